This design comes from an exercise in tuning for small area and a short achievable clock period on the open sky130 flow, not from production work. Only simulation tests tie the RTL to the original design; equivalence was not proved. The runs stand in the order in which they began. Some may have run side by side, so a run need not build on the results above it, and the first need not be the original design. Not every run is shown, and edits may drop behaviour that the tests do not exercise. Power is estimated from default activity; no workload was simulated.

===== config.mk =====
export PLATFORM = sky130hd
export DESIGN_NAME = top
export DESIGN_NICKNAME = top
export VERILOG_FILES = /design/flow/design.v
export SDC_FILE = /design/flow/constraint.sdc
export NUM_CORES = 4
export LEC_CHECK = 0
export CAP_MARGIN = 20
export CORE_MARGIN = 2
export CORE_UTILIZATION = 40
export PLACE_DENSITY = 0.6
export SLEW_MARGIN = 20

===== constraint.sdc =====
create_clock -name core_clock -period 5.5 [get_ports {clk}]
set_input_delay 1.1000 -clock core_clock [delete_from_list [all_inputs] [get_ports {clk}]]
set_output_delay 1.1000 -clock core_clock [all_outputs]
set_load 0.01 [all_outputs]

===== design.v =====
`timescale 1ns / 1ps
module top(clk, reset, imem_addr, imem_data, dmem_addr, dmem_wdata, dmem_we, dmem_rdata, writed);
    input clk, reset;
    output [8:0] imem_addr;
    input [31:0] imem_data;
    output [31:0] dmem_addr, dmem_wdata;
    output dmem_we;
    input [31:0] dmem_rdata;
    output [31:0] writed;
    wire [31:0] outa, outb, mr;
    wire wreg, m2reg, wmem, aluimm, regrt, ewreg, em2reg, ewmem, ealuimm, mwreg, mm2reg, mwmem, wwreg, wm2reg;
    wire [1:0] fwda, fwdb;
    wire [3:0] aluc, ealuc;
    wire [4:0] rn, rs, rd, rt, ern, mrn, wrn;
    wire [5:0] op, func;
    wire [8:0] pc_in, pc_out;
    wire [15:0] imm;
    wire [31:0] imm_ext, qa, qb, ido, eqa, eqb, eimm_ext, eb, er, mqb, mdo, wr, wdo;
    assign imem_addr = pc_out;
    assign ido = imem_data;
    assign dmem_addr = mr;
    assign dmem_wdata = mqb;
    assign dmem_we = mwmem;
    assign mdo = dmem_rdata;
    pc pc_inst(pc_in, pc_out, reset, clk);
    pc_adder pc_adder_inst(pc_out, pc_in);
    if_id if_id_inst(ido, op, func, rs, rd, rt, imm, reset, clk);
    sign_ext sign_ext_inst(imm, imm_ext);
    control_unit control_unit_inst(op, func, rs, rt, wreg, m2reg, wmem, aluc, aluimm, regrt, mrn, mm2reg, mwreg, ern, em2reg, ewreg, fwda, fwdb);
    mux_5 wmux_inst(regrt, rd, rt, rn);
    reg_file reg_file_inst(rs, rt, wrn, writed, qa, qb, wwreg, clk);
    id_exe id_exe_inst(wreg, m2reg, wmem, aluc, aluimm, rn, outa, outb, imm_ext, ewreg, em2reg, ewmem, ealuc, ealuimm, ern, eqa, eqb, eimm_ext, reset, clk);
    mux_32 alu_mux_inst(ealuimm, eqb, eimm_ext, eb);
    alu alu_inst(ealuc, eqa, eb, er);
    exe_mem exe_mem_inst(ewreg, em2reg, ewmem, ern, er, eqb, mwreg, mm2reg, mwmem, mrn, mr, mqb, reset, clk);
    mem_wb mem_wb_inst(mwreg, mm2reg, mrn, mr, mdo, wwreg, wm2reg, wrn, wr, wdo, reset, clk);
    mux_32 wb_mux_inst(wm2reg, wr, wdo, writed);
    mux_fwd fwda_inst(fwda, qa, er, mr, mdo, outa);
    mux_fwd fwdb_inst(fwdb, qb, er, mr, mdo, outb);
endmodule
module pc(in, out, reset, clk);
    input [8:0] in;
    input clk, reset;
    output reg [8:0] out;
    always @ (posedge clk) begin
        if (reset) begin
            out <= 0;
        end
        else begin
            out <= in;
        end
    end   
endmodule
module pc_adder(in, out);
    input [8:0] in;
    output [8:0] out;
    assign out = in + 4;
endmodule
module if_id(ido, op, func, rs, rd, rt, imm, reset, clk);
    input [31:0] ido;
    input clk, reset;
    output reg [5:0] op, func;
    output reg [4:0] rs, rd, rt;
    output reg [15:0] imm;
    always @ (posedge clk) begin
        if (reset) begin  
            op <= 0;
            func <= 0;
        end
        else begin
            op <= ido[31:26];
            func <= ido[5:0];
        end
        rs <= ido[25:21];
        rt <= ido[20:16];
        rd <= ido[15:11];
        imm <= ido[15:0];
    end
endmodule
module sign_ext(in, out);
    input [15:0] in;
    output [31:0] out;
    assign out = {{16{in[15]}}, in};
endmodule
module control_unit(op, func, rs, rt, wreg, m2reg, wmem, aluc, aluimm, regrt, mrn, mm2reg, mwreg, ern, em2reg, ewreg, fwda, fwdb);
    input [5:0] op, func;
    input [4:0] rs, rt, mrn, ern;
    input mm2reg, mwreg, em2reg, ewreg;
    output reg wreg, m2reg, wmem, aluimm, regrt;
    output reg [1:0] fwda, fwdb;
    output reg [3:0] aluc;
    always @ (*) begin
        if(op == 6'b000000) begin  
            wreg = 1;
            wmem = 0;
            m2reg = 0;
            regrt = 0;
            aluimm = 0;
            if (func == 6'b100000) begin  
                aluc = 4'b0010;
            end
            else if (func == 6'b100010) begin  
                aluc = 4'b0110;
            end
            else if (func == 6'b100100) begin  
                aluc = 4'b0000;
            end
            else if (func == 6'b100101) begin  
                aluc = 4'b0001;
            end
            else if (func == 6'b101010) begin  
                aluc = 4'b0111;
            end
            else if (func == 6'b100110) begin  
                aluc = 4'b1101;
            end
            else begin  
                wreg = 0;
                aluc = 4'b0010;
            end
        end
        else if (op == 6'b100011) begin  
            wreg = 1;
            wmem = 0;
            m2reg = 1;
            regrt = 1;
            aluimm = 1;
            aluc = 4'b0010;
        end
        else if (op == 6'b101011) begin  
            wreg = 0;
            wmem = 1;
            m2reg = 0;
            regrt = 1;
            aluimm = 1;
            aluc = 4'b0010;
        end
        else begin  
            wreg = 0;
            wmem = 0;
            m2reg = 0;
            regrt = 1;
            aluimm = 1;
            aluc = 4'b0010;
        end
        fwda = 2'b00;
        fwdb = 2'b00;
        if(ewreg && !em2reg && rs == ern && ern != 0) begin
            fwda = 2'b01;
        end
        else if(mwreg && rs == mrn && mrn != 0) begin
           if(mm2reg) begin
                fwda = 2'b11;
            end
            else begin
                fwda = 2'b10;
            end
        end
        if(ewreg && !em2reg && rt == ern && ern != 0) begin
            fwdb = 2'b01;
        end
        else if(mwreg && rt == mrn && mrn != 0) begin
            if(mm2reg) begin
                fwdb = 2'b11;
            end
            else begin
                fwdb = 2'b10 ;
            end
        end
    end
endmodule
module mux_5(sel, rd, rt, out);
    input sel;
    input [4:0] rd, rt;
    output reg [4:0] out;
    always @ (*) begin
        if (sel) begin
            out = rt;
        end
        else begin
            out = rd;
        end
    end
endmodule
module mux_fwd(sel, q, r, mr, ido, out);
    input [1:0] sel;
    input [31:0] q, r, mr, ido;
    output reg [31:0] out;
    always @(*) begin
        case(sel)
            2'b00: out = q;
            2'b01: out = r;
            2'b10: out = mr;
            default: out = ido;
        endcase
    end
endmodule
module reg_file(read_a, read_b, writen, writed, qa, qb, write_enable, clk);
    input [4:0] read_a, read_b, writen;
    input [31:0] writed;
    input write_enable, clk;
    output [31:0] qa, qb;
    reg [31:0] file [1:31];
    always @ (posedge clk) begin
        if(write_enable && writen != 0) begin
            file[writen] <= writed;
        end
    end
    assign qa = (read_a == 0) ? 32'h0 :
                (write_enable && writen == read_a) ? writed : file[read_a];
    assign qb = (read_b == 0) ? 32'h0 :
                (write_enable && writen == read_b) ? writed : file[read_b];
endmodule
module id_exe(wreg, m2reg, wmem, aluc, aluimm, rn, qa, qb, imm_ext, ewreg, em2reg, ewmem, ealuc, ealuimm, ern, eqa, eqb, eimm_ext, reset, clk);
    input clk, reset;
    input wreg, m2reg, wmem, aluimm;
    input [3:0] aluc;
    input [4:0] rn;
    input [31:0] qa, qb, imm_ext;
    output reg ewreg, em2reg, ewmem, ealuimm;
    output reg [3:0] ealuc;
    output reg [4:0] ern;
    output reg [31:0] eqa, eqb, eimm_ext;
    always @ (posedge clk) begin
        if (reset) begin
            ewreg <= 0;
            ewmem <= 0;
        end
        else begin
            ewreg <= wreg;
            ewmem <= wmem;
        end
        em2reg <= m2reg;
        ealuimm <= aluimm;
        ealuc <= aluc;
        ern <= rn;
        eqa <= qa;
        eqb <= qb;
        eimm_ext <= imm_ext;
    end
endmodule
module mux_32(sel, qb, imm, out);
    input sel;
    input [31:0] qb, imm;
    output reg [31:0] out;
    always @ (*) begin
        if (sel) begin
            out = imm;
        end
        else begin
            out = qb;
        end
    end
endmodule
module alu(ealuc, a, b, r);
    input [3:0] ealuc;
    input [31:0] a, b;
    output reg [31:0] r;
    always @(*) begin
        case(ealuc)
            4'b0000: r = a & b;
            4'b0001: r = a | b;
            4'b0010: r = a + b;
            4'b0110: r = a - b;
            4'b0111: r = a < b ? 1 : 0;
            4'b1100: r = ~(a|b);
            4'b1101: r = a ^ b;
            default: r = 32'h00000000;
        endcase
    end
endmodule
module exe_mem(ewreg, em2reg, ewmem, ern, er, eqb, mwreg, mm2reg, mwmem, mrn, mr, mqb, reset, clk);
    input clk, reset;
    input ewreg, em2reg, ewmem;
    input [4:0] ern;
    input [31:0] er, eqb;
    output reg mwreg, mm2reg, mwmem;
    output reg [4:0] mrn;
    output reg [31:0] mr, mqb;
    always @ (posedge clk) begin
        if (reset) begin
            mwreg <= 0;
            mwmem <= 0;
        end
        else begin
            mwreg <= ewreg;
            mwmem <= ewmem;
        end
        mm2reg <= em2reg;
        mrn <= ern;
        mr <= er;
        mqb <= eqb;
    end
endmodule
module mem_wb(mwreg, mm2reg, mrn, mr, mdo, wwreg, wm2reg, wrn, wr, wdo, reset, clk);
    input clk, reset;
    input mwreg, mm2reg;
    input [4:0] mrn;
    input [31:0] mr, mdo;
    output reg wwreg, wm2reg;
    output reg [4:0] wrn;
    output reg [31:0] wr, wdo;
    always @ (posedge clk) begin
        if (reset) begin
            wwreg <= 0;
        end
        else begin
            wwreg <= mwreg;
        end
        wm2reg <= mm2reg;
        wrn <= mrn;
        wr <= mr;
        wdo <= mdo;
    end
endmodule

===== run.sh =====
#!/bin/bash
# synth_recipe.tcl (not shown) runs the flow's synth.tcl, then flattens the netlist and writes it again
# the make line also repeats each setting of config.mk as NAME=value (left out here)
make -C /OpenROAD-flow-scripts/flow DESIGN_CONFIG=/design/flow/config.mk WORK_HOME=/design/flow/orfs CLKGATE_MAP_FILE= SYNTH_SCRIPT=/design/flow/synth_recipe.tcl finish

==> results of run 1 <==
## final timing paths
path	startpoint	end	slack, ns	cells after the start
worst max-delay path	mem_wb_inst.wm2reg	writed[24]	1.00	3
worst min-delay path	if_id_inst.imm[6]	id_exe_inst.eimm_ext[6]	0.33	0
worst max register to register	id_exe_inst.ealuimm	id_exe_inst.eqb[24]	1.10	14
worst min register to register	if_id_inst.imm[6]	id_exe_inst.eimm_ext[6]	0.33	0
## stage by stage
stage / cells / area (um^2) / total power (uW)
6_report: 6262 / 69830 / 26150
5_1_grt: 6259 / 69820 / 26970
4_1_cts: 6258 / 69800 / 26200
3_5_place_dp: 6007 / 65330 / 17080
3_3_place_gp: 6004 / 65260 / 17050
2_1_floorplan: 3932 / 60790 / 14680
## cell type report
type	instances	area (um^2)	share of cell area, %
Inverter	130	493.0	0.7060
Sequential cell	1273	35450	50.76
Antenna cell	3	7.507	0.01075
Clock inverter	67	659.4	0.9443
Clock buffer	184	3805	5.449
Tap cell	2030	2540	3.637
Timing Repair Buffer	325	3083	4.415
Multi-Input combinational cell	2250	23790	34.07
## cells by family (layout without fill, tap and decap cells)
logic type               count (synthesis)  after routing  share of synthesized area [%]
buffers and inverters                  409            706                          3.063
multiplexers                           770            770                          23.12
adder cells (fa/ha/maj)                112            112                          2.330
AO/OA/AOI/OAI                          711            711                          7.896
other                                    1              5                       0.006169
XOR/XNOR                                51             51                         0.7348
AND/OR/NAND/NOR                        604            604                          4.596
flip-flops                            1273           1273                          58.26
## cells in the mapped netlist, drive strengths merged (10+ instances only)
| cell | instances | share of area [%] |
|---|---|---|
| a211oi | 46 | 0.58 |
| a21o | 20 | 0.25 |
| a21oi | 181 | 1.5 |
| a221o | 11 | 0.18 |
| a221oi | 32 | 0.47 |
| a31oi | 13 | 0.15 |
| buf | 141 | 1.4 |
| clkbuf | 138 | 0.85 |
| dfxtp | 281 | 9.3 |
| edfxtp | 992 | 49 |
| ha | 110 | 2.3 |
| inv | 128 | 0.79 |
| mux2 | 51 | 0.94 |
| mux2i | 217 | 3.6 |
| mux4 | 502 | 19 |
| nand2 | 120 | 0.74 |
| nand2b | 24 | 0.25 |
| nand3 | 40 | 0.34 |
| nor2 | 265 | 1.6 |
| nor2b | 34 | 0.35 |
| nor3 | 38 | 0.31 |
| nor4 | 16 | 0.21 |
| o211ai | 20 | 0.26 |
| o21a | 10 | 0.12 |
| o21ai | 141 | 1.2 |
| o21bai | 13 | 0.16 |
| o221ai | 40 | 0.60 |
| o22a | 24 | 0.35 |
| o22ai | 75 | 0.77 |
| xnor2 | 25 | 0.36 |
| xor2 | 26 | 0.37 |
## layer usage
layer | vias to the layer above | wire length [um]
met5 | - | 41
met4 | 6 | 5191
met3 | 333 | 20600
met2 | 2208 | 93280
met1 | 20630 | 83320
li1 | 16180 | -
## power by group
part	leakage [uW]	internal, uW	total, uW	switching [uW]
registers	0.0113	11600	12000	395
clock network	0.00218	5170	9190	4020
logic	0.0104	1700	4940	3240
## sequential cells by signal, summed over array words and instances, names as in the netlist, 16 cells and up
register and cells:
exe_mem_inst.mqb 32, exe_mem_inst.mr 32, id_exe_inst.eimm_ext 16, id_exe_inst.eqa 32
id_exe_inst.eqb 32, mem_wb_inst.wdo 32, mem_wb_inst.wr 32, reg_file_inst.file 992
==> results.ini, run 1 <==
[logic_synthesis]
seq_area_frac_synth_pct = 58.26
ys_ff_latch = 1273
yosys.cell_types.count = 92
syn_area_per_cell_um2 = 15.46
synth_ff_type = edfxtp_1
async_reset_ff_share_pct = 0
synth_edf_count = 992
syn_area_um2 = 60790
synthCells = 3931
ys_warn_count = 11

[final_layout]
nFillCells = 13170
layout_common_cells = edfxtp_1, mux4_2, dfxtp_1
mostFrequentLayoutCell = edfxtp_1
layout.nets = 4297
drive_above_1_share_pct = 23.48
area_delta_synth_final_pct = 14.87
fin_util_pct = 46.13

[route]
drtPass1Iterations = 7
ant_nets = 0
routed_wl_mm = 202.4
via_count = 39350
drt_iter0_markers = 5349
wl_per_cell_um = 32.33
vias_per_cell = 6.284
drc = 0

[setup_path]
cp_slowest_stage_delay_ns = 0.99
path_buf_inv = 2
crit_path_end_kind = output pin
path_delay_family = multiplexers
critPathMaxFanout = 18
critPathLaunchType = register
cp_cell_sequence = mux2i_1, inv_1, clkdlybuf4s50_1
cp_slowest_cell = mux2i_1
arrival_ns = 3.40
worstPathRequired_ns = 4.40
path_class = reg -> out

[worst_hold_path]
min_path_type = reg -> reg

[clock_network]
clk-insertion-delay-late_ns = 0.79
cts_made_buffers = 139
cts.clk_slew.worst_paths_ns = 0.06
hold_buffers = 0
htreeDepth = 4
cts_tree = built
clock_sink_count = 1273
root_buffer = clkbuf_16
cts_max_path_buffers = 3
post-cts-setup-buffer-count = 0
cts_resized = 0

[timing]
hold_ws_ns = 0.3258
setup_viol = 0
relSlewSlack_pct = 22.05
tns_ns = 0
fin_ws_ns = 1.005
finalMaxSlewViolations = 0
finalCritPeriodShare_pct = 81.73
fin_skew_ns = 0.04544
hold_viol = 0
period_minus_slack_ns = 4.495
fmax_mhz = 222.4
tightestPinTransition_ns = 1.137
rsz0062_at_grt = no

[grt]
busiest_layer = met2
grt_pass1_vias = 37960
grt_max_degree = 116
antenna_found_initial = 10
grtUsageMet1_pct = 36.94
use_met2_pct = 39.84
grt.total_usage_pct = 25.69
grt_pass1_wl_mm = 286.2
overflow = 0
use_met3_pct = 5.320

[place]
io_buffers = 169
gp_congestion = 0.9395
dp_slack_ns = 1.193
hpwl_mm = 129.0

[run_status]
outcome = complete, no violations

[floorplanning]
die_h_um = 393.8
die_area_um2 = 155100
die_w_um = 393.8
core_um2 = 151400
rows = 143
initial_core_util_pct = 40.16
ioPinCount = 172

[pwr]
peakVddDrop_uv = 320.2
leakagePower_uw = 0.02391
power_density_nw_per_um2 = 374.5

[run]
cap_viol_max_count = 0

==> run 2: changes to the inputs <==
==> design.v (replaced) <==
`timescale 1ns / 1ps
module top(clk, reset, imem_addr, imem_data, dmem_addr, dmem_wdata, dmem_we, dmem_rdata, writed);
    input clk, reset;
    output [8:0] imem_addr;
    input [31:0] imem_data;
    output [31:0] dmem_addr, dmem_wdata;
    output dmem_we;
    input [31:0] dmem_rdata;
    output [31:0] writed;
    reg [6:0] pc;
    always @(posedge clk) begin
        if (reset) pc <= 7'd0;
        else pc <= pc + 7'd1;
    end
    assign imem_addr = {pc, 2'b00};
    wire [5:0] f_op = imem_data[31:26];
    wire [5:0] f_fn = imem_data[5:0];
    wire f_r   = (f_op == 6'b000000);
    wire f_add = f_r && (f_fn == 6'b100000);
    wire f_sub = f_r && (f_fn == 6'b100010);
    wire f_and = f_r && (f_fn == 6'b100100);
    wire f_or  = f_r && (f_fn == 6'b100101);
    wire f_xor = f_r && (f_fn == 6'b100110);
    wire f_slt = f_r && (f_fn == 6'b101010);
    wire f_lw  = (f_op == 6'b100011);
    wire f_sw  = (f_op == 6'b101011);
    wire f_alu = f_add | f_sub | f_and | f_or | f_xor | f_slt;
    wire [4:0] f_rn = f_alu ? imem_data[15:11] : imem_data[20:16];
    wire f_wen = (f_alu | f_lw) && (f_rn != 5'd0);
    reg [4:0] d_rs, d_rt, d_rn;
    reg [15:0] d_imm;
    reg d_wen, d_lw, d_sw, d_inv, d_arith, d_and, d_or, d_xor, d_slt;
    always @(posedge clk) begin
        if (reset) begin
            d_wen <= 1'b0;
            d_sw <= 1'b0;
        end
        else begin
            d_wen <= f_wen;
            d_sw <= f_sw;
        end
        d_lw <= f_lw;
        d_inv <= f_sub | f_slt;
        d_arith <= f_add | f_sub | f_lw | f_sw;
        d_and <= f_and;
        d_or <= f_or;
        d_xor <= f_xor;
        d_slt <= f_slt;
        d_rs <= imem_data[25:21];
        d_rt <= imem_data[20:16];
        d_rn <= f_rn;
        d_imm <= imem_data[15:0];
    end
    reg [31:0] rf [1:31];
    reg [4:0] m_rn;
    reg m_wen, m_lw;
    reg [31:0] m_r;
    wire [31:0] m_val = m_lw ? dmem_rdata : m_r;
    genvar gi;
    generate
        for (gi = 1; gi < 32; gi = gi + 1) begin : g_rf
            always @(posedge clk)
                if (m_wen && m_rn == gi) rf[gi] <= m_val;
        end
    endgenerate
    reg [31:0] qa, qb;
    integer i;
    always @(*) begin
        qa = 32'h0;
        qb = 32'h0;
        for (i = 1; i < 32; i = i + 1) begin
            qa = qa | ({32{d_rs == i}} & rf[i]);
            qb = qb | ({32{d_rt == i}} & rf[i]);
        end
    end
    reg [4:0] e_rn;
    reg e_wen, e_lw;
    wire [31:0] e_r;
    wire fa_e = e_wen && !e_lw && d_rs == e_rn;
    wire fa_m = m_wen && d_rs == m_rn;
    wire fb_e = e_wen && !e_lw && d_rt == e_rn;
    wire fb_m = m_wen && d_rt == m_rn;
    wire [31:0] va = fa_e ? e_r : fa_m ? m_val : qa;
    wire [31:0] vb = fb_e ? e_r : fb_m ? m_val : qb;
    wire [31:0] d_immx = {{16{d_imm[15]}}, d_imm};
    wire d_aluimm = d_lw | d_sw;
    reg [31:0] e_a, e_b, e_s;
    reg e_sw, e_cin, e_arith, e_and, e_or, e_xor, e_slt;
    always @(posedge clk) begin
        if (reset) begin
            e_wen <= 1'b0;
            e_sw <= 1'b0;
        end
        else begin
            e_wen <= d_wen;
            e_sw <= d_sw;
        end
        e_lw <= d_lw;
        e_rn <= d_rn;
        e_cin <= d_inv;
        e_arith <= d_arith;
        e_and <= d_and;
        e_or <= d_or;
        e_xor <= d_xor;
        e_slt <= d_slt;
        e_a <= va;
        e_b <= d_aluimm ? d_immx : (d_inv ? ~vb : vb);
        e_s <= vb;
    end
    wire [32:0] e_sum = {1'b0, e_a} + {1'b0, e_b} + {32'h0, e_cin};
    wire [31:0] e_bt = e_b;    
    assign e_r = ({32{e_arith}} & e_sum[31:0])
               | ({32{e_and}} & (e_a & e_bt))
               | ({32{e_or}} & (e_a | e_bt))
               | ({32{e_xor}} & (e_a ^ e_bt))
               | {31'h0, e_slt & ~e_sum[32]};
    reg [31:0] m_s;
    reg m_sw;
    always @(posedge clk) begin
        if (reset) begin
            m_wen <= 1'b0;
            m_sw <= 1'b0;
        end
        else begin
            m_wen <= e_wen;
            m_sw <= e_sw;
        end
        m_lw <= e_lw;
        m_rn <= e_rn;
        m_r <= e_r;
        m_s <= e_s;
    end
    assign dmem_addr = m_r;
    assign dmem_wdata = m_s;
    assign dmem_we = m_sw;
    reg [31:0] w_r;
    always @(posedge clk) w_r <= m_val;
    assign writed = w_r;
endmodule
--- a/config.mk
+++ b/config.mk
@@ -7,2 +7,3 @@
 export LEC_CHECK = 0
+export ABC_CLOCK_PERIOD_IN_PS = 2500
 export CAP_MARGIN = 20
@@ -11,2 +12,3 @@
 export PLACE_DENSITY = 0.6
+export SETUP_SLACK_MARGIN = 2.5
 export SLEW_MARGIN = 20
==> results.ini, run 2 <==
[timing]
fin_skew_ns = 0.03335  ; -0.01209 ns
rsz0062_at_grt = yes
tightestPinTransition_ns = 1.151  ; +0.01420 ns
fmax_mhz = 302.8  ; +36%
period_minus_slack_ns = 3.302  ; -1.193 ns
setup_viol = 0  ; unchanged
finalCritPeriodShare_pct = 60.04  ; -22 points
finalMaxSlewViolations = 0  ; unchanged
tns_ns = 0  ; unchanged
hold_viol = 0  ; unchanged
relSlewSlack_pct = 23.27  ; +1.2 points

[final_layout]
drive_above_1_share_pct = 22.24  ; -1.2 points
regMostFlops = rf
layout.nets = 4632  ; +7.8%
instances_no_fill = 6379  ; +1.9%
largest_reg_flops = 992  ; unchanged
area_delta_synth_final_pct = 24.82
nFillCells = 11170  ; -15%
mostFrequentLayoutCell = edfxtp_1
layout_common_cells = edfxtp_1, a22oi_1, buf_4
fin_util_pct = 50.36  ; +4.2 points
fin_area_um2 = 66290  ; -5.1%

[pwr]
p_int_uw = 16640  ; -10%
comb_power_share_pct = 11.5  ; -7.4 points
power_density_nw_per_um2 = 337.5  ; -9.9%
peakVddDrop_uv = 225.3  ; -30%
p_sw_share_pct = 25.63  ; -3.6 points
seqPwrFrac_pct = 47.5  ; +1.5 points
leakagePower_uw = 0.02393  ; about the same
p_clk_share_pct = 40.9  ; +5.8 points
p_sw_uw = 5735  ; -25%

[setup_path]
critPathMaxFanout = 14  ; -4
worstPathRequired_ns = 6.13  ; +1.73 ns
rr_startpoint = d_rt[4]
path_delay_family = simple AND/OR/NAND/NOR gates
path_buf_inv = 2  ; unchanged
cpMostUsedCell = buf_4
rr_worst_depth = 11  ; -3
arrival_ns = 3.93  ; +0.53 ns
critPathLaunchType = register
crit_cells = 11  ; +8
cp_slowest_stage_delay_ns = 0.47  ; -0.52 ns
startpoint = d_rt[4]
crit_path_end_kind = register
cp_slowest_cell = or3b_4
path_class = reg -> reg
cp_cell_sequence = nor3b_4, buf_4, and2_1, buf_4, a2111oi_1, nand3_1, nor4_2, a21oi_2, or3b_4, xnor2_2, o21ai_1

[clock_network]
hold_buffers = 0  ; unchanged
cts.clk_slew.worst_paths_ns = 0.06  ; about the same
cts_made_buffers = 135  ; -2.9%
clock_sink_count = 1253  ; -1.6%
htreeDepth = 4  ; unchanged
root_buffer = clkbuf_16
cts_max_path_buffers = 3  ; unchanged
clk-insertion-delay-late_ns = 0.80  ; about the same
cts_tree = built

[floorplanning]
initial_core_util_pct = 40.35  ; +0.19 points
die_area_um2 = 135700  ; -13%
rows = 133  ; -7.0%
die_h_um = 368.4  ; -6.5%
core_um2 = 131600  ; -13%
ioPinCount = 172  ; unchanged
die_w_um = 368.4  ; -6.5%

[grt]
grt_pass1_vias = 43170  ; +14%
overflow = 0  ; unchanged
grt_max_degree = 52  ; -55%
grt.total_usage_pct = 38.61  ; +13 points
grt_pass1_wl_mm = 359.0  ; +25%
antenna_found_initial = 19  ; +9

[logic_synthesis]
synth_top_cell_area_share_pct = 56.09  ; +7.1 points
ys_warn_count = 2  ; -9
ys_ff_latch = 1253  ; -1.6%
syn_area_um2 = 53110  ; -13%
async_reset_ff_share_pct = 0  ; unchanged
yosys-top-cells-count = edfxtp_1, a22oi_1, dfxtp_1
synth_ff_type = edfxtp_1
synthMostInstantiatedCell = edfxtp_1
seq_area_frac_synth_pct = 65.93  ; +7.7 points
yosys.cell_types.count = 85  ; -7.6%
synth_top_area_cell = edfxtp_1
synthCells = 4046  ; +2.9%
synthTopCellsByArea = edfxtp_1, dfxtp_1, a22oi_1
syn_area_per_cell_um2 = 13.13  ; -15%
synth_edf_count = 992  ; unchanged

[route]
drtPass1Iterations = 13  ; +6
vias_per_cell = 7.429  ; +18%
via_count = 47390  ; +20%
ant_nets = 0  ; unchanged
drt_iter0_markers = 11680  ; +120%
drc = 0  ; unchanged
routed_wl_mm = 273.2  ; +35%
wl_per_cell_um = 42.83  ; +32%

[worst_hold_path]
whs_path_depth = 0  ; unchanged
hp-start = d_rn[0]
min_path_type = reg -> reg

[place]
postPlaceCellArea_um2 = 57860  ; -11%
placedCellCount = 5859  ; -2.5%
io_buffers = 169  ; unchanged
hpwl_mm = 159.1  ; +23%
gp_congestion = 0.9949  ; +5.9%

[run_status]
outcome = complete, no violations

[run]
cap_viol_max_count = 0  ; unchanged

## run 2: cell count changes after synthesis, moves of 95 or more
cell / previous run / this run
nand4_1: 8 / 125
a22oi_1: 6 / 548
nand3_1: 39 / 245
a21oi_1: 180 / 48
mux2i_1: 217 / 19
mux4_2: 502 / 0
a221oi_1: 31 / 126
a22o_1: 0 / 126
## run 2: kinds of logic (layout without fill, tap and decap cells)
kind of cell | after synthesis | in the layout | synth area share (%)
compound gates | 1207 | 1207 | 17.50
xor+xnor | 56 | 56 | 0.9235
fa+ha+maj | 67 | 67 | 1.607
buf+inv | 410 | 964 | 3.209
flops | 1253 | 1253 | 65.93
mux | 66 | 66 | 1.355
other cells | 1 | 18 | 0.007061
simple gates | 986 | 993 | 9.473
## run 2: what timing repair did
action,in CTS,in global routing
pin swaps,76,80
cloned,5,3
resized for setup,252,137
setup endpoints to repair,136,345
buffers inserted,128,121
## run 2: power by group through the flow
| stage | combinational (uW) | sequential, uW | clock, uW |
|---|---|---|---|
| 2_1_floorplan | 1100 | 10800 | 0 |
| 3_3_place_gp | 1990 | 10800 | 0 |
| 3_5_place_dp | 2010 | 10800 | 0 |
| 4_1_cts | 2280 | 10600 | 9150 |
| 5_1_grt | 2670 | 10600 | 9510 |
| 6_report | 2580 | 10600 | 9160 |
## run 2: layer usage
metal  routed length [um]  track usage, %
met5                  719          0.4274
met4                27010           27.54
met3                50280           20.58
met2               107100           53.51
met1                88090           45.35
## run 2: cell type report
cell class                      count  area, um^2  share of cell area, %
Antenna cell                       16       40.04                0.06040
Timing Repair Buffer              612        5747                  8.669
Clock inverter                     65       563.0                 0.8493
Clock buffer                      181        3820                  5.762
Sequential cell                  1253       35060                  52.89
Tap cell                         1755        2196                  3.312
Multi-Input combinational cell   2391       18460                  27.85
Inverter                          106       402.9                 0.6077
## run 2: per-stage QoR
stage               total power (uW)  setup WS (ns)  hold slack, ns
global route                   22820          2.133          0.3269
CTS                            22060          2.218          0.3219
floorplan                      11880          2.550          0.3096
detailed placement             12840          1.034          0.3121
global placement               12820          1.137          0.3119
finish                         22380          2.198          0.3255
## run 2: worst paths after layout
check | to | slack, ns
max | e_b[30] | 2.20
min | e_rn[0] | 0.33
max reg2reg | e_b[30] | 2.20
min reg2reg | e_rn[0] | 0.33
## run 2: worst register-to-register path, delay by kind of cell (launching register included)
| kind | cells | cell delay [ns] |
|---|---|---|
| and+or+nand+nor | 5 | 1.41 |
| DFF | 1 | 0.41 |
| xor gates and xnor gates | 1 | 0.13 |
| buffers and inverters | 2 | 0.51 |
| AOI/OAI and AO/OA | 3 | 0.70 |
==> run 3: changes to the inputs <==
--- a/config.mk
+++ b/config.mk
@@ -7,3 +7,2 @@
 export LEC_CHECK = 0
-export ABC_CLOCK_PERIOD_IN_PS = 2500
 export CAP_MARGIN = 20
@@ -12,3 +11,2 @@
 export PLACE_DENSITY = 0.6
-export SETUP_SLACK_MARGIN = 2.5
 export SLEW_MARGIN = 20
==> results.ini, run 3 <==
[clock_network]
cts_made_buffers = 135  ; unchanged
clk-insertion-delay-late_ns = 0.80  ; about the same
cts_max_path_buffers = 3  ; unchanged
htreeDepth = 4  ; unchanged
post-cts-setup-buffer-count = 0  ; -100%
clock_sink_count = 1253  ; unchanged
hold_buffers = 0  ; unchanged
cts_resized = 0  ; -100%
root_buffer = clkbuf_16
cts_tree = built
cts.clk_slew.worst_paths_ns = 0.07  ; about the same

[floorplanning]
core_um2 = 131600  ; unchanged
rows = 133  ; unchanged
initial_core_util_pct = 40.35  ; unchanged
die_area_um2 = 135700  ; unchanged
die_w_um = 368.4  ; unchanged
die_h_um = 368.4  ; unchanged
ioPinCount = 172  ; unchanged

[logic_synthesis]
yosys-top-cells-count = edfxtp_1, a22oi_1, dfxtp_1
syn_area_um2 = 53110  ; unchanged
synth_top_area_cell = edfxtp_1
synth_top_cell_area_share_pct = 56.09  ; unchanged
async_reset_ff_share_pct = 0  ; unchanged
synthTopCellsByArea = edfxtp_1, dfxtp_1, a22oi_1
ys_warn_count = 2  ; unchanged
synth_edf_count = 992  ; unchanged
synth_ff_type = edfxtp_1
ys_ff_latch = 1253  ; unchanged
synthCells = 4046  ; unchanged
yosys.cell_types.count = 85  ; unchanged
synthMostInstantiatedCell = edfxtp_1
syn_area_per_cell_um2 = 13.13  ; unchanged
seq_area_frac_synth_pct = 65.93  ; unchanged

[final_layout]
regMostFlops = rf
fin_area_um2 = 62340  ; -6.0%
layout.nets = 4376  ; -5.5%
nFillCells = 11450  ; +2.5%
seq_area_um2 = 35020  ; -0.14%
largest_reg_flops = 992  ; unchanged
layout_common_cells = edfxtp_1, a22oi_1, dfxtp_1
mostFrequentLayoutCell = edfxtp_1
area_delta_synth_final_pct = 17.38
instances_no_fill = 6129  ; -3.9%
fin_util_pct = 47.36  ; -3.0 points
multiInputGateArea_um2 = 16990  ; -8.0%
drive_above_1_share_pct = 12.98  ; -9.3 points

[place]
gp_congestion = 0.9949  ; unchanged
placedCellCount = 5859  ; unchanged
hpwl_mm = 159.1  ; unchanged
io_buffers = 169  ; unchanged
postPlaceCellArea_um2 = 57860  ; unchanged

[run]
cap_viol_max_count = 0  ; unchanged

[timing]
hold_viol = 0  ; unchanged
fmax_mhz = 196.6  ; -35%
tightestPinTransition_ns = 1.447  ; +0.2960 ns
period_minus_slack_ns = 5.087  ; +1.785 ns
fin_skew_ns = 0.03793  ; +0.004579 ns
finalMaxSlewViolations = 0  ; unchanged
setup_viol = 0  ; unchanged
tns_ns = 0  ; unchanged
relSlewSlack_pct = 3.087  ; -20 points
finalCritPeriodShare_pct = 92.49  ; +32 points
rsz0062_at_grt = no

[route]
wl_per_cell_um = 42.73  ; -0.24%
drtPass1Iterations = 12  ; -1
drt_iter0_markers = 10740  ; -8.1%
routed_wl_mm = 261.9  ; -4.1%
via_count = 45560  ; -3.9%
vias_per_cell = 7.434  ; about the same
ant_nets = 0  ; unchanged
drc = 0  ; unchanged

[pwr]
power_density_nw_per_um2 = 351.4  ; +4.1%
leakagePower_uw = 0.02209  ; -7.7%
peakVddDrop_uv = 252.2  ; +12%

[grt]
grt.total_usage_pct = 37.33  ; -1.3 points
use_met2_pct = 52.61  ; -0.90 points
grt_pass1_wl_mm = 347.8  ; -3.1%
grt_pass1_vias = 41840  ; -3.1%
grtUsageMet1_pct = 44.92  ; -0.43 points
grt_max_degree = 52  ; unchanged
busiest_layer = met2
use_met3_pct = 18.39  ; -2.2 points
overflow = 0  ; unchanged
antenna_found_initial = 22  ; +3

[setup_path]
cp_slowest_stage_delay_ns = 1.05  ; +0.58 ns
crit_path_end_kind = register
cp_slowest_cell = a31oi_1
critPathLaunchType = register
arrival_ns = 5.77  ; +1.84 ns
path_class = reg -> reg
critPathMaxFanout = 20  ; +6
cp_cell_sequence = nor2b_4, and2_2, buf_4, a22oi_1, nand2_1, nor4_1, a31oi_1, mux2_2, xnor2_1, o21ai_0
path_buf_inv = 1  ; -1
path_delay_family = simple AND/OR/NAND/NOR gates
worstPathRequired_ns = 6.18  ; +0.05 ns

[worst_hold_path]
min_path_type = reg -> reg

[run_status]
outcome = complete, no violations

[run 3: cells by family (layout without fill, tap and decap cells)]
group | count (synthesis) | in the layout | synth area share (%)
other | 1 | 24 | 0.007061
muxes | 66 | 66 | 1.355
DFF | 1253 | 1253 | 65.93
xor gates and xnor gates | 56 | 56 | 0.9235
adders and majority gates | 67 | 67 | 1.607
AOI/OAI and AO/OA | 1207 | 1207 | 17.50
buffers and inverters | 410 | 715 | 3.209
and+or+nand+nor | 986 | 986 | 9.473
[run 3: worst paths after layout]
path / startpoint / to / slack (ns) / cells after the start
max: d_rt[0] / e_b[11] / 0.41 / 10
min: d_rn[1] / e_rn[1] / 0.32 / 0
max reg2reg: d_rt[0] / e_b[11] / 0.41 / 10
min reg2reg: d_rn[1] / e_rn[1] / 0.32 / 0
[run 3: worst reg2reg max path, cell delays in order, from the launching register on]
cell,delay (ns)
dfxtp_1,0.70
nor2b_4,0.79
and2_2,0.94
buf_4,0.44
a22oi_1,0.17
nand2_1,0.13
nor4_1,0.06
a31oi_1,1.05
mux2_2,0.38
xnor2_1,0.06
o21ai_0,0.24
[run 3: through the flow]
| step | hold WS (ns) | setup slack (ns) | total power, uW |
|---|---|---|---|
| final | 0.3229 | 0.4132 | 21910 |
| after global routing | 0.3272 | 0.7639 | 22370 |
| after CTS | 0.3219 | 1.023 | 21790 |
| after detailed placement | 0.3121 | 1.034 | 12840 |
| after global placement | 0.3119 | 1.137 | 12820 |
| after floorplan | 0.3096 | 2.550 | 11880 |
[run 3: layout make-up]
type | count | area share, %
timing repair buffer | 363 | 5.302
multi-input combinational | 2384 | 27.25
antenna | 22 | 0.08831
sequential | 1253 | 56.17
clock inverter | 65 | 0.9031
inverter | 106 | 0.6382
tap | 1755 | 3.522
clock buffer | 181 | 6.127
[run 3: report_power, final]
| group | internal (uW) | total [uW] | leakage (uW) | switching (uW) |
|---|---|---|---|---|
| Clock | 5230 | 9150 | 0.00214 | 3920 |
| Sequential | 10500 | 10600 | 0.0118 | 154 |
| Combinational | 694 | 2130 | 0.00811 | 1440 |
| Total | 16400 | 21900 | 0.0221 | 5510 |
[run 3: routing by layer]
layer	wire length, um	vias up
li1	-	16750
met1	86620	21950
met2	106300	5317
met3	46500	1522
met4	22240	22
met5	211	-
==> run 4: changes to the inputs <==
--- a/design.v
+++ b/design.v
@@ -9,2 +9,4 @@
     output [31:0] writed;
+    genvar gi, gl;
+    integer i;
     reg [6:0] pc;
@@ -17,2 +19,4 @@
     wire [5:0] f_fn = imem_data[5:0];
+    wire [4:0] f_rs = imem_data[25:21];
+    wire [4:0] f_rt = imem_data[20:16];
     wire f_r   = (f_op == 6'b000000);
@@ -27,7 +31,11 @@
     wire f_alu = f_add | f_sub | f_and | f_or | f_xor | f_slt;
-    wire [4:0] f_rn = f_alu ? imem_data[15:11] : imem_data[20:16];
+    wire [4:0] f_rn = f_alu ? imem_data[15:11] : f_rt;
     wire f_wen = (f_alu | f_lw) && (f_rn != 5'd0);
-    reg [4:0] d_rs, d_rt, d_rn;
+    reg [4:0] d_rn;
     reg [15:0] d_imm;
+    reg [31:1] d_sa, d_sb;           
+    reg d_fma, d_fmb, d_fea, d_feb;   
     reg d_wen, d_lw, d_sw, d_inv, d_arith, d_and, d_or, d_xor, d_slt;
+    reg [4:0] e_rn;
+    reg e_wen, e_lw;
     always @(posedge clk) begin
@@ -48,6 +56,12 @@
         d_slt <= f_slt;
-        d_rs <= imem_data[25:21];
-        d_rt <= imem_data[20:16];
         d_rn <= f_rn;
         d_imm <= imem_data[15:0];
+        for (i = 1; i < 32; i = i + 1) begin
+            d_sa[i] <= (f_rs == i);
+            d_sb[i] <= (f_rt == i);
+        end
+        d_fma <= e_wen && (f_rs == e_rn);
+        d_fmb <= e_wen && (f_rt == e_rn);
+        d_fea <= d_wen && !d_lw && (f_rs == d_rn);
+        d_feb <= d_wen && !d_lw && (f_rt == d_rn);
     end
@@ -58,3 +72,2 @@
     wire [31:0] m_val = m_lw ? dmem_rdata : m_r;
-    genvar gi;
     generate
@@ -66,3 +79,2 @@
     reg [31:0] qa, qb;
-    integer i;
     always @(*) begin
@@ -71,19 +83,12 @@
         for (i = 1; i < 32; i = i + 1) begin
-            qa = qa | ({32{d_rs == i}} & rf[i]);
-            qb = qb | ({32{d_rt == i}} & rf[i]);
-        end
-    end
-    reg [4:0] e_rn;
-    reg e_wen, e_lw;
-    wire [31:0] e_r;
-    wire fa_e = e_wen && !e_lw && d_rs == e_rn;
-    wire fa_m = m_wen && d_rs == m_rn;
-    wire fb_e = e_wen && !e_lw && d_rt == e_rn;
-    wire fb_m = m_wen && d_rt == m_rn;
-    wire [31:0] va = fa_e ? e_r : fa_m ? m_val : qa;
-    wire [31:0] vb = fb_e ? e_r : fb_m ? m_val : qb;
+            qa = qa | ({32{d_sa[i]}} & rf[i]);
+            qb = qb | ({32{d_sb[i]}} & rf[i]);
+        end
+    end
+    wire [31:0] ua = d_fma ? m_val : qa;
+    wire [31:0] ub = d_fmb ? m_val : qb;
+    wire d_aluimm = d_lw | d_sw;
     wire [31:0] d_immx = {{16{d_imm[15]}}, d_imm};
-    wire d_aluimm = d_lw | d_sw;
     reg [31:0] e_a, e_b, e_s;
-    reg e_sw, e_cin, e_arith, e_and, e_or, e_xor, e_slt;
+    reg e_sw, e_cin, e_arith, e_and, e_or, e_xor, e_slt, e_fa, e_fb, e_fs;
     always @(posedge clk) begin
@@ -105,13 +110,70 @@
         e_slt <= d_slt;
-        e_a <= va;
-        e_b <= d_aluimm ? d_immx : (d_inv ? ~vb : vb);
-        e_s <= vb;
-    end
-    wire [32:0] e_sum = {1'b0, e_a} + {1'b0, e_b} + {32'h0, e_cin};
-    wire [31:0] e_bt = e_b;    
-    assign e_r = ({32{e_arith}} & e_sum[31:0])
-               | ({32{e_and}} & (e_a & e_bt))
-               | ({32{e_or}} & (e_a | e_bt))
-               | ({32{e_xor}} & (e_a ^ e_bt))
-               | {31'h0, e_slt & ~e_sum[32]};
+        e_fa <= d_fea;
+        e_fb <= d_feb && !d_aluimm;
+        e_fs <= d_feb;
+        e_a <= ua;
+        e_b <= d_aluimm ? d_immx : (d_inv ? ~ub : ub);
+        e_s <= ub;
+    end
+    wire [31:0] e_p1, e_p0, e_g1, e_g0, e_pn, e_gn;
+    wire [31:0] x_a = {32{e_fa}} & m_r | {32{~e_fa}} & e_a;
+    wire [31:0] x_b = {32{e_fb}} & (m_r ^ {32{e_cin}}) | {32{~e_fb}} & e_b;
+    wire [31:0] x_p = x_a ^ x_b;
+    wire [31:0] x_lg = ({32{e_and}} & x_a & x_b) | ({32{e_or}} & (x_a | x_b)) | ({32{e_xor}} & x_p);
+    wire [31:0] e_t1 = ({32{e_arith}} & ~x_p) | x_lg;
+    wire [31:0] e_t0 = ({32{e_arith}} & x_p) | x_lg;
+    ex_pre0 u_pre0(.ea(e_a[0]), .eb(e_b[0]), .fa(e_fa), .fb(e_fb), .inv(e_cin), .ci(e_cin),
+                   .p1(e_p1[0]), .p0(e_p0[0]), .g1(e_g1[0]), .g0(e_g0[0]));
+    generate
+        for (gi = 1; gi < 32; gi = gi + 1) begin : g_pre
+            ex_pre u_pre(.ea(e_a[gi]), .eb(e_b[gi]), .fa(e_fa), .fb(e_fb), .inv(e_cin),
+                         .p1(e_p1[gi]), .p0(e_p0[gi]), .g1(e_g1[gi]), .g0(e_g0[gi]));
+        end
+        for (gi = 0; gi < 32; gi = gi + 1) begin : g_pm
+            ex_pmux u_pm(.m(m_r[gi]), .p1(e_p1[gi]), .p0(e_p0[gi]), .g1(e_g1[gi]), .g0(e_g0[gi]),
+                         .pn(e_pn[gi]), .gn(e_gn[gi]));
+        end
+    endgenerate
+    wire [31:0] kg [0:5];
+    wire [31:0] kp [0:5];
+    assign kg[0] = e_gn;
+    assign kp[0] = e_pn;
+    generate
+        for (gl = 0; gl < 5; gl = gl + 1) begin : g_lvl
+            for (gi = 0; gi < 32; gi = gi + 1) begin : g_bit
+                if (gi < (1 << gl)) begin : g_pass
+                    assign kg[gl+1][gi] = ~kg[gl][gi];
+                    assign kp[gl+1][gi] = ~kp[gl][gi];
+                end
+                else if (gi < (2 << gl)) begin : g_gonly
+                    if (gl % 2 == 1) begin : g_a
+                        ks_ag u_n(.g(kg[gl][gi]), .p(kp[gl][gi]), .gj(kg[gl][gi - (1 << gl)]), .gn(kg[gl+1][gi]));
+                    end
+                    else begin : g_b
+                        ks_bg u_n(.gn(kg[gl][gi]), .pn(kp[gl][gi]), .gjn(kg[gl][gi - (1 << gl)]), .g(kg[gl+1][gi]));
+                    end
+                    assign kp[gl+1][gi] = 1'b0;
+                end
+                else begin : g_full
+                    if (gl % 2 == 1) begin : g_a
+                        ks_a u_n(.g(kg[gl][gi]), .p(kp[gl][gi]), .gj(kg[gl][gi - (1 << gl)]), .pj(kp[gl][gi - (1 << gl)]),
+                                 .gn(kg[gl+1][gi]), .pn(kp[gl+1][gi]));
+                    end
+                    else begin : g_b
+                        ks_b u_n(.gn(kg[gl][gi]), .pn(kp[gl][gi]), .gjn(kg[gl][gi - (1 << gl)]), .pjn(kp[gl][gi - (1 << gl)]),
+                                 .g(kg[gl+1][gi]), .p(kp[gl+1][gi]));
+                    end
+                end
+            end
+        end
+    endgenerate
+    wire [32:1] e_c = kg[5];
+    wire [31:0] e_r;
+    generate
+        for (gi = 1; gi < 32; gi = gi + 1) begin : g_out
+            ex_sel u_out(.s(e_c[gi]), .d1(e_t1[gi]), .d0(e_t0[gi]), .y(e_r[gi]));
+        end
+    endgenerate
+    wire e_r0e = e_cin ? e_t1[0] : e_t0[0];
+    ex_sel u_out0(.s(e_c[32]), .d1(!e_slt & e_r0e), .d0(e_slt | e_r0e), .y(e_r[0]));
     reg [31:0] m_s;
@@ -130,3 +192,3 @@
         m_r <= e_r;
-        m_s <= e_s;
+        m_s <= e_fs ? m_r : e_s;
     end
@@ -139 +201,58 @@
 endmodule
+module ex_pre(ea, eb, fa, fb, inv, p1, p0, g1, g0);
+    input ea, eb, fa, fb, inv;
+    output p1, p0, g1, g0;
+    wire a1 = fa | ea;
+    wire a0 = !fa & ea;
+    wire b1 = fb ? !inv : eb;
+    wire b0 = fb ? inv : eb;
+    assign p1 = a1 ^ b1;
+    assign g1 = a1 & b1;
+    assign p0 = a0 ^ b0;
+    assign g0 = a0 & b0;
+endmodule
+module ex_pre0(ea, eb, fa, fb, inv, ci, p1, p0, g1, g0);
+    input ea, eb, fa, fb, inv, ci;
+    output p1, p0, g1, g0;
+    wire a1 = fa | ea;
+    wire a0 = !fa & ea;
+    wire b1 = fb ? !inv : eb;
+    wire b0 = fb ? inv : eb;
+    assign p1 = a1 ^ b1;
+    assign g1 = (a1 & b1) | (p1 & ci);
+    assign p0 = a0 ^ b0;
+    assign g0 = (a0 & b0) | (p0 & ci);
+endmodule
+module ex_pmux(m, p1, p0, g1, g0, pn, gn);
+    input m, p1, p0, g1, g0;
+    output pn, gn;
+    assign pn = ~(m ? p1 : p0);
+    assign gn = ~(m ? g1 : g0);
+endmodule
+module ks_a(g, p, gj, pj, gn, pn);
+    input g, p, gj, pj;
+    output gn, pn;
+    assign gn = ~(g | (p & gj));
+    assign pn = ~(p & pj);
+endmodule
+module ks_ag(g, p, gj, gn);
+    input g, p, gj;
+    output gn;
+    assign gn = ~(g | (p & gj));
+endmodule
+module ks_b(gn, pn, gjn, pjn, g, p);
+    input gn, pn, gjn, pjn;
+    output g, p;
+    assign g = ~(gn & (pn | gjn));
+    assign p = ~(pn | pjn);
+endmodule
+module ks_bg(gn, pn, gjn, g);
+    input gn, pn, gjn;
+    output g;
+    assign g = ~(gn & (pn | gjn));
+endmodule
+module ex_sel(s, d1, d0, y);
+    input s, d1, d0;
+    output y;
+    assign y = s ? d1 : d0;
+endmodule
--- a/config.mk
+++ b/config.mk
@@ -11,2 +11,5 @@
 export PLACE_DENSITY = 0.6
+export SETUP_SLACK_MARGIN = 2.9
 export SLEW_MARGIN = 20
+export SYNTH_HIERARCHICAL = 1
+export TNS_END_PERCENT = 5
==> results.ini, run 4 <==
[timing]
finalCritPeriodShare_pct = 56.39  ; -36 points
fmax_mhz = 322.5  ; +64%
finalMaxSlewViolations = 0  ; unchanged
tightestPinTransition_ns = 1.285  ; -0.1615 ns
fin_ws_ns = 2.399  ; +1.986 ns
relSlewSlack_pct = 14.31  ; +11 points
hold_viol = 0  ; unchanged
tns_ns = 0  ; unchanged
period_minus_slack_ns = 3.101  ; -1.986 ns
fin_skew_ns = 0.03422  ; -0.003716 ns
setup_viol = 0  ; unchanged
rsz0062_at_grt = yes

[setup_path]
path_class = reg -> reg
cp-endpoint = e_b[29]
rr_startpoint = d_sb[14]
cp_slowest_cell = dfxtp_2
crit_path_end_kind = register
cp_cell_sequence = buf_4, a22o_1, a221oi_1, nand4_1, o31a_1, xnor2_1, a21oi_1
critPathLaunchType = register
rr_worst_depth = 7  ; -3
reg2reg_to = e_b[29]
critPathMaxFanout = 19  ; -5.0%
cp_slowest_stage_delay_ns = 1.18  ; +0.13 ns
startpoint = d_sb[14]
worstPathRequired_ns = 6.10  ; -0.08 ns
arrival_ns = 3.71  ; -2.06 ns
r2r_slack_ns = 2.40  ; +1.99 ns

[final_layout]
mostFrequentLayoutCell = edfxtp_1
layout.nets = 4687  ; +7.1%
drive_above_1_share_pct = 17.47  ; +4.5 points
area_delta_synth_final_pct = 17.89
fin_area_um2 = 67140  ; +7.7%
layout_common_cells = edfxtp_1, a22oi_1, a22o_1, a221oi_1, nand2_1
largest_reg_flops = 992  ; unchanged
regMostFlops = rf

[run]
cap_viol_max_count = 0  ; unchanged

[clock_network]
cts_max_path_buffers = 3  ; unchanged
clk-insertion-delay-late_ns = 0.79  ; about the same
cts_tree = built
root_buffer = clkbuf_16
clock_sink_count = 1312  ; +4.7%
cts_made_buffers = 141  ; +4.4%
htreeDepth = 4  ; unchanged
cts.clk_slew.worst_paths_ns = 0.06  ; about the same
hold_buffers = 0  ; unchanged

[floorplanning]
rows = 138  ; +3.8%
die_h_um = 381.3  ; +3.5%
core_um2 = 141400  ; +7.4%
initial_core_util_pct = 40.27  ; -0.077 points
ioPinCount = 172  ; unchanged
die_w_um = 381.3  ; +3.5%
die_area_um2 = 145400  ; +7.1%

[pwr]
power_density_nw_per_um2 = 342.8  ; -2.5%
peakVddDrop_uv = 357.0  ; +42%
power_uw = 23010  ; +5.0%
leakagePower_uw = 0.02294  ; +3.8%

[logic_synthesis]
syn_area_per_cell_um2 = 13.24  ; +0.85%
synthCells = 4302  ; +6.3%
ys_warn_count = 9  ; +7
syn_area_um2 = 56950  ; +7.2%

[grt]
overflow = 0  ; unchanged
antenna_found_initial = 14  ; -36%
grt.total_usage_pct = 35.99  ; -1.3 points
grt_max_degree = 44  ; -15%
grt_pass1_vias = 44120  ; +5.5%
grt_pass1_wl_mm = 363.8  ; +4.6%

[place]
io_buffers = 169  ; unchanged
hpwl_mm = 152.9  ; -3.9%
dp_slack_ns = 1.961  ; +0.9263 ns
postPlaceCellArea_um2 = 61360  ; +6.0%
gp_congestion = 0.9386  ; -5.7%

[route]
drt_iter0_markers = 9987  ; -7.0%
drc = 0  ; unchanged
via_count = 47430  ; +4.1%
drtPass1Iterations = 9  ; -3
vias_per_cell = 7.256  ; -2.4%
wl_per_cell_um = 41.44  ; -3.0%
ant_nets = 0  ; unchanged
routed_wl_mm = 270.9  ; +3.4%

[worst_hold_path]
min_path_type = reg -> reg
hp-start = d_or

[run_status]
outcome = complete, no violations

-- run 4: cell types whose count changed in the layout (fill, tap and decap cells not counted), sizes merged, moves of 63 or more --
cell,delta
a21oi,+121
a221oi,+194
a222oi,-65
a22o,+194
a22oi,-197
and3,-79
mux2i,+108
nand2,+85
nand3,-173
o21ai,+90
o31a,+63
-- run 4: how the worst min path moves through the flow --
stage            end  cells past startpoint  slack, ns
2_1_floorplan   e_fa                      0       0.31
4_1_cts         e_or                      0       0.32
3_5_place_dp    e_or                      0       0.31
5_1_grt         m_lw                      0       0.34
6_report        e_or                      0       0.32
3_3_place_gp   e_xor                      0       0.31
-- run 4: routing by layer --
layer	vias to the layer above	share of wire [%]	global-route usage [%]
li1	17730	-	-
met1	22830	33	43.22
met2	5264	41	52.37
met3	1597	17	15.29
met4	12	9.1	24.29
met5	-	0.054	0.1653
-- run 4: repair_timing --
action,4_1_cts,5_1_grt
resized for setup,186,11
pin swaps,5,2
setup buffers,39,14
gates cloned,4,1
endpoints found under the setup margin,1077,975
-- run 4: critical path: cells and delay by family, from the launching register on --
| family | cells | cell delay (ns) |
|---|---|---|
| AOI/OAI and AO/OA | 4 | 0.81 |
| buffers and inverters | 1 | 0.53 |
| DFF | 1 | 1.18 |
| xor gates and xnor gates | 1 | 0.19 |
| and+or+nand+nor | 1 | 0.18 |
-- run 4: layout make-up --
class | count | area, um^2
fillers | 12270 | 74270
flip-flops and latches | 1312 | 36490
multi-input cells | 2609 | 19900
clock buffers | 189 | 3821
repair buffers | 344 | 3438
well taps | 1890 | 2365
clock inverters | 67 | 649.4
inverters | 114 | 435.4
diodes | 10 | 25.02
repair inverters | 2 | 15.01
-- run 4: power by group --
part           internal [uW]  switching (uW)
clock network           5260            4150
logic                    957            1620
registers              10700             285
total                  17000            6050
-- run 4: through the flow --
stage                     hold WS (ns)  util [%]  instances
after floorplan                 0.3095         -       4303
after global placement          0.3132     43.27       6204
after detailed placement        0.3121     43.39       6211
after CTS                       0.3247     47.31       6510
after global routing            0.3364     47.46       6527
final                           0.3225     47.48       6537
==> run 5: changes to the inputs <==
--- a/design.v
+++ b/design.v
@@ -33,2 +33,3 @@
     wire f_wen = (f_alu | f_lw) && (f_rn != 5'd0);
+    wire f_fma, f_fmb;
     reg [4:0] d_rn;
@@ -40,2 +41,4 @@
     reg e_wen, e_lw;
+    assign f_fma = e_wen && (f_rs == e_rn);
+    assign f_fmb = e_wen && (f_rt == e_rn);
     always @(posedge clk) begin
@@ -59,7 +62,7 @@
         for (i = 1; i < 32; i = i + 1) begin
-            d_sa[i] <= (f_rs == i);
-            d_sb[i] <= (f_rt == i);
-        end
-        d_fma <= e_wen && (f_rs == e_rn);
-        d_fmb <= e_wen && (f_rt == e_rn);
+            d_sa[i] <= (f_rs == i) && !f_fma;
+            d_sb[i] <= (f_rt == i) && !f_fmb;
+        end
+        d_fma <= f_fma;
+        d_fmb <= f_fmb;
         d_fea <= d_wen && !d_lw && (f_rs == d_rn);
@@ -78,13 +81,26 @@
     endgenerate
-    reg [31:0] qa, qb;
-    always @(*) begin
-        qa = 32'h0;
-        qb = 32'h0;
-        for (i = 1; i < 32; i = i + 1) begin
-            qa = qa | ({32{d_sa[i]}} & rf[i]);
-            qb = qb | ({32{d_sb[i]}} & rf[i]);
-        end
-    end
-    wire [31:0] ua = d_fma ? m_val : qa;
-    wire [31:0] ub = d_fmb ? m_val : qb;
+    wire [31:0] qa, qb;
+    wire [32:1] sa = {1'b0, d_sa};
+    wire [32:1] sb = {1'b0, d_sb};
+    generate
+        for (gi = 0; gi < 32; gi = gi + 1) begin : g_rd
+            wire [10:0] na, nb;
+            for (gl = 0; gl < 11; gl = gl + 1) begin : g_grp
+                if (gl < 10) begin : g_3
+                    rd_aoi3 u_a(.s0(sa[3*gl+1]), .d0(rf[3*gl+1][gi]), .s1(sa[3*gl+2]), .d1(rf[3*gl+2][gi]),
+                                .s2(sa[3*gl+3]), .d2(rf[3*gl+3][gi]), .yn(na[gl]));
+                    rd_aoi3 u_b(.s0(sb[3*gl+1]), .d0(rf[3*gl+1][gi]), .s1(sb[3*gl+2]), .d1(rf[3*gl+2][gi]),
+                                .s2(sb[3*gl+3]), .d2(rf[3*gl+3][gi]), .yn(nb[gl]));
+                end
+                else begin : g_1
+                    rd_aoi2 u_a(.s0(sa[31]), .d0(rf[31][gi]), .s1(d_fma), .d1(m_val[gi]), .yn(na[gl]));
+                    rd_aoi2 u_b(.s0(sb[31]), .d0(rf[31][gi]), .s1(d_fmb), .d1(m_val[gi]), .yn(nb[gl]));
+                end
+            end
+            rd_or11 u_oa(.n(na), .y(qa[gi]));
+            rd_or11 u_ob(.n(nb), .y(qb[gi]));
+        end
+    endgenerate
+    wire [31:0] ua = qa;
+    wire [31:0] ub = qb;
     wire d_aluimm = d_lw | d_sw;
@@ -258 +274,16 @@
 endmodule
+module rd_aoi3(s0, d0, s1, d1, s2, d2, yn);
+    input s0, d0, s1, d1, s2, d2;
+    output yn;
+    assign yn = ~((s0 & d0) | (s1 & d1) | (s2 & d2));
+endmodule
+module rd_aoi2(s0, d0, s1, d1, yn);
+    input s0, d0, s1, d1;
+    output yn;
+    assign yn = ~((s0 & d0) | (s1 & d1));
+endmodule
+module rd_or11(n, y);
+    input [10:0] n;
+    output y;
+    assign y = ~&n;
+endmodule
==> flow/run.sh (new file) <==
#!/bin/bash
# The standard layout, with buf_2 cells (instead of the flow's default pick)
# buffering the input and output ports. make's output goes to flow_make.log;
# each ORFS step also keeps its own log under orfs/logs/.
set -euo pipefail
bash standard.sh 'BUFFER_PORTS_ARGS=-buffer_cell sky130_fd_sc_hd__buf_2' finish > flow_make.log 2>&1
==> standard.sh (new file) <==
#!/bin/bash
# synth_recipe.tcl (not shown) runs the flow's synth.tcl, then flattens the netlist and writes it again
# the make line also repeats each setting of config.mk as NAME=value (left out here)
make -C /OpenROAD-flow-scripts/flow DESIGN_CONFIG=/design/flow/config.mk WORK_HOME=/design/flow/orfs CLKGATE_MAP_FILE= SYNTH_SCRIPT=/design/flow/synth_recipe.tcl "${@:-finish}"
removed: run.sh
==> results.ini, run 5 <==
[floorplanning]
initial_core_util_pct = 40.17  ; -0.099 points
ioPinCount = 172  ; unchanged
core_um2 = 137000  ; -3.1%
die_w_um = 374.9  ; -1.7%
die_h_um = 374.9  ; -1.7%
rows = 136  ; -1.4%
die_area_um2 = 140600  ; -3.3%

[pwr]
p_sw_uw = 5931  ; -2.0%
peakVddDrop_uv = 343.7  ; -3.7%
power_density_nw_per_um2 = 358.1  ; +4.5%
p_int_uw = 17290  ; +2.0%
p_clk_share_pct = 41.5  ; +0.6 points
leakagePower_uw = 0.02211  ; -3.6%
comb_power_share_pct = 11.5  ; +0.3 points
seqPwrFrac_pct = 47.0  ; -0.9 points
p_sw_share_pct = 25.54  ; -0.77 points

[route]
via_count = 41070  ; -13%
drt_iter0_markers = 8427  ; -16%
wl_per_cell_um = 34.17  ; -18%
drtPass1Iterations = 13  ; +4
drc = 0  ; unchanged
vias_per_cell = 6.822  ; -6.0%
routed_wl_mm = 205.7  ; -24%
ant_nets = 0  ; unchanged

[setup_path]
cp_slowest_stage_delay_ns = 0.58  ; -0.60 ns
crit_path_end_kind = register
arrival_ns = 3.42  ; -0.29 ns
worstPathRequired_ns = 6.17  ; +0.07 ns
path_class = reg -> reg
critPathMaxFanout = 32  ; +13
critPathLaunchType = register
cp_slowest_cell = or3_1
cp_cell_sequence = buf_4, a222oi_1, nand4_1, or3_1, xnor2_1, a21oi_1

[clock_network]
cts.clk_slew.worst_paths_ns = 0.06  ; about the same
hold_buffers = 0  ; unchanged
clock_sink_count = 1312  ; unchanged
cts_made_buffers = 142  ; +0.71%
clk-insertion-delay-late_ns = 0.79  ; about the same
cts_max_path_buffers = 3  ; unchanged
htreeDepth = 4  ; unchanged
cts_tree = built
root_buffer = clkbuf_16

[final_layout]
area_delta_synth_final_pct = 17.85  ; about the same
layout.nets = 4256  ; -9.2%
mostFrequentLayoutCell = edfxtp_1
instances_no_fill = 6020  ; -7.9%
layout_common_cells = edfxtp_1, a222oi_1, dfxtp_1
regMostFlops = rf
drive_above_1_share_pct = 23.99  ; +6.5 points
largest_reg_flops = 992  ; unchanged

[grt]
grt.total_usage_pct = 28.25  ; -7.7 points
grt_pass1_vias = 39390  ; -11%
overflow = 0  ; unchanged
grt_max_degree = 51  ; +16%
grt_pass1_wl_mm = 285.7  ; -21%
antenna_found_initial = 12  ; -2

[timing]
fmax_mhz = 362.9  ; +13%
tightestPinTransition_ns = 1.106  ; -0.1799 ns
finalMaxSlewViolations = 0  ; unchanged
finalCritPeriodShare_pct = 50.10  ; -6.3 points
tns_ns = 0  ; unchanged
fin_skew_ns = 0.02709  ; -0.007125 ns
rsz0062_at_grt = yes
relSlewSlack_pct = 26.30  ; +12 points
setup_viol = 0  ; unchanged
hold_viol = 0  ; unchanged
hold_ws_ns = 0.3253  ; +0.002777 ns
period_minus_slack_ns = 2.756  ; -0.3456 ns

[run_status]
outcome = complete, no violations

[run]
cap_viol_max_count = 0  ; unchanged

[worst_hold_path]
min_path_type = reg -> reg

[logic_synthesis]
ys_warn_count = 9  ; unchanged
synthCells = 3694  ; -14%
syn_area_per_cell_um2 = 14.90  ; +13%
syn_area_um2 = 55030  ; -3.4%

[place]
gp_congestion = 0.8990  ; -4.2%
io_buffers = 169  ; unchanged
placedCellCount = 5706  ; -8.1%
hpwl_mm = 118.1  ; -23%

==> run 5: worst paths after layout <==
check	start	end	slack [ns]	depth (start not counted)
setup / recovery	d_sb[19]	e_b[23]	2.74	6
hold / removal	d_slt	e_slt	0.33	0
setup reg to reg	d_sb[19]	e_b[23]	2.74	6
hold reg to reg	d_slt	e_slt	0.33	0
==> run 5: critical path: cells and delay by family (launching register included) <==
family / cells / cell delay, ns
xor+xnor: 1 / 0.16
flops: 1 / 0.30
buf+inv: 1 / 0.31
simple gates: 2 / 1.05
compound gates: 2 / 0.78
==> run 5: routing by layer <==
layer | up-vias | track usage [%] | wire length [um]
met1 | 20350 | 37.34 | 77010
li1 | 16880 | - | -
met2 | 3174 | 43.62 | 91440
met5 | - | 0.4803 | 113
met4 | 6 | 12.64 | 9740
met3 | 656 | 7.379 | 27380
==> run 5: power groups by stage <==
stage	registers [uW]	clock network, uW	logic, uW
after floorplan	11100	0	1460
after global placement	11100	0	2220
after detailed placement	11100	0	2260
after CTS	10900	9710	2430
after global routing	10900	10100	2850
final	10900	9630	2680
==> run 5: area by class of cell <==
class                      instances  area, um^2
clock inverter                    79       809.5
fill                           11790       72130
sequential                      1312       36250
inverter                          83       316.6
clock buffer                     186        3856
antenna                           12       30.03
timing repair buffer             322        2253
tap                             1794        2245
multi-input combinational       2232       19090
==> run 5: metrics by stage <==
step	setup WS [ns]	cell area [um^2]	power, uW	util (%)
after global routing	2.714	64820	23880	47.32
after global placement	1.943	58950	13350	43.03
after detailed placement	1.888	58950	13390	43.03
after CTS	2.755	64260	23060	46.91
after floorplan	2.773	55050	12570	-
final	2.744	64850	23220	47.34
==> run 5: timing repair <==
action,in CTS,in global routing
setup endpoints to repair,129,103
pin swaps,5,12
buffers inserted,19,15
resized for setup,111,69
gates cloned,0,3
==> run 6: changes to the inputs <==
--- a/design.v
+++ b/design.v
@@ -71,4 +71,4 @@
     reg [31:0] rf [1:31];
-    reg [4:0] m_rn;
-    reg m_wen, m_lw;
+    reg [31:1] m_we;                 
+    reg m_lw;
     reg [31:0] m_r;
@@ -78,3 +78,3 @@
             always @(posedge clk)
-                if (m_wen && m_rn == gi) rf[gi] <= m_val;
+                if (m_we[gi]) rf[gi] <= m_val;
         end
@@ -197,12 +197,7 @@
     always @(posedge clk) begin
-        if (reset) begin
-            m_wen <= 1'b0;
-            m_sw <= 1'b0;
-        end
-        else begin
-            m_wen <= e_wen;
-            m_sw <= e_sw;
-        end
+        if (reset) m_sw <= 1'b0;
+        else m_sw <= e_sw;
+        for (i = 1; i < 32; i = i + 1)
+            m_we[i] <= !reset && e_wen && (e_rn == i);
         m_lw <= e_lw;
-        m_rn <= e_rn;
         m_r <= e_r;
@@ -220,10 +215,8 @@
     output p1, p0, g1, g0;
-    wire a1 = fa | ea;
-    wire a0 = !fa & ea;
     wire b1 = fb ? !inv : eb;
     wire b0 = fb ? inv : eb;
-    assign p1 = a1 ^ b1;
-    assign g1 = a1 & b1;
-    assign p0 = a0 ^ b0;
-    assign g0 = a0 & b0;
+    assign p1 = fa ? !b1 : (ea ^ b1);
+    assign g1 = (fa | ea) & b1;
+    assign p0 = fa ? b0 : (ea ^ b0);
+    assign g0 = !fa & ea & b0;
 endmodule
@@ -232,10 +225,8 @@
     output p1, p0, g1, g0;
-    wire a1 = fa | ea;
-    wire a0 = !fa & ea;
     wire b1 = fb ? !inv : eb;
     wire b0 = fb ? inv : eb;
-    assign p1 = a1 ^ b1;
-    assign g1 = (a1 & b1) | (p1 & ci);
-    assign p0 = a0 ^ b0;
-    assign g0 = (a0 & b0) | (p0 & ci);
+    assign p1 = fa ? !b1 : (ea ^ b1);
+    assign g1 = ci ? (fa | ea | b1) : ((fa | ea) & b1);
+    assign p0 = fa ? b0 : (ea ^ b0);
+    assign g0 = ci ? ((!fa & ea) | b0) : (!fa & ea & b0);
 endmodule
--- a/config.mk
+++ b/config.mk
@@ -14,2 +14 @@
 export SYNTH_HIERARCHICAL = 1
-export TNS_END_PERCENT = 5
==> results.ini, run 6 <==
[run_status]
outcome = complete, no violations

[worst_hold_path]
whs_path_depth = 0  ; unchanged
hp-start = e_lw
min_path_type = reg -> reg
hold-path-endpoint = m_lw

[final_layout]
drive_above_1_share_pct = 28.78  ; +4.8 points
largest_reg_flops = 992  ; unchanged
area_delta_synth_final_pct = 20.44
instances_no_fill = 6122  ; +1.7%
regMostFlops = rf
mostFrequentLayoutCell = edfxtp_1
layout.nets = 4292  ; +0.85%
layout_common_cells = edfxtp_1, a222oi_1, dfxtp_1

[setup_path]
cp_slowest_cell = nand4_1
rr_worst_depth = 6  ; unchanged
critPathMaxFanout = 32  ; unchanged
crit_path_end_kind = register
path_class = reg -> reg
worstPathRequired_ns = 6.21  ; +0.04 ns
rr_startpoint = d_sb[22]
critPathLaunchType = register
reg2reg_to = e_b[27]
arrival_ns = 3.47  ; +0.05 ns
r2r_slack_ns = 2.75  ; about the same
cp_cell_sequence = buf_6, a222oi_1, nand4_1, or3_4, xnor2_2, a21oi_1
cp_slowest_stage_delay_ns = 0.71  ; +0.13 ns

[timing]
period_minus_slack_ns = 2.754  ; -0.001950 ns
tightestPinTransition_ns = 0.9273  ; -0.1782 ns
finalCritPeriodShare_pct = 50.07  ; about the same
finalMaxSlewViolations = 0  ; unchanged
hold_viol = 0  ; unchanged
relSlewSlack_pct = 38.18  ; +12 points
fmax_mhz = 363.2  ; about the same
rsz0062_at_grt = yes
tns_ns = 0  ; unchanged
setup_viol = 0  ; unchanged
fin_skew_ns = 0.03619  ; +0.009101 ns

[clock_network]
root_buffer = clkbuf_16
clock_sink_count = 1337  ; +1.9%
cts_made_buffers = 144  ; +1.4%
cts_max_path_buffers = 3  ; unchanged
hold_buffers = 0  ; unchanged
htreeDepth = 4  ; unchanged
cts.clk_slew.worst_paths_ns = 0.07  ; about the same
cts_tree = built
clk-insertion-delay-late_ns = 0.80  ; about the same

[grt]
use_met2_pct = 43.77  ; +0.14 points
grtUsageMet1_pct = 38.24  ; +0.90 points
grt_pass1_vias = 39990  ; +1.5%
antenna_found_initial = 17  ; +5
grt_pass1_wl_mm = 300.2  ; +5.0%
grt.total_usage_pct = 29.83  ; +1.6 points
use_met3_pct = 9.714  ; +2.3 points
busiest_layer = met2
grt_max_degree = 50  ; -2.0%
overflow = 0  ; unchanged

[floorplanning]
die_w_um = 376.8  ; +0.52%
rows = 136  ; unchanged
core_um2 = 137700  ; +0.50%
initial_core_util_pct = 40.39  ; +0.22 points
die_h_um = 376.8  ; +0.52%
die_area_um2 = 142000  ; +1.0%
ioPinCount = 172  ; unchanged

[route]
drt_iter0_markers = 8537  ; +1.3%
wl_per_cell_um = 36.01  ; +5.4%
ant_nets = 0  ; unchanged
routed_wl_mm = 220.4  ; +7.2%
drc = 0  ; unchanged
via_count = 42080  ; +2.5%
drtPass1Iterations = 13  ; unchanged
vias_per_cell = 6.873  ; +0.75%

[pwr]
peakVddDrop_uv = 245.7  ; -29%
power_density_nw_per_um2 = 356.1  ; -0.55%
leakagePower_uw = 0.02256  ; +2.0%

[run]
cap_viol_max_count = 0  ; unchanged

[place]
placedCellCount = 5757  ; +0.89%
io_buffers = 169  ; unchanged
hpwl_mm = 124.3  ; +5.3%
gp_congestion = 0.9079  ; +0.99%

[logic_synthesis]
ys_warn_count = 9  ; unchanged
syn_area_per_cell_um2 = 14.82  ; -0.52%
synthCells = 3752  ; +1.6%
syn_area_um2 = 55600  ; +1.0%

-- run 6: worst max-delay path by stage --
stage,from,to,slack (ns),cells past startpoint
after global placement,e_cin,m_r[30],2.09,11
after CTS,e_fb,m_r[30],2.80,13
after floorplan,e_fb,m_r[30],2.51,10
final,d_sb[22],e_b[27],2.75,6
after detailed placement,e_cin,m_r[30],2.04,11
after global routing,e_cin,m_r[30],2.73,14
-- run 6: power breakdown --
| part | switching, uW | total [uW] | internal (uW) |
|---|---|---|---|
| Combinational | 2020 | 3190 | 1180 |
| Clock | 4100 | 9550 | 5450 |
| Sequential | 175 | 11100 | 10900 |
-- run 6: layout make-up --
class	count	area, um^2
diodes	16	40.04
clock buffers	200	3996
repair buffers	368	3040
inverters	84	317.8
well taps	1794	2245
multi-input cells	2258	19840
fillers	11660	70690
clock inverters	65	619.3
flip-flops and latches	1337	36870
-- run 6: through the flow --
step	util, %	hold WS, ns	power, uW	instance area (um^2)	setup WS (ns)
2_1_floorplan	-	0.3095	12910	55810	2.513
3_3_place_gp	43.15	0.3109	13740	59400	2.095
3_5_place_dp	43.19	0.3136	13760	59460	2.035
4_1_cts	47.19	0.3142	23340	64960	2.798
5_1_grt	48.63	0.3280	24490	66950	2.729
6_report	48.65	0.3244	23850	66970	2.746
-- run 6: layer usage --
layer / up-vias / routed length, um / share of wire [%]
met3: 687 / 30240 / 14
met2: 3290 / 94100 / 43
met5: - / 47 / 0.021
met1: 20950 / 80640 / 37
met4: 6 / 15400 / 7.0
li1: 17150 / - / -
-- run 6: worst max-delay path, delay by kind of cell, from the launching register on --
| family | cells | cell delay, ns |
|---|---|---|
| AO/OA/AOI/OAI | 2 | 0.57 |
| buffers and inverters | 1 | 0.22 |
| XOR/XNOR | 1 | 0.15 |
| AND/OR/NAND/NOR | 2 | 1.41 |
| flip-flops | 1 | 0.30 |
-- run 6: timing repair --
action                                  in CTS  in global routing
gates cloned                                 4                 10
pin swaps                                   22                 90
gates resized for setup                    140                292
endpoints found under the setup margin     144                 53
buffers inserted                            34                 36
hold endpoints to repair                     0                  0
==> run 7: changes to the inputs <==
--- a/design.v
+++ b/design.v
@@ -73,4 +73,4 @@
     reg m_lw;
-    reg [31:0] m_r;
-    wire [31:0] m_val = m_lw ? dmem_rdata : m_r;
+    reg [31:0] m_r, m_o;
+    wire [31:0] m_val = m_lw ? dmem_rdata : m_o;
     generate
@@ -186,3 +186,3 @@
     wire [32:1] e_c = kg[5];
-    wire [31:0] e_r;
+    wire [31:0] e_r, e_ro;
     generate
@@ -190,2 +190,3 @@
             ex_sel u_out(.s(e_c[gi]), .d1(e_t1[gi]), .d0(e_t0[gi]), .y(e_r[gi]));
+            ex_sel u_outo(.s(e_c[gi]), .d1(e_t1[gi]), .d0(e_t0[gi]), .y(e_ro[gi]));
         end
@@ -194,2 +195,3 @@
     ex_sel u_out0(.s(e_c[32]), .d1(!e_slt & e_r0e), .d0(e_slt | e_r0e), .y(e_r[0]));
+    ex_sel u_outo0(.s(e_c[32]), .d1(!e_slt & e_r0e), .d0(e_slt | e_r0e), .y(e_ro[0]));
     reg [31:0] m_s;
@@ -203,5 +205,6 @@
         m_r <= e_r;
-        m_s <= e_fs ? m_r : e_s;
-    end
-    assign dmem_addr = m_r;
+        m_o <= e_ro;
+        m_s <= e_fs ? m_o : e_s;
+    end
+    assign dmem_addr = m_o;
     assign dmem_wdata = m_s;
--- a/config.mk
+++ b/config.mk
@@ -11,3 +11,3 @@
 export PLACE_DENSITY = 0.6
-export SETUP_SLACK_MARGIN = 2.9
+export SETUP_SLACK_MARGIN = 3.0
 export SLEW_MARGIN = 20
==> results.ini, run 7 <==
[setup_path]
r2r_slack_ns = 2.82  ; +0.07 ns
critPathMaxFanout = 11  ; -66%
path_buf_inv = 2  ; +1
worstPathRequired_ns = 6.15  ; -0.06 ns
startpoint = e_fb
rr_startpoint = e_fb
cp_cell_sequence = buf_12, buf_16, nor2b_2, a21oi_4, xnor2_1, mux2i_4, nor2_2, nand2_2, nor2_2, a21oi_4, o21ai_4, mux2_4
arrival_ns = 3.34  ; -0.13 ns
critPathLaunchType = register
cp_slowest_stage_delay_ns = 0.36  ; -0.35 ns
cp_slowest_cell = dfxtp_4
path_class = reg -> reg
crit_path_end_kind = register
path_delay_family = simple AND/OR/NAND/NOR gates

[timing]
fmax_mhz = 372.4  ; +2.6%
fin_skew_ns = 0.04284  ; +0.006650 ns
hold_viol = 0  ; unchanged
rsz0062_at_grt = yes
relSlewSlack_pct = 31.47  ; -6.7 points
setup_viol = 0  ; unchanged
period_minus_slack_ns = 2.685  ; -0.06869 ns
fin_ws_ns = 2.815  ; +0.06869 ns
finalMaxSlewViolations = 0  ; unchanged
tns_ns = 0  ; unchanged
finalCritPeriodShare_pct = 48.82  ; -1.2 points
tightestPinTransition_ns = 1.026  ; +0.09917 ns

[grt]
grt_pass1_wl_mm = 301.0  ; +0.28%
grt_pass1_vias = 40840  ; +2.1%
antenna_found_initial = 28  ; +11
overflow = 0  ; unchanged
grt.total_usage_pct = 29.08  ; -0.75 points
grt_max_degree = 47  ; -6.0%

[floorplanning]
initial_core_util_pct = 40.19  ; -0.20 points
die_h_um = 380.5  ; +0.97%
rows = 138  ; +1.5%
die_w_um = 380.5  ; +0.97%
die_area_um2 = 144800  ; +1.9%
ioPinCount = 172  ; unchanged
core_um2 = 141100  ; +2.5%

[route]
ant_nets = 0  ; unchanged
vias_per_cell = 6.824  ; -0.72%
drtPass1Iterations = 10  ; -3
wl_per_cell_um = 34.92  ; -3.0%
drt_iter0_markers = 8374  ; -1.9%
drc = 0  ; unchanged
via_count = 42820  ; +1.8%
routed_wl_mm = 219.1  ; -0.59%

[place]
hpwl_mm = 124.8  ; +0.41%
io_buffers = 169  ; unchanged
gp_congestion = 0.8959  ; -1.3%
placedCellCount = 5907  ; +2.6%
dp_slack_ns = 1.862  ; -0.1730 ns

[run_status]
outcome = complete, no violations

[logic_synthesis]
syn_area_per_cell_um2 = 14.87  ; +0.34%
syn_area_um2 = 56700  ; +2.0%
ys_warn_count = 9  ; unchanged
synthCells = 3813  ; +1.6%

[clock_network]
clk-insertion-delay-late_ns = 0.79  ; about the same
clock_sink_count = 1369  ; +2.4%
cts.clk_slew.worst_paths_ns = 0.06  ; about the same
root_buffer = clkbuf_16
htreeDepth = 4  ; unchanged
hold_buffers = 0  ; unchanged
cts_made_buffers = 146  ; +1.4%
cts_max_path_buffers = 3  ; unchanged
cts_tree = built

[final_layout]
regMostFlops = rf
largest_reg_flops = 992  ; unchanged
mostFrequentLayoutCell = edfxtp_1
area_delta_synth_final_pct = 20.56  ; about the same
layout.nets = 4358  ; +1.5%
instances_no_fill = 6275  ; +2.5%
layout_common_cells = edfxtp_1, a222oi_1, dfxtp_1
drive_above_1_share_pct = 29.09  ; +0.31 points

[worst_hold_path]
hp-start = d_xor
min_path_type = reg -> reg

[run]
cap_viol_max_count = 0  ; unchanged

[pwr]
leakagePower_uw = 0.02310  ; +2.4%
power_density_nw_per_um2 = 359.0  ; +0.81%
peakVddDrop_uv = 261.6  ; +6.5%

-- run 7: cell count changes in the layout (fill, tap and decap cells not counted), moves of 9 or more --
cell,delta
o21ai_4,+11
mux2_2,-14
dfxtp_1,+34
nor2_4,-17
mux2_4,+44
or3_4,+9
dfxtp_4,-13
nor2_2,+18
dfxtp_2,+11
or3_1,-9
-- run 7: cell type report --
type	count	area, um^2
Tap cell	1890	2365
Fill cell	12090	72710
Timing Repair Buffer	369	3109
Multi-Input combinational cell	2288	20290
Inverter	85	334.1
Antenna cell	9	22.52
Clock buffer	204	4145
Clock inverter	61	611.8
Sequential cell	1369	37480
-- run 7: where the power goes --
group / total (uW) / switching [uW] / internal [uW]
sequential: 11400 / 178 / 11200
combinational: 3320 / 2060 / 1260
clock: 9870 / 4090 / 5780
-- run 7: final timing paths --
| kind | endpoint | depth (start not counted) |
|---|---|---|
| max reg2reg | m_r[0] | 12 |
| min reg2reg | e_xor | 0 |
| max | m_r[0] | 12 |
| min | e_xor | 0 |
-- run 7: metrics by stage --
step / area, um^2 / hold WS, ns / power [uW] / util [%]
finish: 68360 / 0.3266 / 24540 / 48.46
global route: 68340 / 0.3307 / 25200 / 48.44
CTS: 67460 / 0.3292 / 24370 / 47.82
detailed placement: 60560 / 0.3147 / 14110 / 42.93
global placement: 60560 / 0.3131 / 14070 / 42.93
floorplan: 56810 / 0.3095 / 13240 / -
-- run 7: routing by layer --
layer	global-route usage [%]	routed length, um	vias up
met5	0.1984	201	-
met4	14.65	12330	20
met1	37.65	79630	21240
met3	9.668	32000	750
li1	-	-	17370
met2	43.50	94970	3441
-- run 7: what timing repair did --
item                       4_1_cts  5_1_grt
pin swaps                       70       46
setup endpoints to repair      181       93
setup buffers                   56       24
gates cloned                    12        2
resized for setup              312      138
-- run 7: worst reg2reg max path: cells and delay by family (launching register included) --
family	cells	cell delay [ns]
buf+inv	2	0.35
xor+xnor	1	0.25
compound gates	3	0.37
flops	1	0.36
mux	2	0.48
simple gates	4	0.77
==> run 8: changes to the inputs <==
--- a/design.v
+++ b/design.v
@@ -109,2 +109,4 @@
     reg e_sw, e_cin, e_arith, e_and, e_or, e_xor, e_slt, e_fa, e_fb, e_fs;
+    reg [3:0] e_fa4, e_fb4, e_ci4;
+    wire [3:0] d_fa4, d_fb4, d_ci4;
     always @(posedge clk) begin
@@ -128,2 +130,5 @@
         e_fb <= d_feb && !d_aluimm;
+        e_fa4 <= d_fa4;
+        e_fb4 <= d_fb4;
+        e_ci4 <= d_ci4;
         e_fs <= d_feb;
@@ -134,4 +139,13 @@
     wire [31:0] e_p1, e_p0, e_g1, e_g0, e_pn, e_gn;
-    wire [31:0] x_a = {32{e_fa}} & m_r | {32{~e_fa}} & e_a;
-    wire [31:0] x_b = {32{e_fb}} & (m_r ^ {32{e_cin}}) | {32{~e_fb}} & e_b;
+    generate
+        for (gi = 0; gi < 4; gi = gi + 1) begin : g_ctl
+            ctl_copy u_cp(.fea(d_fea), .feb(d_feb), .aluimm(d_aluimm), .inv(d_inv),
+                          .fa(d_fa4[gi]), .fb(d_fb4[gi]), .ci(d_ci4[gi]));
+        end
+    endgenerate
+    wire [31:0] b_fa = {{8{e_fa4[3]}}, {8{e_fa4[2]}}, {8{e_fa4[1]}}, {8{e_fa4[0]}}};
+    wire [31:0] b_fb = {{8{e_fb4[3]}}, {8{e_fb4[2]}}, {8{e_fb4[1]}}, {8{e_fb4[0]}}};
+    wire [31:0] b_ci = {{8{e_ci4[3]}}, {8{e_ci4[2]}}, {8{e_ci4[1]}}, {8{e_ci4[0]}}};
+    wire [31:0] x_a = b_fa & m_r | ~b_fa & e_a;
+    wire [31:0] x_b = b_fb & (m_r ^ b_ci) | ~b_fb & e_b;
     wire [31:0] x_p = x_a ^ x_b;
@@ -140,3 +154,3 @@
     wire [31:0] e_t0 = ({32{e_arith}} & x_p) | x_lg;
-    ex_pre0 u_pre0(.ea(e_a[0]), .eb(e_b[0]), .fa(e_fa), .fb(e_fb), .inv(e_cin), .ci(e_cin),
+    ex_pre0 u_pre0(.ea(e_a[0]), .eb(e_b[0]), .fa(b_fa[0]), .fb(b_fb[0]), .inv(b_ci[0]), .ci(e_cin),
                    .p1(e_p1[0]), .p0(e_p0[0]), .g1(e_g1[0]), .g0(e_g0[0]));
@@ -144,3 +158,3 @@
         for (gi = 1; gi < 32; gi = gi + 1) begin : g_pre
-            ex_pre u_pre(.ea(e_a[gi]), .eb(e_b[gi]), .fa(e_fa), .fb(e_fb), .inv(e_cin),
+            ex_pre u_pre(.ea(e_a[gi]), .eb(e_b[gi]), .fa(b_fa[gi]), .fb(b_fb[gi]), .inv(b_ci[gi]),
                          .p1(e_p1[gi]), .p0(e_p0[gi]), .g1(e_g1[gi]), .g0(e_g0[gi]));
@@ -283 +297,8 @@
 endmodule
+module ctl_copy(fea, feb, aluimm, inv, fa, fb, ci);
+    input fea, feb, aluimm, inv;
+    output fa, fb, ci;
+    assign fa = fea;
+    assign fb = feb & !aluimm;
+    assign ci = inv;
+endmodule
==> results.ini, run 8 <==
[setup_path]
critPathMaxFanout = 5  ; -6
crit_path_end_kind = register
path_class = reg -> reg
rr_worst_depth = 11  ; -1
critPathLaunchType = register
worstPathRequired_ns = 6.15  ; about the same
arrival_ns = 3.22  ; -0.12 ns

[route]
drtPass1Iterations = 10  ; unchanged
drt_iter0_markers = 7598  ; -9.3%
vias_per_cell = 6.667  ; -2.3%
via_count = 41850  ; -2.3%
drc = 0  ; unchanged
wl_per_cell_um = 33.16  ; -5.0%
ant_nets = 0  ; unchanged
routed_wl_mm = 208.1  ; -5.0%

[final_layout]
fin_util_pct = 48.12  ; -0.34 points
nFillCells = 12030  ; -0.55%
layout_common_cells = edfxtp_1, a222oi_1, dfxtp_1
area_delta_synth_final_pct = 19.37
layout.nets = 4355  ; -0.069%
largest_reg_flops = 992  ; unchanged
drive_above_1_share_pct = 28.50  ; -0.59 points
mostFrequentLayoutCell = edfxtp_1
fin_area_um2 = 68040  ; -0.46%
regMostFlops = rf

[worst_hold_path]
min_path_type = reg -> reg
whs_path_depth = 0  ; unchanged

[clock_network]
cts_max_path_buffers = 3  ; unchanged
root_buffer = clkbuf_16
clk-insertion-delay-late_ns = 0.78  ; about the same
cts_tree = built
hold_buffers = 0  ; unchanged
cts_made_buffers = 146  ; unchanged
clock_sink_count = 1379  ; +0.73%
htreeDepth = 4  ; unchanged
cts.clk_slew.worst_paths_ns = 0.06  ; about the same

[run]
cap_viol_max_count = 0  ; unchanged

[timing]
relSlewSlack_pct = 23.16  ; -8.3 points
hold_ws_ns = 0.3241  ; -0.002444 ns
hold_viol = 0  ; unchanged
fmax_mhz = 388.5  ; +4.3%
setup_viol = 0  ; unchanged
fin_ws_ns = 2.926  ; +0.1111 ns
finalCritPeriodShare_pct = 46.80  ; -2.0 points
rsz0062_at_grt = yes
fin_skew_ns = 0.02185  ; -0.02099 ns
period_minus_slack_ns = 2.574  ; -0.1111 ns
finalMaxSlewViolations = 0  ; unchanged
tns_ns = 0  ; unchanged
tightestPinTransition_ns = 1.153  ; +0.1262 ns

[place]
dp_slack_ns = 1.973  ; +0.1108 ns
gp_congestion = 0.8898  ; -0.68%
postPlaceCellArea_um2 = 60720  ; +0.26%
hpwl_mm = 119.3  ; -4.4%
io_buffers = 169  ; unchanged

[grt]
grt_pass1_wl_mm = 289.2  ; -3.9%
antenna_found_initial = 10  ; -64%
grt_max_degree = 50  ; +6.4%
grt_pass1_vias = 40510  ; -0.80%
overflow = 0  ; unchanged
grt.total_usage_pct = 27.48  ; -1.6 points

[logic_synthesis]
syn_area_per_cell_um2 = 14.86  ; about the same
ys_warn_count = 9  ; unchanged
synthCells = 3835  ; +0.58%
syn_area_um2 = 57000  ; +0.53%

[floorplanning]
die_h_um = 381.5  ; +0.26%
initial_core_util_pct = 40.31  ; +0.11 points
die_w_um = 381.5  ; +0.26%
die_area_um2 = 145500  ; +0.52%
rows = 138  ; unchanged
core_um2 = 141400  ; +0.24%
ioPinCount = 172  ; unchanged

[pwr]
power_density_nw_per_um2 = 357.8  ; -0.34%
leakagePower_uw = 0.02242  ; -3.0%
peakVddDrop_uv = 366.6  ; +40%

[run_status]
outcome = complete, no violations

-- run 8: power by group --
| part | internal, uW | switching (uW) |
|---|---|---|
| Sequential | 11300 | 173 |
| Clock | 5650 | 4140 |
| Combinational | 1150 | 1930 |
| Total | 18100 | 6240 |
-- run 8: worst paths after layout --
kind	endpoint	from	slack, ns
worst min register to register	m_lw	e_lw	0.32
worst max register to register	m_o[26]	e_fb4[1]	2.93
worst min-delay path	m_lw	e_lw	0.32
worst max-delay path	m_o[26]	e_fb4[1]	2.93
-- run 8: repair_timing --
action                     4_1_cts  5_1_grt
setup endpoints to repair      152       82
setup buffers                   40       36
cloned                           1        2
gates resized for setup        197      228
pin swaps                       26       80
-- run 8: area by class of cell --
| type | count | area (um^2) | area share (%) |
|---|---|---|---|
| Sequential cell | 1379 | 37700 | 55.41 |
| Multi-Input combinational cell | 2292 | 20380 | 29.95 |
| Antenna cell | 8 | 20.02 | 0.02942 |
| Tap cell | 1890 | 2365 | 3.475 |
| Clock buffer | 201 | 4123 | 6.059 |
| Inverter | 87 | 331.6 | 0.4873 |
| Clock inverter | 70 | 629.4 | 0.9250 |
| Timing Repair Buffer | 350 | 2497 | 3.670 |
-- run 8: per-layer routing --
| metal | global-route usage (%) | routed length [um] | up-vias |
|---|---|---|---|
| li1 | - | - | 17360 |
| met1 | 34.76 | 76160 | 20920 |
| met2 | 44.31 | 96750 | 2936 |
| met3 | 7.248 | 25630 | 627 |
| met4 | 12.10 | 9576 | 4 |
| met5 | 0 | 28 | - |
-- run 8: worst max-delay path: stages, from the launching register on --
cell       delay [ns]
dfxtp_4          0.42
clkbuf_16        0.18
nor2b_4          0.05
a21oi_2          0.13
xor2_1           0.25
mux2i_4          0.16
nor2_4           0.23
nand2_2          0.16
nor2_4           0.18
nand2_1          0.12
o21ai_4          0.23
mux2_4           0.32
-- run 8: stage by stage --
step	cells	total power, uW
detailed placement	5919	14090
finish	6277	24350
CTS	6231	24020
floorplan	3836	13230
global placement	5917	14060
global route	6269	25050
==> run 9: changes to the inputs <==
--- a/config.mk
+++ b/config.mk
@@ -10,2 +10,4 @@
 export CORE_UTILIZATION = 40
+export CTS_CLUSTER_DIAMETER = 120
+export CTS_CLUSTER_SIZE = 24
 export PLACE_DENSITY = 0.6
==> results.ini, run 9 <==
[final_layout]
seq_area_um2 = 37680  ; about the same
mostFrequentLayoutCell = edfxtp_1
fin_util_pct = 46.12  ; -2.0 points
area_delta_synth_final_pct = 14.41
layout_common_cells = edfxtp_1, a222oi_1, dfxtp_1
regMostFlops = rf
drive_above_1_share_pct = 25.96  ; -2.5 points
largest_reg_flops = 992  ; unchanged
nFillCells = 12310  ; +2.4%
multiInputGateArea_um2 = 20270  ; -0.55%
layout.nets = 4277  ; -1.8%

[pwr]
leakagePower_uw = 0.02105  ; -6.1%
power_density_nw_per_um2 = 311.5  ; -13%
p_sw_share_pct = 26.65  ; +1.0 points
p_sw_uw = 5414  ; -13%
seqPwrFrac_pct = 56.4  ; +9.3 points
comb_power_share_pct = 14.8  ; +2.2 points
p_int_uw = 14900  ; -18%
p_clk_share_pct = 28.8  ; -11 points
peakVddDrop_uv = 237.9  ; -35%

[timing]
tns_ns = 0  ; unchanged
finalMaxSlewViolations = 0  ; unchanged
fin_skew_ns = 0.03336  ; +0.01152 ns
setup_viol = 0  ; unchanged
fmax_mhz = 390.0  ; +0.38%
hold_viol = 0  ; unchanged
period_minus_slack_ns = 2.564  ; -0.009640 ns
finalCritPeriodShare_pct = 46.62  ; -0.18 points
relSlewSlack_pct = 22.63  ; -0.53 points
rsz0062_at_grt = yes
tightestPinTransition_ns = 1.161  ; +0.007960 ns

[route]
wl_per_cell_um = 34.01  ; +2.6%
drt_iter0_markers = 7947  ; +4.6%
vias_per_cell = 6.760  ; +1.4%
routed_wl_mm = 208.3  ; about the same
via_count = 41410  ; -1.1%
ant_nets = 0  ; unchanged
drc = 0  ; unchanged
drtPass1Iterations = 13  ; +3

[clock_network]
htreeDepth = 3  ; -1
cts_max_path_buffers = 3  ; unchanged
cts_made_buffers = 68  ; -53%
hold_buffers = 0  ; unchanged
cts.clk_slew.worst_paths_ns = 0.10  ; +0.04 ns
clk-insertion-delay-late_ns = 0.72  ; -0.06 ns
root_buffer = clkbuf_16
cts_tree = built
clock_sink_count = 1379  ; unchanged

[setup_path]
critPathLaunchType = register
crit_path_end_kind = register
cpMostUsedCell = o21ai_4
path_class = reg -> reg
worstPathRequired_ns = 6.10  ; -0.05 ns
cp_slowest_stage_delay_ns = 0.43  ; about the same
cp_slowest_cell = dfxtp_4
arrival_ns = 3.17  ; -0.05 ns
cp_cell_sequence = buf_12, nor2b_2, a21oi_2, xor2_1, mux2i_4, nor2_4, nand2_2, o21ai_4, a21oi_4, o21ai_4, mux2_4
critPathMaxFanout = 5  ; unchanged

[floorplanning]
die_area_um2 = 145500  ; unchanged
die_w_um = 381.5  ; unchanged
core_um2 = 141400  ; unchanged
initial_core_util_pct = 40.31  ; unchanged
rows = 138  ; unchanged
die_h_um = 381.5  ; unchanged
ioPinCount = 172  ; unchanged

[run]
cap_viol_max_count = 0  ; unchanged

[logic_synthesis]
synthCells = 3835  ; unchanged
ys_warn_count = 9  ; unchanged
syn_area_um2 = 57000  ; unchanged
syn_area_per_cell_um2 = 14.86  ; unchanged

[grt]
grt.total_usage_pct = 27.29  ; -0.18 points
grt_max_degree = 50  ; unchanged
antenna_found_initial = 16  ; +6
grt_pass1_vias = 39730  ; -1.9%
grt_pass1_wl_mm = 287.3  ; -0.66%
overflow = 0  ; unchanged

[place]
gp_congestion = 0.8898  ; unchanged
io_buffers = 169  ; unchanged
hpwl_mm = 119.3  ; unchanged

[run_status]
outcome = complete, no violations

[worst_hold_path]
min_path_type = reg -> reg

[run 9: layer usage]
metal,GRT usage [%],vias up,routed length (um)
met3,6.788,562,26820
met2,44.50,3013,96660
met5,0,-,47
met4,10.75,6,8869
li1,-,17100,-
met1,34.90,20720,75930
[run 9: cell type report]
type,count,share of cell area [%]
antenna,9,0.03453
clock buffer,110,2.997
clock inverter,8,0.1362
inverter,87,0.5123
multi-input combinational,2297,31.08
sequential,1379,57.78
tap,1890,3.626
timing repair buffer,345,3.843
[run 9: worst paths after layout]
kind / slack [ns] / start / depth (start not counted) / to
worst min register to register: 0.33 / e_lw / 0 / m_lw
worst max-delay path: 2.94 / e_fb4[1] / 11 / m_o[28]
worst min-delay path: 0.33 / e_lw / 0 / m_lw
worst max register to register: 2.94 / e_fb4[1] / 11 / m_o[28]
[run 9: metrics by stage]
stage / power (uW) / instance area (um^2) / worst slack [ns] / hold WS (ns) / std cells
4_1_cts: 20030 / 63820 / 2.889 / 0.3302 / 6078
3_5_place_dp: 14090 / 60720 / 1.973 / 0.3121 / 5919
2_1_floorplan: 13230 / 57030 / 2.996 / 0.3096 / 3836
3_3_place_gp: 14060 / 60680 / 2.008 / 0.3139 / 5917
6_report: 20320 / 65220 / 2.936 / 0.3293 / 6125
5_1_grt: 20920 / 65190 / 2.841 / 0.3360 / 6116
[run 9: repair_timing]
| item | 4_1_cts | 5_1_grt |
|---|---|---|
| gates cloned | 2 | 6 |
| pin swaps | 23 | 57 |
| buffers inserted | 39 | 32 |
| setup endpoints to repair | 146 | 86 |
| gates resized for setup | 188 | 202 |
[run 9: worst max-delay path: cells and delay by family, from the launching register on]
kind / cells / cell delay [ns]
AOI/OAI and AO/OA: 4 / 0.66
muxes: 2 / 0.48
and+or+nand+nor: 3 / 0.45
DFF: 1 / 0.43
xor gates and xnor gates: 1 / 0.26
buffers and inverters: 1 / 0.16
[run 9: power groups by stage]
stage / combinational [uW] / sequential, uW / clock, uW
after global routing: 3170 / 11500 / 6270
after detailed placement: 2390 / 11700 / 0
after floorplan: 1550 / 11700 / 0
after CTS: 2650 / 11500 / 5920
final: 3000 / 11500 / 5860
after global placement: 2360 / 11700 / 0
==> run 10: changes to the inputs <==
--- a/design.v
+++ b/design.v
@@ -36,3 +36,6 @@
     reg [15:0] d_imm;
-    reg [31:1] d_sa, d_sb;           
+    reg [31:1] d_sa0, d_sa1, d_sb0, d_sb1;
+    reg [1:0] d_fma2, d_fmb2;
+    wire [31:1] f_sa0, f_sa1, f_sb0, f_sb1;
+    wire [1:0] f_fma2, f_fmb2;
     reg d_fma, d_fmb, d_fea, d_feb;   
@@ -61,6 +64,8 @@
         d_imm <= imem_data[15:0];
-        for (i = 1; i < 32; i = i + 1) begin
-            d_sa[i] <= (f_rs == i) && !f_fma;
-            d_sb[i] <= (f_rt == i) && !f_fmb;
-        end
+        d_sa0 <= f_sa0;
+        d_sa1 <= f_sa1;
+        d_sb0 <= f_sb0;
+        d_sb1 <= f_sb1;
+        d_fma2 <= f_fma2;
+        d_fmb2 <= f_fmb2;
         d_fma <= f_fma;
@@ -82,4 +87,6 @@
     wire [31:0] qa, qb;
-    wire [32:1] sa = {1'b0, d_sa};
-    wire [32:1] sb = {1'b0, d_sb};
+    rd_dec u_dsa0(.r(f_rs), .fm(f_fma), .sel(f_sa0), .fmo(f_fma2[0]));
+    rd_dec u_dsa1(.r(f_rs), .fm(f_fma), .sel(f_sa1), .fmo(f_fma2[1]));
+    rd_dec u_dsb0(.r(f_rt), .fm(f_fmb), .sel(f_sb0), .fmo(f_fmb2[0]));
+    rd_dec u_dsb1(.r(f_rt), .fm(f_fmb), .sel(f_sb1), .fmo(f_fmb2[1]));
     generate
@@ -87,2 +94,6 @@
             wire [10:0] na, nb;
+            wire [32:1] sa = {1'b0, (gi < 16) ? d_sa0 : d_sa1};
+            wire [32:1] sb = {1'b0, (gi < 16) ? d_sb0 : d_sb1};
+            wire fma = d_fma2[gi / 16];
+            wire fmb = d_fmb2[gi / 16];
             for (gl = 0; gl < 11; gl = gl + 1) begin : g_grp
@@ -95,4 +106,4 @@
                 else begin : g_1
-                    rd_aoi2 u_a(.s0(sa[31]), .d0(rf[31][gi]), .s1(d_fma), .d1(m_val[gi]), .yn(na[gl]));
-                    rd_aoi2 u_b(.s0(sb[31]), .d0(rf[31][gi]), .s1(d_fmb), .d1(m_val[gi]), .yn(nb[gl]));
+                    rd_aoi2 u_a(.s0(sa[31]), .d0(rf[31][gi]), .s1(fma), .d1(m_val[gi]), .yn(na[gl]));
+                    rd_aoi2 u_b(.s0(sb[31]), .d0(rf[31][gi]), .s1(fmb), .d1(m_val[gi]), .yn(nb[gl]));
                 end
@@ -304 +315,14 @@
 endmodule
+module rd_dec(r, fm, sel, fmo);
+    input [4:0] r;
+    input fm;
+    output [31:1] sel;
+    output fmo;
+    genvar k;
+    generate
+        for (k = 1; k < 32; k = k + 1) begin : g_k
+            assign sel[k] = (r == k) && !fm;
+        end
+    endgenerate
+    assign fmo = fm;
+endmodule
==> results.ini, run 10 <==
[run_status]
outcome = complete, no violations

[place]
gp_congestion = 0.9025  ; +1.4%
io_buffers = 169  ; unchanged
hpwl_mm = 127.7  ; +7.0%
postPlaceCellArea_um2 = 62060  ; +2.2%
dp_slack_ns = 2.050  ; +0.07665 ns

[logic_synthesis]
synthCells = 3983  ; +3.9%
ys_warn_count = 9  ; unchanged
syn_area_per_cell_um2 = 14.76  ; -0.70%
syn_area_um2 = 58790  ; +3.1%

[setup_path]
reg2reg_to = m_r[30]
arrival_ns = 3.22  ; +0.05 ns
r2r_slack_ns = 2.88  ; -0.06 ns
crit_path_end_kind = register
worstPathRequired_ns = 6.10  ; about the same
path_class = reg -> reg
critPathLaunchType = register
rr_worst_depth = 13  ; +2
rr_startpoint = e_fb4[0]
critPathMaxFanout = 6  ; +1

[route]
drt_iter0_markers = 8562  ; +7.7%
vias_per_cell = 6.671  ; -1.3%
ant_nets = 0  ; unchanged
drtPass1Iterations = 14  ; +1
via_count = 41640  ; +0.56%
routed_wl_mm = 205.7  ; -1.3%
drc = 0  ; unchanged
wl_per_cell_um = 32.95  ; -3.1%

[clock_network]
clk-insertion-delay-late_ns = 0.73  ; about the same
root_buffer = clkbuf_16
cts_made_buffers = 71  ; +4.4%
cts_tree = built
clock_sink_count = 1443  ; +4.6%
hold_buffers = 0  ; unchanged
cts.clk_slew.worst_paths_ns = 0.10  ; about the same
cts_max_path_buffers = 3  ; unchanged
htreeDepth = 3  ; unchanged

[grt]
grt_pass1_vias = 39410  ; -0.79%
grt_pass1_wl_mm = 284.0  ; -1.2%
grt_max_degree = 50  ; unchanged
grt.total_usage_pct = 26.16  ; -1.1 points
antenna_found_initial = 32  ; +16
overflow = 0  ; unchanged

[final_layout]
drive_above_1_share_pct = 24.30  ; -1.7 points
largest_reg_flops = 992  ; unchanged
regMostFlops = rf
fin_area_um2 = 66230  ; +1.6%
layout_common_cells = edfxtp_1, a222oi_1, dfxtp_1
layout.nets = 4359  ; +1.9%
area_delta_synth_final_pct = 12.66
multiInputGateArea_um2 = 20330  ; +0.34%
mostFrequentLayoutCell = edfxtp_1
nFillCells = 12810  ; +4.1%
seq_area_um2 = 39000  ; +3.5%
fin_util_pct = 45.44  ; -0.68 points

[timing]
rsz0062_at_grt = yes
hold_ws_ns = 0.3366  ; +0.007263 ns
relSlewSlack_pct = 21.47  ; -1.2 points
period_minus_slack_ns = 2.620  ; +0.05568 ns
fin_ws_ns = 2.880  ; -0.05568 ns
finalCritPeriodShare_pct = 47.63  ; +1.0 points
finalMaxSlewViolations = 0  ; unchanged
fin_skew_ns = 0.03885  ; +0.005487 ns
setup_viol = 0  ; unchanged
tightestPinTransition_ns = 1.176  ; +0.01575 ns
tns_ns = 0  ; unchanged
hold_viol = 0  ; unchanged
fmax_mhz = 381.7  ; -2.1%

[pwr]
p_clk_share_pct = 29.0  ; +0.2 points
comb_power_share_pct = 14.2  ; -0.6 points
p_int_uw = 15440  ; +3.6%
p_sw_uw = 5627  ; +3.9%
peakVddDrop_uv = 215.9  ; -9.3%
p_sw_share_pct = 26.71  ; +0.062 points
leakagePower_uw = 0.02191  ; +4.1%
seqPwrFrac_pct = 56.8  ; +0.4 points
power_density_nw_per_um2 = 318.1  ; +2.1%

[floorplanning]
die_area_um2 = 150000  ; +3.1%
initial_core_util_pct = 40.34  ; about the same
rows = 140  ; +1.4%
ioPinCount = 172  ; unchanged
core_um2 = 145700  ; +3.1%
die_h_um = 387.4  ; +1.5%
die_w_um = 387.4  ; +1.5%

[worst_hold_path]
whs_path_depth = 0  ; unchanged
hp-start = d_xor
hold-path-endpoint = e_xor
min_path_type = reg -> reg

[run]
cap_viol_max_count = 0  ; unchanged

==> run 10: metal layers <==
metal | global-route usage [%] | up-vias | wire [um]
li1 | - | 17460 | -
met1 | 35.62 | 20960 | 80220
met2 | 39.22 | 2825 | 89480
met3 | 8.014 | 369 | 28170
met4 | 9.780 | 28 | 7632
met5 | 0 | - | 182
==> run 10: how the worst max path moves through the flow <==
stage | from | end | slack [ns] | depth (start not counted)
floorplan | e_fb4[0] | m_o[31] | 3.00 | 9
CTS | e_fb4[0] | m_r[30] | 2.87 | 11
detailed placement | e_fa4[0] | m_r[23] | 2.05 | 9
global route | e_fb4[0] | m_o[29] | 2.80 | 13
global placement | e_fa4[0] | m_r[23] | 2.10 | 9
finish | e_fb4[0] | m_r[30] | 2.88 | 13
==> run 10: worst max-delay path, stage by stage (launching register included) <==
cell     delay (ns)
dfxtp_4        0.47
buf_12         0.17
nor2b_4        0.05
a21oi_2        0.15
xor2_1         0.19
mux2i_2        0.09
buf_6          0.15
nor2_4         0.17
nand2_4        0.09
o21ai_4        0.21
a21oi_4        0.09
buf_6          0.13
o21ai_4        0.20
mux2_4         0.32
==> run 10: layout make-up <==
cell class / instances / area share, %
clock buffers: 121 / 3.030
clock inverters: 9 / 0.2059
inverters: 85 / 0.4893
well taps: 1917 / 3.622
flip-flops and latches: 1443 / 58.89
repair buffers: 284 / 3.029
diodes: 8 / 0.03023
multi-input cells: 2375 / 30.70
==> run 10: power by group through the flow <==
stage	combinational (uW)	clock (uW)	sequential, uW
floorplan	1690	0	12100
global placement	2360	0	12200
detailed placement	2400	0	12200
CTS	2700	6180	12000
global route	3190	6560	12000
finish	3000	6100	12000
==> run 10: timing repair <==
| item | CTS | global route |
|---|---|---|
| gates resized for setup | 202 | 152 |
| setup endpoints to repair | 148 | 146 |
| cloned | 0 | 2 |
| buffers inserted | 43 | 24 |
| pin swaps | 32 | 60 |
==> run 10: stage by stage <==
step | std cells | power [uW]
3_3_place_gp | 6034 | 14580
4_1_cts | 6208 | 20840
3_5_place_dp | 6035 | 14610
5_1_grt | 6235 | 21720
2_1_floorplan | 3984 | 13780
6_report | 6242 | 21060
==> run 11: changes to the inputs <==
--- a/design.v
+++ b/design.v
@@ -36,6 +36,3 @@
     reg [15:0] d_imm;
-    reg [31:1] d_sa0, d_sa1, d_sb0, d_sb1;
-    reg [1:0] d_fma2, d_fmb2;
-    wire [31:1] f_sa0, f_sa1, f_sb0, f_sb1;
-    wire [1:0] f_fma2, f_fmb2;
+    reg [31:1] d_sa, d_sb;           
     reg d_fma, d_fmb, d_fea, d_feb;   
@@ -64,8 +61,6 @@
         d_imm <= imem_data[15:0];
-        d_sa0 <= f_sa0;
-        d_sa1 <= f_sa1;
-        d_sb0 <= f_sb0;
-        d_sb1 <= f_sb1;
-        d_fma2 <= f_fma2;
-        d_fmb2 <= f_fmb2;
+        for (i = 1; i < 32; i = i + 1) begin
+            d_sa[i] <= (f_rs == i) && !f_fma;
+            d_sb[i] <= (f_rt == i) && !f_fmb;
+        end
         d_fma <= f_fma;
@@ -87,6 +82,4 @@
     wire [31:0] qa, qb;
-    rd_dec u_dsa0(.r(f_rs), .fm(f_fma), .sel(f_sa0), .fmo(f_fma2[0]));
-    rd_dec u_dsa1(.r(f_rs), .fm(f_fma), .sel(f_sa1), .fmo(f_fma2[1]));
-    rd_dec u_dsb0(.r(f_rt), .fm(f_fmb), .sel(f_sb0), .fmo(f_fmb2[0]));
-    rd_dec u_dsb1(.r(f_rt), .fm(f_fmb), .sel(f_sb1), .fmo(f_fmb2[1]));
+    wire [32:1] sa = {1'b0, d_sa};
+    wire [32:1] sb = {1'b0, d_sb};
     generate
@@ -94,6 +87,2 @@
             wire [10:0] na, nb;
-            wire [32:1] sa = {1'b0, (gi < 16) ? d_sa0 : d_sa1};
-            wire [32:1] sb = {1'b0, (gi < 16) ? d_sb0 : d_sb1};
-            wire fma = d_fma2[gi / 16];
-            wire fmb = d_fmb2[gi / 16];
             for (gl = 0; gl < 11; gl = gl + 1) begin : g_grp
@@ -106,4 +95,4 @@
                 else begin : g_1
-                    rd_aoi2 u_a(.s0(sa[31]), .d0(rf[31][gi]), .s1(fma), .d1(m_val[gi]), .yn(na[gl]));
-                    rd_aoi2 u_b(.s0(sb[31]), .d0(rf[31][gi]), .s1(fmb), .d1(m_val[gi]), .yn(nb[gl]));
+                    rd_aoi2 u_a(.s0(sa[31]), .d0(rf[31][gi]), .s1(d_fma), .d1(m_val[gi]), .yn(na[gl]));
+                    rd_aoi2 u_b(.s0(sb[31]), .d0(rf[31][gi]), .s1(d_fmb), .d1(m_val[gi]), .yn(nb[gl]));
                 end
@@ -315,14 +304 @@
 endmodule
-module rd_dec(r, fm, sel, fmo);
-    input [4:0] r;
-    input fm;
-    output [31:1] sel;
-    output fmo;
-    genvar k;
-    generate
-        for (k = 1; k < 32; k = k + 1) begin : g_k
-            assign sel[k] = (r == k) && !fm;
-        end
-    endgenerate
-    assign fmo = fm;
-endmodule
--- a/config.mk
+++ b/config.mk
@@ -9,6 +9,6 @@
 export CORE_MARGIN = 2
-export CORE_UTILIZATION = 40
+export CORE_UTILIZATION = 50
 export CTS_CLUSTER_DIAMETER = 120
 export CTS_CLUSTER_SIZE = 24
-export PLACE_DENSITY = 0.6
+export PLACE_DENSITY = 0.65
 export SETUP_SLACK_MARGIN = 3.0
==> results.ini, run 11 <==
[route]
drc = 0  ; unchanged
wl_per_cell_um = 34.00  ; +3.2%
routed_wl_mm = 194.3  ; -5.5%
drt_iter0_markers = 8621  ; +0.69%
vias_per_cell = 7.212  ; +8.1%
ant_nets = 0  ; unchanged
via_count = 41220  ; -1.0%
drtPass1Iterations = 13  ; -1

[final_layout]
largest_reg_flops = 992  ; unchanged
layout_common_cells = edfxtp_1, a222oi_1, dfxtp_1
regMostFlops = rf
drive_above_1_share_pct = 25.56  ; +1.3 points
mostFrequentLayoutCell = edfxtp_1
layout.nets = 4263  ; -2.2%
area_delta_synth_final_pct = 12.92

[clock_network]
root_buffer = clkbuf_16
cts.clk_slew.worst_paths_ns = 0.10  ; about the same
clock_sink_count = 1379  ; -4.4%
clk-insertion-delay-late_ns = 0.67  ; -0.06 ns
htreeDepth = 3  ; unchanged
cts_made_buffers = 67  ; -5.6%
cts_max_path_buffers = 3  ; unchanged
cts_tree = built

[floorplanning]
die_h_um = 341.6  ; -12%
die_w_um = 341.6  ; -12%
die_area_um2 = 116700  ; -22%
ioPinCount = 172  ; unchanged
core_um2 = 112800  ; -23%
initial_core_util_pct = 50.53  ; +10 points
rows = 123  ; -12%

[timing]
relSlewSlack_pct = 18.03  ; -3.4 points
rsz0062_at_grt = yes
setup_viol = 0  ; unchanged
period_minus_slack_ns = 2.687  ; +0.06691 ns
finalMaxSlewViolations = 0  ; unchanged
fmax_mhz = 372.2  ; -2.5%
tightestPinTransition_ns = 1.230  ; +0.05324 ns
hold_viol = 0  ; unchanged
hold_ws_ns = 0.3295  ; -0.007047 ns
tns_ns = 0  ; unchanged
finalCritPeriodShare_pct = 48.85  ; +1.2 points
fin_skew_ns = 0.02027  ; -0.01858 ns

[worst_hold_path]
hp-start = e_lw
whs_path_depth = 0  ; unchanged
hold-path-endpoint = m_lw
min_path_type = reg -> reg

[logic_synthesis]
syn_area_um2 = 57000  ; -3.0%
syn_area_per_cell_um2 = 14.86  ; +0.70%
synthCells = 3835  ; -3.7%
ys_warn_count = 9  ; unchanged

[grt]
overflow = 0  ; unchanged
grt.total_usage_pct = 32.02  ; +5.9 points
busiest_layer = met2
grt_pass1_vias = 39410  ; -0.0076%
grtUsageMet1_pct = 41.32  ; +5.7 points
grt_max_degree = 50  ; unchanged
antenna_found_initial = 14  ; -56%
use_met2_pct = 50.53  ; +11 points
use_met3_pct = 9.361  ; +1.3 points
grt_pass1_wl_mm = 271.9  ; -4.3%

[setup_path]
worstPathRequired_ns = 6.05  ; -0.05 ns
rr_worst_depth = 13  ; unchanged
rr_startpoint = e_fb4[0]
critPathLaunchType = register
r2r_slack_ns = 2.81  ; -0.07 ns
critPathMaxFanout = 4  ; -2
arrival_ns = 3.24  ; +0.02 ns
path_class = reg -> reg
reg2reg_to = m_o[31]
crit_path_end_kind = register

[place]
hpwl_mm = 114.1  ; -11%
io_buffers = 169  ; unchanged
gp_congestion = 0.9289  ; +2.9%

[run_status]
outcome = complete, no violations

[pwr]
leakagePower_uw = 0.02085  ; -4.8%
peakVddDrop_uv = 260.7  ; +21%
power_density_nw_per_um2 = 313.5  ; -1.4%

[run]
cap_viol_max_count = 0  ; unchanged

==> run 11: power by group <==
group / switching (uW) / internal (uW) / total (uW)
combinational: 1880 / 1120 / 2990
sequential: 154 / 11300 / 11400
clock: 3260 / 2480 / 5740
total: 5290 / 14900 / 20200
==> run 11: repair_timing <==
item	4_1_cts	5_1_grt
pin swaps	23	65
endpoints found under the setup margin	151	80
resized for setup	153	199
setup buffers	42	27
hold buffers	0	0
cloned	0	2
==> run 11: worst max-delay path: stages, from the launching register on <==
cell and delay [ns]:
dfxtp_4 0.39, buf_12 0.12, buf_12 0.11, nor2b_4 0.04
a21oi_2 0.16, xor2_1 0.25, mux2i_2 0.15, nor2_2 0.21
buf_4 0.16, a21oi_4 0.08, o21ai_4 0.26, a21oi_2 0.10
o21ai_2 0.21, mux2_4 0.32
==> run 11: how the worst max path moves through the flow <==
stage / start / to / slack [ns] / cells past startpoint
after floorplan: e_fb4[0] / m_o[31] / 3.00 / 9
after global placement: e_fa4[0] / m_r[31] / 1.95 / 9
after detailed placement: e_fa4[0] / m_r[31] / 1.92 / 9
after CTS: e_fb4[0] / m_r[31] / 2.89 / 10
after global routing: e_fb4[0] / m_o[31] / 2.73 / 13
final: e_fb4[0] / m_o[31] / 2.81 / 13
==> run 11: routing by layer <==
layer  wire length, um  vias to the layer above
met5                56                        -
met4              9278                       10
met3             26690                      577
met2             88050                     3126
met1             70280                    20430
li1                  -                    17080
==> run 11: final cells by class <==
cell class | count | area, um^2
Clock buffer | 112 | 1931
Tap cell | 1500 | 1877
Antenna cell | 6 | 15.01
Sequential cell | 1379 | 37640
Timing Repair Buffer | 337 | 2371
Inverter | 87 | 335.3
Clock inverter | 3 | 47.55
Multi-Input combinational cell | 2292 | 20140
Fill cell | 8822 | 48450
==> run 11: stage by stage <==
stage,utilization [%],std cells,setup WS [ns],total power (uW),cell area (um^2)
after floorplan,-,3836,2.996,13230,57030
after global placement,53.34,5524,1.949,14030,60170
after detailed placement,53.34,5524,1.924,14070,60170
after CTS,55.97,5681,2.886,19840,63140
after global routing,57.04,5710,2.726,20790,64350
final,57.05,5716,2.813,20180,64360
==> run 12: changes to the inputs <==
--- a/config.mk
+++ b/config.mk
@@ -9,7 +9,7 @@
 export CORE_MARGIN = 2
-export CORE_UTILIZATION = 50
+export CORE_UTILIZATION = 40
 export CTS_CLUSTER_DIAMETER = 120
 export CTS_CLUSTER_SIZE = 24
-export PLACE_DENSITY = 0.65
-export SETUP_SLACK_MARGIN = 3.0
+export PLACE_DENSITY = 0.6
+export SETUP_SLACK_MARGIN = 3.15
 export SLEW_MARGIN = 20
==> results.ini, run 12 <==
[grt]
grt_max_degree = 50  ; unchanged
overflow = 0  ; unchanged
grt_pass1_vias = 40090  ; +1.7%
grt_pass1_wl_mm = 288.3  ; +6.0%
grt.total_usage_pct = 27.24  ; -4.8 points
antenna_found_initial = 22  ; +8

[clock_network]
cts_max_path_buffers = 3  ; unchanged
clk-insertion-delay-late_ns = 0.74  ; +0.07 ns
cts_made_buffers = 68  ; +1.5%
clock_sink_count = 1379  ; unchanged
hold_buffers = 0  ; unchanged
root_buffer = clkbuf_16
cts.clk_slew.worst_paths_ns = 0.10  ; about the same
cts_tree = built
htreeDepth = 3  ; unchanged

[final_layout]
instances_no_fill = 6183  ; +8.2%
multiInputGateArea_um2 = 20700  ; +2.8%
nFillCells = 12260  ; +39%
mostFrequentLayoutCell = edfxtp_1
fin_util_pct = 46.90  ; -10 points
layout.nets = 4330  ; +1.6%
regMostFlops = rf
fin_area_um2 = 66330  ; +3.1%
drive_above_1_share_pct = 27.93  ; +2.4 points
largest_reg_flops = 992  ; unchanged
layout_common_cells = edfxtp_1, a222oi_1, dfxtp_1
area_delta_synth_final_pct = 16.36
seq_area_um2 = 37780  ; +0.36%

[floorplanning]
die_h_um = 381.5  ; +12%
initial_core_util_pct = 40.31  ; -10 points
die_w_um = 381.5  ; +12%
core_um2 = 141400  ; +25%
die_area_um2 = 145500  ; +25%
ioPinCount = 172  ; unchanged
rows = 138  ; +12%

[timing]
finalMaxSlewViolations = 0  ; unchanged
relSlewSlack_pct = 21.44  ; +3.4 points
fin_skew_ns = 0.05232  ; +0.03204 ns
fmax_mhz = 389.4  ; +4.6%
finalCritPeriodShare_pct = 46.69  ; -2.2 points
rsz0062_at_grt = yes
tns_ns = 0  ; unchanged
hold_ws_ns = 0.3344  ; +0.004833 ns
hold_viol = 0  ; unchanged
tightestPinTransition_ns = 1.178  ; -0.05113 ns
period_minus_slack_ns = 2.568  ; -0.1186 ns
setup_viol = 0  ; unchanged

[setup_path]
path_class = reg -> reg
cp_slowest_cell = dfxtp_4
arrival_ns = 3.20  ; -0.04 ns
critPathMaxFanout = 10  ; +6
crit_path_end_kind = register
critPathLaunchType = register
path_delay_family = compound AO/OA/AOI/OAI gates
cp_cell_sequence = buf_8, nor2b_2, a21oi_2, xor2_1, mux2i_2, buf_4, nor2_4, nand2_2, o21ai_4, a21oi_2, o21ai_4, mux2_4
crit_cells = 12  ; -1
path_buf_inv = 2  ; -1
cp_slowest_stage_delay_ns = 0.43  ; +0.04 ns
worstPathRequired_ns = 6.13  ; +0.08 ns
rr_worst_depth = 12  ; -1

[route]
wl_per_cell_um = 35.40  ; +4.1%
drc = 0  ; unchanged
ant_nets = 0  ; unchanged
drt_iter0_markers = 8577  ; -0.51%
vias_per_cell = 6.845  ; -5.1%
routed_wl_mm = 218.9  ; +13%
via_count = 42330  ; +2.7%
drtPass1Iterations = 14  ; +1

[logic_synthesis]
synthCells = 3835  ; unchanged
syn_area_um2 = 57000  ; unchanged
ys_warn_count = 9  ; unchanged
syn_area_per_cell_um2 = 14.86  ; unchanged

[place]
postPlaceCellArea_um2 = 60810  ; +1.1%
placedCellCount = 5910  ; +7.0%
hpwl_mm = 120.5  ; +5.5%
io_buffers = 169  ; unchanged
gp_congestion = 0.8992  ; -3.2%

[worst_hold_path]
min_path_type = reg -> reg
whs_path_depth = 0  ; unchanged

[run]
cap_viol_max_count = 0  ; unchanged

[pwr]
power_density_nw_per_um2 = 308.6  ; -1.6%
peakVddDrop_uv = 265.0  ; +1.6%
leakagePower_uw = 0.02143  ; +2.8%

[run_status]
outcome = complete, no violations

-- run 12: power by group --
group	switching (uW)	internal, uW
Sequential	168	11300
Clock	3410	2480
Combinational	1960	1180
Total	5540	14900
-- run 12: path summary, 6_finish.rpt --
check / startpoint / end / slack (ns)
max: e_fb4[0] / m_o[30] / 2.93
min: d_or / e_or / 0.33
max reg2reg: e_fb4[0] / m_o[30] / 2.93
min reg2reg: d_or / e_or / 0.33
-- run 12: per-layer routing --
metal | share of wire [%] | GRT usage (%) | up-vias
met5 | 0.026 | 0 | -
met4 | 5.0 | 12.22 | 8
met3 | 14 | 6.788 | 632
met2 | 44 | 43.12 | 3273
met1 | 37 | 35.34 | 21170
li1 | - | - | 17250
-- run 12: cell type report --
cell class / count / area share, %
timing repair buffer: 382 / 4.650
inverter: 87 / 0.5037
tap: 1890 / 3.565
antenna: 8 / 0.03018
clock inverter: 8 / 0.1528
clock buffer: 116 / 2.933
sequential: 1379 / 56.96
multi-input combinational: 2313 / 31.21
-- run 12: repair_timing --
action	CTS	global route
setup endpoints to repair	194	122
buffers inserted	75	35
gates cloned	0	30
pin swaps	69	86
gates resized for setup	298	170
-- run 12: worst register-to-register path, stage by stage, from the launching register on --
cell and delay [ns]:
dfxtp_4 0.43, buf_8 0.18, nor2b_2 0.08, a21oi_2 0.14, xor2_1 0.19, mux2i_2 0.09, buf_4 0.16, nor2_4 0.15
nand2_2 0.11, o21ai_4 0.21, a21oi_2 0.12, o21ai_4 0.28, mux2_4 0.33
-- run 12: stage by stage --
| step | power (uW) | setup slack (ns) |
|---|---|---|
| global route | 21020 | 2.846 |
| CTS | 20130 | 3.019 |
| detailed placement | 14120 | 2.170 |
| finish | 20470 | 2.932 |
| floorplan | 13260 | 3.153 |
| global placement | 14080 | 2.186 |
==> run 13: changes to the inputs <==
--- a/config.mk
+++ b/config.mk
@@ -13,4 +13,5 @@
 export PLACE_DENSITY = 0.6
-export SETUP_SLACK_MARGIN = 3.15
+export SETUP_SLACK_MARGIN = 3.0
 export SLEW_MARGIN = 20
 export SYNTH_HIERARCHICAL = 1
+export TNS_END_PERCENT = 30
==> results.ini, run 13 <==
[timing]
tightestPinTransition_ns = 1.159  ; -0.01963 ns
fin_skew_ns = 0.03634  ; -0.01597 ns
tns_ns = 0  ; unchanged
finalMaxSlewViolations = 0  ; unchanged
rsz0062_at_grt = yes
fmax_mhz = 376.5  ; -3.3%
relSlewSlack_pct = 22.74  ; +1.3 points
hold_ws_ns = 0.3294  ; -0.004972 ns
finalCritPeriodShare_pct = 48.29  ; +1.6 points
hold_viol = 0  ; unchanged
period_minus_slack_ns = 2.656  ; +0.08781 ns
setup_viol = 0  ; unchanged

[final_layout]
largest_reg_flops = 992  ; unchanged
layout_common_cells = edfxtp_1, a222oi_1, dfxtp_1
fin_util_pct = 45.51  ; -1.4 points
layout.nets = 4250  ; -1.8%
regMostFlops = rf
fin_area_um2 = 64360  ; -3.0%
drive_above_1_share_pct = 24.39  ; -3.5 points
area_delta_synth_final_pct = 12.91
instances_no_fill = 6092  ; -1.5%
mostFrequentLayoutCell = edfxtp_1

[setup_path]
path_class = reg -> reg
worstPathRequired_ns = 6.07  ; -0.06 ns
cp_slowest_cell = or3_1
critPathMaxFanout = 32  ; +22
arrival_ns = 3.22  ; +0.02 ns
critPathLaunchType = register
crit_path_end_kind = register
cp_cell_sequence = buf_4, a222oi_1, nand4_1, or3_1, xnor2_1, a21oi_1
cp_slowest_stage_delay_ns = 0.60  ; +0.17 ns

[floorplanning]
die_area_um2 = 145500  ; unchanged
initial_core_util_pct = 40.31  ; unchanged
core_um2 = 141400  ; unchanged
ioPinCount = 172  ; unchanged
die_w_um = 381.5  ; unchanged
die_h_um = 381.5  ; unchanged
rows = 138  ; unchanged

[place]
io_buffers = 169  ; unchanged
postPlaceCellArea_um2 = 60720  ; -0.15%
gp_congestion = 0.8898  ; -1.0%
hpwl_mm = 119.3  ; -0.96%
placedCellCount = 5919  ; +0.15%

[grt]
overflow = 0  ; unchanged
grt_pass1_wl_mm = 286.4  ; -0.67%
antenna_found_initial = 16  ; -27%
grt_pass1_vias = 39620  ; -1.2%
grt_max_degree = 50  ; unchanged
grt.total_usage_pct = 27.21  ; -0.031 points

[pwr]
seqPwrFrac_pct = 56.9  ; +1.0 points
peakVddDrop_uv = 245.9  ; -7.2%
comb_power_share_pct = 14.1  ; -1.2 points
p_int_uw = 14830  ; -0.69%
power_density_nw_per_um2 = 313.1  ; +1.5%
p_clk_share_pct = 29.0  ; +0.3 points
leakagePower_uw = 0.02073  ; -3.3%
p_sw_share_pct = 26.40  ; -0.64 points
p_sw_uw = 5321  ; -3.9%

[clock_network]
clk-insertion-delay-late_ns = 0.72  ; -0.02 ns
cts_made_buffers = 68  ; unchanged
clock_sink_count = 1379  ; unchanged
cts_max_path_buffers = 3  ; unchanged
root_buffer = clkbuf_16
cts_tree = built
cts.clk_slew.worst_paths_ns = 0.10  ; about the same
hold_buffers = 0  ; unchanged
htreeDepth = 3  ; unchanged

[logic_synthesis]
syn_area_per_cell_um2 = 14.86  ; unchanged
syn_area_um2 = 57000  ; unchanged
ys_warn_count = 9  ; unchanged
synthCells = 3835  ; unchanged

[route]
wl_per_cell_um = 33.78  ; -4.6%
drt_iter0_markers = 7687  ; -10%
routed_wl_mm = 205.8  ; -6.0%
drtPass1Iterations = 13  ; -1
drc = 0  ; unchanged
vias_per_cell = 6.730  ; -1.7%
ant_nets = 0  ; unchanged
via_count = 41000  ; -3.1%

[worst_hold_path]
min_path_type = reg -> reg

[run_status]
outcome = complete, no violations

[run]
cap_viol_max_count = 0  ; unchanged

## run 13: layer usage
metal	global-route usage, %	vias to the layer above	routed length (um)
met5	0	-	34
met4	10.64	4	8372
met3	6.814	543	25000
met2	44.42	2842	96210
met1	34.74	20570	76180
li1	-	17040	-
## run 13: worst max-delay path: cells and delay by family, from the launching register on
| family | cells | cell delay [ns] |
|---|---|---|
| AO/OA/AOI/OAI | 2 | 0.63 |
| XOR/XNOR | 1 | 0.21 |
| buffers and inverters | 1 | 0.31 |
| flip-flops | 1 | 0.32 |
| AND/OR/NAND/NOR | 2 | 1.00 |
## run 13: area by class of cell
class	count	area (um^2)
flip-flops and latches	1379	37650
repair buffers	323	2218
inverters	87	331.6
clock buffers	110	1954
diodes	3	7.507
clock inverters	8	88.84
fillers	12410	77060
multi-input cells	2292	19750
well taps	1890	2365
## run 13: worst paths after layout
path / start / endpoint / slack (ns) / cells past startpoint
hold / removal: e_lw / m_lw / 0.33 / 0
setup / recovery: d_sb[28] / e_b[30] / 2.84 / 6
hold reg to reg: e_lw / m_lw / 0.33 / 0
setup reg to reg: d_sb[28] / e_b[30] / 2.84 / 6
## run 13: repair_timing
item | CTS | global route
endpoints found under the setup margin | 146 | 97
cloned | 1 | 2
pin swaps | 21 | 43
gates resized for setup | 155 | 112
buffers inserted | 38 | 11
hold endpoints to repair | 0 | 0
## run 13: power groups by stage
| stage | clock network (uW) | registers [uW] | logic (uW) |
|---|---|---|---|
| floorplan | 0 | 11700 | 1550 |
| global placement | 0 | 11700 | 2360 |
| detailed placement | 0 | 11700 | 2390 |
| CTS | 5920 | 11500 | 2630 |
| global route | 6270 | 11500 | 3020 |
| finish | 5840 | 11500 | 2850 |
## run 13: through the flow
step                      power [uW]  setup slack (ns)
after floorplan                13230             2.996
after global placement         14060             2.008
after detailed placement       14090             1.973
after CTS                      20020             2.888
after global routing           20770             2.794
final                          20150             2.844

## what the ideal ports hide
How much do the figures lean on ideal ports? The routed layouts below were timed once more, with nothing changed but the port constraints.
Step 1 sets driving cells, clkbuf_16 on the clock port and buf_2 on the other inputs (assumed; they add their load-dependent delay and slew).
Step 2 times the ports against the registers' clock, not the clock port: input delays grow and output delays shrink by t, the midpoint of the rising clock arrivals with the driver on.
a / b / c = no drivers / after step 1 / after step 2; a / b = the first two.
| run | t (ns) | slack for setup (ns) | worst setup path at the end |
|---|---|---|---|
| run 1 | 0.853 | 1.005 / 0.925 / 1.101 | register to register |
| run 2 | 0.857 | 2.198 / 2.198 / 1.856 | input to register |
| run 3 | 0.851 | 0.413 / 0.413 / 0.413 | register to register |
| run 4 | 0.858 | 2.399 / 2.399 / 1.757 | input to register |
| run 5 | 0.857 | 2.744 / 2.669 / 2.309 | input to register |
| run 6 | 0.855 | 2.746 / 2.746 / 2.290 | input to register |
| run 7 | 0.849 | 2.815 / 2.815 / 2.548 | input to register |
| run 8 | 0.853 | 2.926 / 2.926 / 2.451 | input to register |
| run 9 | 0.784 | 2.936 / 2.899 / 2.500 | input to register |
| run 10 | 0.784 | 2.880 / 2.880 / 2.247 | input to register |
| run 11 | 0.737 | 2.813 / 2.813 / 2.476 | input to register |
| run 12 | 0.798 | 2.932 / 2.932 / 2.626 | input to register |
| run 13 | 0.784 | 2.844 / 2.842 / 2.400 | input to register |
After both steps setup and hold are still met in every run listed. For run 4, which loses most, drivers alone change the setup slack by 0.000 ns; drivers and shift together by -0.642 ns.
